Context: an optimization exercise on an open-source flow, tuned for small area. The choices shown serve that exercise and are no tape-out recipe. RTL that was checked went through simulation tests only; none was proved equivalent to the original. The runs stand in the order in which they began. Some may have run side by side, so a run need not build on the results above it, and the first need not be the original design. Some runs may be left out. An edit can pass the tests and still lose a function that they never use. Only the layout flow was run in runs 3 and 4; the RTL was not checked for function there. Power and IR drop assume default switching activity.

==> design.v <==
module axis_line_buffer#(
    parameter DATA_W    = 8,
    parameter MAX_WIDTH = 131,
    parameter WIN_H     = 3,
    parameter WIN_W     = 3
    )(
    input   clk,
    input   rst_n,
    input                   config_pulse,
    input   [16     -1 : 0] config_width,
    input   [16     -1 : 0] config_height,
    output                  done,
    input   [DATA_W -1 : 0] s_axis_pix_tdata,
    input                   s_axis_pix_tvalid,
    output                  s_axis_pix_tready,
    output  [WIN_H * WIN_W * DATA_W -1 : 0]
                            m_axis_win_tdata,
    output                  m_axis_win_tvalid,
    input                   m_axis_win_tready
    );
    wire    pipeline_enable;
    assign  pipeline_enable = s_axis_pix_tvalid && s_axis_pix_tready;
    reg     [16 -1 : 0] img_width_r;     
    reg     [16 -1 : 0] img_height_r;    
    always @ (posedge clk) begin
        if (!rst_n) begin
            img_width_r     <= 0;
            img_height_r    <= 0;
        end
        else if (done && config_pulse) begin
            img_width_r     <= config_width - 1;
            img_height_r    <= config_height - 1;
        end
    end
    reg     [16 -1 : 0] w_cnt_r;
    reg     [16 -1 : 0] h_cnt_r;
    always @ (posedge clk) begin
        if (!rst_n) begin
            w_cnt_r <= 0;
            h_cnt_r <= 0;
        end
        else if (done && config_pulse) begin
            w_cnt_r <= 0;
            h_cnt_r <= 0;
        end
        else if (pipeline_enable) begin
            if (w_cnt_r == img_width_r) begin
                h_cnt_r <= (h_cnt_r == img_height_r) ? 0 : h_cnt_r + 1;
                w_cnt_r <= 0;
            end
            else begin
                h_cnt_r <= h_cnt_r;
                w_cnt_r <= w_cnt_r + 1;
            end
        end
    end
    reg     done_r;
    assign  done = done_r;
    always @ (posedge clk) begin
        if (!rst_n) begin
            done_r <= 1'b1;
        end
        else if (config_pulse && done) begin
            done_r <= 1'b0;
        end
        else if (pipeline_enable && (w_cnt_r == img_width_r) &&
            (h_cnt_r == img_height_r)) begin
            done_r <= 1'b1;
        end
    end
    genvar iw, ih;
    wire    [WIN_H * DATA_W -1 : 0] row_out_all;
    generate
        for (ih = 0; ih < WIN_H; ih = ih + 1) begin: GEN_ROW
            wire    [DATA_W -1 : 0] row_in;
            wire    [DATA_W -1 : 0] row_out;
            reg     [(WIN_W - 1) * DATA_W   -1 : 0] row_data_r;
            if (ih > 0) begin: ROW_IN_PREV
                assign  row_in = row_out_all[(ih - 1) * DATA_W +: DATA_W];
            end
            else begin: ROW_IN_PIX
                assign  row_in = s_axis_pix_tdata;
            end
            assign  row_out_all[ih * DATA_W +: DATA_W] = row_out;
            if (WIN_W == 2) begin: W2
                always @ (posedge clk) begin
                    if (pipeline_enable) begin
                        row_data_r <= row_in;
                    end
                end
            end
            else begin: WW
                always @ (posedge clk) begin
                    if (pipeline_enable) begin
                        row_data_r <= {row_in, row_data_r[(WIN_W - 1) * DATA_W -1 : DATA_W]};
                    end
                end
            end
            if (ih < WIN_H - 1) begin: TOP_ROW
                cycle_buffer #(
                    .DEPTH          (MAX_WIDTH - WIN_W + 1  ),
                    .DATA_W         (DATA_W                 )
                ) buffer_inst (
                    .clk            (clk                    ),
                    .rst_n          (rst_n                  ),
                    .config_pulse   (config_pulse && done   ),
                    .config_step    (config_width - WIN_W   ),
                    .data_i         (row_data_r[DATA_W-1 :0]),
                    .enable         (pipeline_enable        ),
                    .data_o         (row_out                )
                );
            end
            wire    [WIN_W * DATA_W -1 : 0] m_axis_row_tdata;
            assign  m_axis_row_tdata[DATA_W * WIN_W - 1 -: DATA_W] = row_in;
            assign  m_axis_row_tdata[DATA_W * (WIN_W - 1) -1 : 0] = row_data_r;
            assign  m_axis_win_tdata[(WIN_H - ih) * (WIN_W * DATA_W) -1 
                -: (WIN_W * DATA_W)] = m_axis_row_tdata;
        end
    endgenerate
    reg     win_valid_r;
    always @ (posedge clk) begin
        if (!rst_n) begin
            win_valid_r <= 1'b0;
        end
        else if (pipeline_enable) begin
            if ((w_cnt_r == WIN_W - 2) && (h_cnt_r > WIN_H - 2)) begin
                win_valid_r <= 1'b1;
            end
            else if (w_cnt_r == img_width_r) begin
                win_valid_r <= 1'b0;
            end
        end
    end
    assign  m_axis_win_tvalid = win_valid_r && s_axis_pix_tvalid;
    assign  s_axis_pix_tready = m_axis_win_tready || !win_valid_r;
endmodule
module cycle_buffer #(
    parameter   DEPTH   = 128,
    parameter   DATA_W  = 8
    )(
    input   clk,
    input   rst_n,
    input                   config_pulse,
    input   [16     -1 : 0] config_step,
    input   [DATA_W -1 : 0] data_i,
    input                   enable,
    output  [DATA_W -1 : 0] data_o
    );
    reg     [16 -1 : 0] wr_addr_r;
    reg     [16 -1 : 0] rd_addr_r;
    always @ (posedge clk) begin
        if (!rst_n) begin
            wr_addr_r <= 0;
            rd_addr_r <= 0;
        end
        else if (config_pulse) begin
            wr_addr_r <= config_step;
            rd_addr_r <= 0;
        end
        else if (enable) begin
            wr_addr_r <= (wr_addr_r == DEPTH - 1) ? 0 : wr_addr_r + 1;
            rd_addr_r <= (rd_addr_r == DEPTH - 1) ? 0 : rd_addr_r + 1;
        end
    end
    reg     [DATA_W -1 : 0] buffer[0:DEPTH-1];
    reg     [DATA_W -1 : 0] data_o_r;
    assign  data_o = data_o_r;
    always @ (posedge clk) begin
        if (enable) begin
            data_o_r <= buffer[rd_addr_r];
        end
    end
    always @ (posedge clk) begin
        if (enable) begin
            buffer[wr_addr_r] <= data_i;
        end
    end
endmodule
==> run.sh <==
#!/bin/bash
# synth_recipe.tcl (not shown) runs the flow's synth.tcl, then flattens the netlist and writes it again
# the make line also repeats each setting of config.mk as NAME=value (left out here)
make -C /OpenROAD-flow-scripts/flow DESIGN_CONFIG=/design/flow/config.mk WORK_HOME=/design/flow/orfs CLKGATE_MAP_FILE= SYNTH_SCRIPT=/design/flow/synth_recipe.tcl finish
==> config.mk <==
export PLATFORM = sky130hd
export DESIGN_NAME = axis_line_buffer
export DESIGN_NICKNAME = axis_line_buffer
export VERILOG_FILES = /design/flow/design.v
export SDC_FILE = /design/flow/constraint.sdc
export NUM_CORES = 4
export LEC_CHECK = 0
export CAP_MARGIN = 20
export CORE_MARGIN = 2
export CORE_UTILIZATION = 40
export SLEW_MARGIN = 20
==> constraint.sdc <==
create_clock -name core_clock -period 5.0 [get_ports {clk}]
set_input_delay 1.0000 -clock core_clock [delete_from_list [all_inputs] [get_ports {clk}]]
set_output_delay 1.0000 -clock core_clock [all_outputs]
set_load 0.01 [all_outputs]
==> results of run 1 <==
cell type report:
class                   count  area (um2)  share of cell area (%)
diodes                      2        5.00                 0.00490
clock buffers             274        5900                    5.78
clock inverters           138        1330                    1.31
inverters                  39         156                   0.153
multi-input cells        2251       21500                    21.1
flip-flops and latches   2258       66500                    65.2
well taps                2975        3720                    3.65
repair buffers            312        2940                    2.88
registers in the layout (all words and copies together) (netlist names):
register / count
GEN_ROW.TOP_ROW.buffer_inst.buffer: 2064
GEN_ROW.row_data_r: 48
GEN_ROW.TOP_ROW.buffer_inst.rd_addr_r: 32
GEN_ROW.TOP_ROW.buffer_inst.wr_addr_r: 32
GEN_ROW.TOP_ROW.buffer_inst.data_o_r: 16
h_cnt_r: 16
img_height_r: 16
img_width_r: 16
w_cnt_r: 16
done_r: 1
win_valid_r: 1
kinds of logic after synthesis:
kind of cell,Yosys count,synth area share [%]
DFF,2258,74.2
and+or+nand+nor,931,4.82
muxes,656,13.6
AOI/OAI and AO/OA,527,4.09
buffers and inverters,311,1.79
xor gates and xnor gates,117,1.14
adders and majority gates,20,0.279
cell usage after synthesis, drive strengths merged (40+ instances only):
master / number
a21oi: 114
a22oi: 114
buf: 150
clkbuf: 122
dfxtp: 130
edfxtp: 2128
mux2i: 194
mux4: 448
nand2: 180
nand3: 87
nand4: 42
nor2: 413
o21ai: 68
xnor2: 77
xor2: 40
where the power goes:
part	total (mW)	internal [mW]	switching, mW
Combinational	2.03	0.756	1.27
Sequential	21.0	20.9	0.161
Clock	16.6	9.40	7.22
Total	39.7	31.0	8.65
worst paths after layout:
check | from | end | slack, ns
max reg2reg | GEN_ROW[0].TOP_ROW.buffer_inst.rd_addr_r[0] | GEN_ROW[0].TOP_ROW.buffer_inst.data_o_r[4] | 0.90
min reg2reg | GEN_ROW[1].row_data_r[8] | GEN_ROW[1].row_data_r[0] | 0.45
max | GEN_ROW[0].TOP_ROW.buffer_inst.rd_addr_r[0] | GEN_ROW[0].TOP_ROW.buffer_inst.data_o_r[4] | 0.90
min | GEN_ROW[1].row_data_r[8] | GEN_ROW[1].row_data_r[0] | 0.45
stage by stage:
| stage | cells | hold WS, ns | instance area, um2 | power, mW | utilization (%) |
|---|---|---|---|---|---|
| 6_report | 8249 | 0.446 | 102000 | 39.7 | 45.9 |
| 5_1_grt | 8247 | 0.468 | 102000 | 40.8 | 45.9 |
| 4_1_cts | 8247 | 0.449 | 102000 | 39.9 | 45.9 |
| 3_5_place_dp | 7835 | 0.434 | 94800 | 23.5 | 42.6 |
| 3_3_place_gp | 7835 | 0.431 | 94800 | 23.4 | 42.6 |
| 2_1_floorplan | 4820 | 0.462 | 89600 | 22.6 | - |
routing by layer:
layer	up-vias	global-route usage (%)	wire [um]
li1	20078	-	-
met1	24732	29.4	98800
met2	2210	31.8	109000
met3	384	3.90	20100
met4	6	6.14	7340
met5	-	0	38
worst max-delay path: stages, from the launching register on:
cell and delay, ns:
sky130_fd_sc_hd__dfxtp_4 0.72, sky130_fd_sc_hd__buf_12 0.31, sky130_fd_sc_hd__mux4_2 0.53, sky130_fd_sc_hd__a22oi_1 0.36
sky130_fd_sc_hd__a211oi_1 0.20, sky130_fd_sc_hd__a2111oi_0 1.02, sky130_fd_sc_hd__buf_4 0.24, sky130_fd_sc_hd__a2bb2oi_1 0.07
sky130_fd_sc_hd__o31a_1 0.36
==> results.yml, run 1 <==
synthesis:
  number_of_instances_in_the_synthesized_netlist: 4820
  post_synth.cell_area_avg_um2: 18.6
  ys_seq_elements: 2258
  synthTopCellsByArea: "sky130_fd_sc_hd__edfxtp_1 71%, sky130_fd_sc_hd__mux4_2 11%, sky130_fd_sc_hd__dfxtp_1 2.9%"
  portion_of_synthesized_cell_area_occupied_by_the_leading_cell_type_pct: 71.3
  syn_nets: 4885
  synth_seq_area_share_pct: 74.2
  synth_edf_count: 2128
  netlist_area_um2: 89600
  yosys_warnings: 4
  synthDominantAreaCellType: "sky130_fd_sc_hd__edfxtp_1"
  synth_top_flop_cell: "sky130_fd_sc_hd__edfxtp_1"
  ys_types: 81
  postSynth.asyncResetShare_pct: 0
critical_path:
  worst-r2r-cell-count: 8
  critPathLaunchType: "flip-flop"
  cp-end-kind: "flip-flop"
  worst_ep_required_time_ns: 5.58
  worst_ep_arrival_time_ns: 4.68
  crit_type: "reg -> reg"
  critical_path_peak_fanout: 29
timing:
  final-max-slew-violation-count: 0
  slew_headroom_pct: 23.6
  setup_repair_after_global_routing_missed_its_margin: "false"
  fin_setup_tns_ns: 0
  final.period_utilization_pct: 82.1
  max_clock_freq_ghz: 0.244
  final_worst_path_setup_slack_ns: 0.896
  timing.final.hold_violations: 0
  worst_slew_pin_slew_ns: 1.12
  final_setup_violations: 0
  final_period_demand_of_the_worst_path_ns: 4.10
  fin_worst_skew_ns: 0.0707
die:
  die_height_um: 477
  overall_die_width_um: 477
  std_cell_rows: 173
  die-area_um2: 228000
  core-area_um2: 223000
  floorplan.io_pins: 120
  start_util_pct: 40.3
power:
  ir_drop_mv: 0.376
  static-leakage-power_nw: 31.1
  pwr_density_cell_nw_per_um2: 389
grt:
  number_of_antenna_violations_at_the_first_check_in_global_routing: 13
  grt_remaining_overflow: 0
  global_route_wire_length_before_repair_um: 342000
  via_count_of_the_first_global_routing_pass: 46998
  grt_usage_pct: 20.5
  grt_start_max_net_pins: 126
finish:
  nFillCells: 18910
  syn_to_final_growth_pct: 14.0
  layout.nets: 5149
  layout_common_cells: "2128 x sky130_fd_sc_hd__edfxtp_1, 442 x sky130_fd_sc_hd__mux4_2, 411 x sky130_fd_sc_hd__nor2_1, 226 x sky130_fd_sc_hd__clkbuf_16, 194 x sky130_fd_sc_hd__mux2i_1"
  layout_commonest_cell: "sky130_fd_sc_hd__edfxtp_1"
  drive_gt1_share_pct: 19.3
detailed_routing:
  drtIter0Drc: 5629
  viasPerCell: 5.75
  drtPass1Iterations: 6
  route.antenna.remaining_nets: 0
  post_drt_wl_per_cell_um: 28.6
  route.detailed.drc: 0
  vias_after_detailed_routing: 47410
  routed_wire_length_um: 236000
cts:
  cts_htree_levels: 4
  clkSlewWorstSetupHoldPaths_ns: 0.06
  post-cts-setup-buffer-count: 0
  cts_resized: 0
  clock_tree_from_tritoncts: "yes"
  clock_sinks: 2258
  numCtsBuffers: 222
  worst_skew_pair.late_latency_ns: 0.87
  clock_tree.root_cell: "sky130_fd_sc_hd__clkbuf_16"
  cts_hold_repair.buffers: 0
  ctsLongestPathBuffers: 3
placement:
  gpl_wtd_cong: 0.879
  placement.setup.worst_slack_ns: 0.780
  detailed_place_hpwl_um: 150000
  port_buffers: 119
status:
  run_status: "complete, no violations"
job:
  max_cap_check_violation_count: 0
worst_hold_path:
  min_delay_path_depth: 0
  hold_path.class: "reg -> reg"
==> run 2: changes to the inputs <==
==> design.v (replaced) <==
module axis_line_buffer (
    input           clk,
    input           rst_n,
    input           config_pulse,
    input  [15:0]   config_width,
    input  [15:0]   config_height,
    output          done,
    input  [7:0]    s_axis_pix_tdata,
    input           s_axis_pix_tvalid,
    output          s_axis_pix_tready,
    output [71:0]   m_axis_win_tdata,
    output          m_axis_win_tvalid,
    input           m_axis_win_tready
    );
    wire    start = config_pulse && done;
    reg             done_r;
    reg     [6:0]   wm_r;        
    reg     [7:0]   col_r;       
    reg     [15:0]  hrem_r;      
    reg     [1:0]   row_r;       
    assign  done = done_r;
    wire    win_valid = row_r[1] && (col_r != 8'd253) && (col_r != 8'd254);
    assign  s_axis_pix_tready = m_axis_win_tready || !win_valid;
    assign  m_axis_win_tvalid = win_valid && s_axis_pix_tvalid;
    wire    en       = s_axis_pix_tvalid && s_axis_pix_tready;
    wire    line_end = (col_r == {1'b0, wm_r});
    wire    last     = (hrem_r == 16'd1);
    always @(posedge clk) begin
        if (!rst_n) begin
            done_r  <= 1'b1;
            row_r   <= 2'b00;
        end
        else if (start) begin
            done_r  <= 1'b0;
            row_r   <= 2'b00;
        end
        else if (en && line_end) begin
            if (last)
                done_r <= 1'b1;
            row_r   <= {row_r[1] | row_r[0], 1'b1};
        end
    end
    always @(posedge clk) begin
        if (start) begin
            wm_r    <= config_width[6:0] - 7'd4;
            col_r   <= 8'd253;
            hrem_r  <= config_height;
        end
        else if (en) begin
            if (line_end) begin
                col_r   <= 8'd253;
                hrem_r  <= hrem_r - 16'd1;
            end
            else begin
                col_r   <= col_r + 8'd1;
            end
        end
    end
    reg     [7:0]   s0_r, s1_r;      
    reg     [7:0]   a0_r, a1_r;      
    reg     [7:0]   b0_r, b1_r;      
    wire    [7:0]   d1, d2;          
    always @(posedge clk) begin
        if (en) begin
            s0_r <= s_axis_pix_tdata;
            s1_r <= s0_r;
            a0_r <= d1;
            a1_r <= a0_r;
            b0_r <= d2;
            b1_r <= b0_r;
        end
    end
    var_delay u_d1 (.clk(clk), .en(en), .sel(wm_r), .din(s1_r), .dout(d1));
    var_delay u_d2 (.clk(clk), .en(en), .sel(wm_r), .din(a1_r), .dout(d2));
    assign  m_axis_win_tdata = {s_axis_pix_tdata, s0_r, s1_r,
                                d1, a0_r, a1_r,
                                d2, b0_r, b1_r};
endmodule
module var_delay (
    input           clk,
    input           en,
    input   [6:0]   sel,
    input   [7:0]   din,
    output  [7:0]   dout
    );
    wire    [7:0]   t [0:7];
    assign  t[7] = din;
    genvar k;
    generate
        for (k = 6; k >= 0; k = k - 1) begin: SEG
            reg [8*(1<<k)-1:0] sr;
            if (k == 0) begin: ONE
                always @(posedge clk)
                    if (en) sr <= t[k+1];
            end
            else begin: MANY
                always @(posedge clk)
                    if (en) sr <= {sr[8*((1<<k)-1)-1:0], t[k+1]};
            end
            assign t[k] = sel[k] ? sr[8*(1<<k)-1 -: 8] : t[k+1];
        end
    endgenerate
    reg     [7:0]   f0_r, f1_r;
    always @(posedge clk) begin
        if (en) begin
            f0_r <= t[0];
            f1_r <= f0_r;
        end
    end
    assign  dout = f1_r;
endmodule
==> run 2 against run 1 <==
Effect of this change:
- register-to-register slack improved by 0.69 ns
- cell area decreased by 24%
- count of clock-buffer cells in the layout decreased by 27
- critical path depth decreased by 3
- critical endpoint is now s_axis_pix_tready
==> results.yml, run 2 <==
finish:
  nFillCells: 13532
  syn_to_final_growth_pct: 15.9
  biggestRegsByFlops: "u_d1.SEG.sr (1016), u_d2.SEG.sr (1016), hrem_r (16)"
  layout_commonest_cell: "sky130_fd_sc_hd__edfxtp_1"
  layout.nets: 2958
  finalCoreUtilization_pct: 46.6
  drive_gt1_share_pct: 11.9
  antenna_cells: 0
  stdcell_count: 5282
  layout_common_cells: "2135 x sky130_fd_sc_hd__edfxtp_1, 203 x sky130_fd_sc_hd__clkbuf_16, 110 x sky130_fd_sc_hd__clkdlybuf4s50_1, 74 x sky130_fd_sc_hd__nand2_1, 51 x sky130_fd_sc_hd__clkinv_1"
die:
  floorplan.io_pins: 120
  start_util_pct: 40.2
  std_cell_rows: 150
  overall_die_width_um: 414
  core-area_um2: 167000
  die-area_um2: 171000
  die_height_um: 414
power:
  seq_power_share_pct: 57.9
  p_switching_mw: 7.28
  ir_drop_mv: 0.358
  power_switching_share_pct: 19.7
  combinationalPowerShare_pct: 2.3
  static-leakage-power_nw: 25.8
  pwr_density_cell_nw_per_um2: 474
  power.clock.fraction_pct: 39.8
  final_total_pwr_mw: 36.9
  power.internal_mw: 29.6
timing:
  final_setup_violations: 0
  holdWs_ns: 0.378
  final_worst_path_setup_slack_ns: 1.29
  worst_slew_pin_slew_ns: 0.882
  setup_repair_after_global_routing_missed_its_margin: "false"
  fin_worst_skew_ns: 0.0522
  final.period_utilization_pct: 74.3
  max_clock_freq_ghz: 0.269
  slew_headroom_pct: 41.2
  final_period_demand_of_the_worst_path_ns: 3.71
  final-max-slew-violation-count: 0
  timing.final.hold_violations: 0
cts:
  cts_hold_repair.buffers: 0
  clock_sinks: 2146
  cts_htree_levels: 4
  clock_tree.root_cell: "sky130_fd_sc_hd__clkbuf_16"
  ctsLongestPathBuffers: 3
  cts_resized: 0
  clock_tree_from_tritoncts: "yes"
  worst_skew_pair.late_latency_ns: 0.81
  clkSlewWorstSetupHoldPaths_ns: 0.06
  post-cts-setup-buffer-count: 0
  numCtsBuffers: 202
synthesis:
  yosys_warnings: 2
  synthDominantAreaCellType: "sky130_fd_sc_hd__edfxtp_1"
  synth_seq_area_share_pct: 95.8
  synth_compound_area_share_pct: 1.73
  netlist_area_um2: 67200
  share_of_the_synthesized_netlist_area_taken_by_xor_and_xnor_gates_pct: 0.339
  synth_top_family_by_area: "compound AO/OA/AOI/OAI gates"
  ys_seq_elements: 2146
  synthMostInstantiatedCell: "sky130_fd_sc_hd__edfxtp_1"
  ys_types: 48
  synth_top_flop_cell: "sky130_fd_sc_hd__edfxtp_1"
  postSynth.asyncResetShare_pct: 0
  synthMuxAreaShare_pct: 0.268
  synthTopCellsByArea: "sky130_fd_sc_hd__edfxtp_1 95%, sky130_fd_sc_hd__nand2_1 0.42%, sky130_fd_sc_hd__dfxtp_1 0.33%"
  number_of_instances_in_the_synthesized_netlist: 2590
  syn_nets: 2641
  post_synth_most_frequent_cells: "2135 x sky130_fd_sc_hd__edfxtp_1, 75 x sky130_fd_sc_hd__nand2_1, 37 x sky130_fd_sc_hd__a21oi_1"
  synth_simple_gate_area_share_pct: 1.38
  synth_edf_count: 2135
  synth-adder-area-share_pct: 0.112
  portion_of_synthesized_cell_area_occupied_by_the_leading_cell_type_pct: 95.5
  post_synth.cell_area_avg_um2: 25.9
critical_path:
  path_cells: "inv_1, ha_1, o21a_1, a311o_1, clkdlybuf4s50_1"
  crit_type: "reg -> out"
  cp-end-kind: "output port"
  worst_path_largest_cell_delay_ns: 0.52
  r2r_end: "u_d1.SEG[6].sr[158]"
  worst_ep_required_time_ns: 4.00
  worst_ep_arrival_time_ns: 2.71
  cp_num_cells: 5
  worst-r2r-cell-count: 8
  critical_path_peak_fanout: 8
  endpoint: "s_axis_pix_tready"
  critPathSlowestCell: "sky130_fd_sc_hd__clkdlybuf4s50_1"
  cpLargestDelayFamily: "compound AO/OA/AOI/OAI gates"
  critPathLaunchType: "flip-flop"
  crit-reg2reg-launch: "col_r[0]"
  cp_num_buf_inv: 2
  cp-startpoint: "col_r[0]"
  r2r_slack_ns: 1.59
worst_hold_path:
  min_delay_path_depth: 0
  hold_path.class: "reg -> reg"
status:
  run_status: "complete, no violations"
detailed_routing:
  route.antenna.remaining_nets: 0
  drtPass1Iterations: 5
  routed_wire_length_um: 88500
  viasPerCell: 4.56
  vias_after_detailed_routing: 24110
  route.detailed.drc: 0
  post_drt_wl_per_cell_um: 16.7
  drtIter0Drc: 2270
placement:
  port_buffers: 110
  detailed_place_hpwl_um: 42200
  gpl_wtd_cong: 0.682
  placedCellCount: 4907
  placement.setup.worst_slack_ns: 0.973
grt:
  via_count_of_the_first_global_routing_pass: 23531
  number_of_antenna_violations_at_the_first_check_in_global_routing: 5
  grt_usage_pct: 10.2
  grt_start_max_net_pins: 178
  global_route_wire_length_before_repair_um: 136000
  grt_remaining_overflow: 0
job:
  max_cap_check_violation_count: 0
## run 2: power by group through the flow
stage               sequential, mW  clock (mW)  combinational (mW)
global placement              21.7           0               0.840
global route                  21.5        15.9               0.938
CTS                           21.4        15.3               0.862
detailed placement            21.7           0               0.862
finish                        21.4        14.7               0.836
floorplan                     21.7           0               0.514
## run 2: per-layer routing
| metal | up-vias | track usage, % | part of all wire [%] |
|---|---|---|---|
| met5 | - | 0 | 0 |
| met4 | 0 | 3.88 | 2.6 |
| met3 | 184 | 2.68 | 4.6 |
| met2 | 457 | 13.8 | 42 |
| met1 | 12385 | 15.8 | 51 |
| li1 | 11084 | - | - |
## run 2: final cells by class
class | count | area, um2 | share of cell area, %
Timing Repair Buffer | 153 | 1610 | 2.07
Clock inverter | 128 | 1210 | 1.56
Inverter | 12 | 71.3 | 0.0917
Tap cell | 2204 | 2760 | 3.54
Multi-Input combinational cell | 392 | 2580 | 3.31
Sequential cell | 2146 | 64300 | 82.7
Clock buffer | 247 | 5250 | 6.74
## run 2: logic make-up (layout without fill, tap and decap cells)
family,after synthesis,after routing
AO/OA/AOI/OAI,159,159
XOR/XNOR,26,26
adder cells (fa/ha/maj),6,6
buffers and inverters,52,540
flip-flops,2146,2146
multiplexers,16,16
AND/OR/NAND/NOR,185,185
## run 2: how the worst min path moves through the flow
stage,startpoint,endpoint,slack [ns]
floorplan,u_d1.SEG[1].sr[2],u_d1.SEG[1].sr[10],0.40
global placement,u_d1.SEG[1].sr[2],u_d1.SEG[1].sr[10],0.40
detailed placement,u_d1.SEG[4].sr[112],u_d1.SEG[4].sr[120],0.40
CTS,u_d2.SEG[5].sr[20],u_d2.SEG[5].sr[28],0.37
global route,u_d2.SEG[5].sr[20],u_d2.SEG[5].sr[28],0.38
finish,u_d2.SEG[5].sr[20],u_d2.SEG[5].sr[28],0.38
## run 2: stage by stage
step	setup TNS (ns)	area (um2)
floorplan	-2846.69	67200
global placement	0	71400
detailed placement	0	71400
CTS	0	77800
global route	0	77800
finish	0	77800
==> run 3: changes to the inputs <==
--- a/design.v
+++ b/design.v
@@ -13,5 +13,4 @@
     input           m_axis_win_tready
     );
-    wire    start = config_pulse && done;
     reg             done_r;
     reg     [6:0]   wm_r;        
@@ -29,19 +28,25 @@
         if (!rst_n) begin
             done_r  <= 1'b1;
-            row_r   <= 2'b00;
         end
-        else if (start) begin
-            done_r  <= 1'b0;
-            row_r   <= 2'b00;
+        else if (done_r) begin
+            if (config_pulse)
+                done_r <= 1'b0;
         end
-        else if (en && line_end) begin
-            if (last)
-                done_r <= 1'b1;
-            row_r   <= {row_r[1] | row_r[0], 1'b1};
+        else if (en && line_end && last) begin
+            done_r  <= 1'b1;
         end
     end
     always @(posedge clk) begin
-        if (start) begin
+        if (!rst_n || done_r)
+            row_r   <= 2'b00;
+        else if (en && line_end)
+            row_r   <= {row_r[1] | row_r[0], 1'b1};
+    end
+    always @(posedge clk) begin
+        if (done_r)
             wm_r    <= config_width[6:0] - 7'd4;
+    end
+    always @(posedge clk) begin
+        if (done_r) begin
             col_r   <= 8'd253;
             hrem_r  <= config_height;
@@ -84,28 +89,33 @@
     output  [7:0]   dout
     );
-    wire    [7:0]   t [0:7];
-    assign  t[7] = din;
-    genvar k;
-    generate
-        for (k = 6; k >= 0; k = k - 1) begin: SEG
-            reg [8*(1<<k)-1:0] sr;
-            if (k == 0) begin: ONE
-                always @(posedge clk)
-                    if (en) sr <= t[k+1];
-            end
-            else begin: MANY
-                always @(posedge clk)
-                    if (en) sr <= {sr[8*((1<<k)-1)-1:0], t[k+1]};
-            end
-            assign t[k] = sel[k] ? sr[8*(1<<k)-1 -: 8] : t[k+1];
-        end
-    endgenerate
-    reg     [7:0]   f0_r, f1_r;
+    reg     [8*64-1:0]  s6_r;    
+    reg     [8*32-1:0]  s5_r;    
+    reg     [8*16-1:0]  s4_r;    
+    reg     [8*8-1:0]   s3_r;    
+    reg     [8*4-1:0]   s2_r;    
+    reg     [8*2-1:0]   s1_r;    
+    reg     [7:0]       s0_r;    
+    reg     [7:0]       f0_r;    
+    reg     [7:0]       f1_r;    
+    wire    [7:0]   t6 = ~(sel[6] ? s6_r[8*64-1 -: 8] : din);    
+    wire    [7:0]   t5 = ~(sel[5] ? s5_r[8*32-1 -: 8] : t6);     
+    wire    [7:0]   t4 = ~(sel[4] ? s4_r[8*16-1 -: 8] : f0_r);   
+    wire    [7:0]   t3 = ~(sel[3] ? s3_r[8*8-1  -: 8] : t4);     
+    wire    [7:0]   t2 = ~(sel[2] ? s2_r[8*4-1  -: 8] : t3);     
+    wire    [7:0]   t1 = ~(sel[1] ? s1_r[8*2-1  -: 8] : t2);     
+    wire    [7:0]   t0 = ~(sel[0] ? s0_r              : t1);     
     always @(posedge clk) begin
         if (en) begin
-            f0_r <= t[0];
-            f1_r <= f0_r;
+            s6_r <= {s6_r[8*63-1:0], din};
+            s5_r <= {s5_r[8*31-1:0], t6};
+            f0_r <= t5;
+            s4_r <= {s4_r[8*15-1:0], f0_r};
+            s3_r <= {s3_r[8*7-1:0],  t4};
+            s2_r <= {s2_r[8*3-1:0],  t3};
+            s1_r <= {s1_r[8*1-1:0],  t2};
+            s0_r <= t1;
+            f1_r <= t0;
         end
     end
-    assign  dout = f1_r;
+    assign  dout = ~f1_r;
 endmodule
==> flow/run.sh (new file) <==
#!/bin/bash
# Standard ORFS layout (standard.sh) with two changes:
#  - clock tree synthesis with a chosen clock buffer and sink cluster size,
#    and no dummy loads,
#  - port buffers use the smallest buffer cell.
export CTS_ARGS="-sink_clustering_enable -repair_clock_nets -dont_use_dummy_load -buf_list sky130_fd_sc_hd__clkbuf_4 -sink_clustering_size 12 -sink_clustering_max_diameter 40"
export BUFFER_PORTS_ARGS="-buffer_cell sky130_fd_sc_hd__buf_1"
bash standard.sh finish > standard.log 2>&1
==> standard.sh (new file) <==
#!/bin/bash
# synth_recipe.tcl (not shown) runs the flow's synth.tcl, then flattens the netlist and writes it again
# the make line also repeats each setting of config.mk as NAME=value (left out here)
make -C /OpenROAD-flow-scripts/flow DESIGN_CONFIG=/design/flow/config.mk WORK_HOME=/design/flow/orfs CLKGATE_MAP_FILE= SYNTH_SCRIPT=/design/flow/synth_recipe.tcl "${@:-finish}"
--- a/config.mk
+++ b/config.mk
@@ -8,4 +8,4 @@
 export CAP_MARGIN = 20
 export CORE_MARGIN = 2
-export CORE_UTILIZATION = 40
+export CORE_UTILIZATION = 65
 export SLEW_MARGIN = 20
removed: run.sh
==> run 3 against run 2 <==
Effect of this change:
- critical endpoint unchanged
- worst setup slack better by 0.074 ns
- register-to-register slack worse by 0.18 ns
- clock skew up 0.036 ns
- core utilization up 23 points
==> results.yml, run 3 <==
die:
  die-area_um2: 105000
  std_cell_rows: 117
  start_util_pct: 65.5
  overall_die_width_um: 324
  floorplan.io_pins: 120
  die_height_um: 324
  core-area_um2: 102000
critical_path:
  critical_path_peak_fanout: 9
  crit-reg2reg-launch: "col_r[0]"
  r2r_end: "u_d2.s6_r[210]"
  worst-r2r-cell-count: 9
  worst_path_largest_cell_delay_ns: 0.52
  cp-end-kind: "output port"
  critPathSlowestCell: "sky130_fd_sc_hd__dfxtp_1"
  path_cells: "inv_1, ha_1, or2_2, a41o_4, buf_1"
  worst_ep_required_time_ns: 4.00
  r2r_slack_ns: 1.41
  worst_ep_arrival_time_ns: 2.64
  crit_type: "reg -> out"
  critPathLaunchType: "flip-flop"
job:
  max_cap_check_violation_count: 0
synthesis:
  netlist_area_um2: 66700
  ys_types: 46
  synth_seq_area_share_pct: 96.5
  yosys_warnings: 2
  synthDominantAreaCellType: "sky130_fd_sc_hd__edfxtp_1"
  number_of_instances_in_the_synthesized_netlist: 2456
  post_synth.cell_area_avg_um2: 27.2
  synthTopCellsByArea: "sky130_fd_sc_hd__edfxtp_1 96%, sky130_fd_sc_hd__mux2i_1 1.7%, sky130_fd_sc_hd__dfxtp_1 0.33%"
  syn_nets: 2507
  postSynth.asyncResetShare_pct: 0
  ys_seq_elements: 2146
  post_synth_most_frequent_cells: "2135 x sky130_fd_sc_hd__edfxtp_1, 112 x sky130_fd_sc_hd__mux2i_1, 29 x sky130_fd_sc_hd__nand2_1"
  synth_top_flop_cell: "sky130_fd_sc_hd__edfxtp_1"
  synth_edf_count: 2135
  portion_of_synthesized_cell_area_occupied_by_the_leading_cell_type_pct: 96.1
  synthMostInstantiatedCell: "sky130_fd_sc_hd__edfxtp_1"
timing:
  final_period_demand_of_the_worst_path_ns: 3.64
  timing.final.hold_violations: 0
  final.period_utilization_pct: 72.8
  slew_headroom_pct: 30.1
  fin_setup_tns_ns: 0
  worst_slew_pin_slew_ns: 1.04
  fin_worst_skew_ns: 0.0886
  max_clock_freq_ghz: 0.275
  final_setup_violations: 0
  final-max-slew-violation-count: 0
  setup_repair_after_global_routing_missed_its_margin: "false"
detailed_routing:
  drtIter0Drc: 2129
  route.detailed.drc: 0
  viasPerCell: 5.51
  routed_wire_length_um: 82100
  drtPass1Iterations: 5
  post_drt_wl_per_cell_um: 19.7
  vias_after_detailed_routing: 23014
  route.antenna.remaining_nets: 0
finish:
  biggestRegsByFlops: "u_d1.s6_r (512), u_d2.s6_r (512)"
  layout_common_cells: "2135 x sky130_fd_sc_hd__edfxtp_1, 210 x sky130_fd_sc_hd__clkbuf_4, 112 x sky130_fd_sc_hd__mux2i_1, 110 x sky130_fd_sc_hd__buf_1, 29 x sky130_fd_sc_hd__nand2_1"
  layout_commonest_cell: "sky130_fd_sc_hd__edfxtp_1"
  layout.nets: 2853
  syn_to_final_growth_pct: 6.27
  nFillCells: 6091
  register_area_um2: 64300
  drive_gt1_share_pct: 9.46
  multi_input_gate_area_in_the_final_layout_um2: 2070
placement:
  gpl_wtd_cong: 0.723
  detailed_place_hpwl_um: 39000
  port_buffers: 110
grt:
  grt_usage_pct: 15.7
  number_of_antenna_violations_at_the_first_check_in_global_routing: 3
  global_route_wire_length_before_repair_um: 125000
  grt_start_max_net_pins: 155
  grt_remaining_overflow: 0
  via_count_of_the_first_global_routing_pass: 22244
power:
  pwr_density_cell_nw_per_um2: 405
  power_switching_share_pct: 19.6
  static-leakage-power_nw: 23.5
  p_switching_mw: 5.62
  ir_drop_mv: 0.248
  combinationalPowerShare_pct: 2.5
  seq_power_share_pct: 74.4
  power.clock.fraction_pct: 23.2
  final_total_pwr_mw: 28.7
  power.internal_mw: 23.1
cts:
  numCtsBuffers: 210
  worst_skew_pair.late_latency_ns: 1.13
  post-cts-setup-buffer-count: 0
  clock_tree_from_tritoncts: "yes"
  clkSlewWorstSetupHoldPaths_ns: 0.10
  clock_tree.root_cell: "sky130_fd_sc_hd__clkbuf_4"
  clock_sinks: 2146
  ctsLongestPathBuffers: 3
  cts_htree_levels: 4
worst_hold_path:
  whs_endpoint: "done_r"
  min_delay_path_depth: 2
  hp-start: "rst_n"
  hold_path.class: "in -> reg"
status:
  run_status: "complete, no violations"
## run 3: changes by cell type after synthesis, moves of 17 or more
cell	before	now
sky130_fd_sc_hd__o31ai_1	17	0
sky130_fd_sc_hd__nand2_1	75	29
sky130_fd_sc_hd__nor2_1	32	15
sky130_fd_sc_hd__a21oi_1	37	4
sky130_fd_sc_hd__o21a_1	17	0
sky130_fd_sc_hd__nor2b_1	32	0
sky130_fd_sc_hd__mux2i_1	0	112
sky130_fd_sc_hd__clkbuf_1	24	5
sky130_fd_sc_hd__a211oi_1	26	1
## run 3: cell families (layout without fill, tap and decap cells)
group | count (synthesis) | after routing | synth area share, %
DFF | 2146 | 2146 | 96.5
AOI/OAI and AO/OA | 37 | 37 | 0.364
and+or+nand+nor | 76 | 76 | 0.612
xor gates and xnor gates | 23 | 23 | 0.302
other | 0 | 7 | 0
buffers and inverters | 56 | 400 | 0.456
muxes | 112 | 112 | 1.68
adders and majority gates | 6 | 6 | 0.113
## run 3: power by group through the flow
stage / Sequential [mW] / Clock, mW / Combinational [mW]
after CTS: 21.4 / 7.11 / 0.735
after floorplan: 22.6 / 0 / 0.464
after detailed placement: 21.7 / 0 / 0.733
final: 21.4 / 6.65 / 0.715
after global placement: 21.7 / 0 / 0.698
after global routing: 21.5 / 7.72 / 0.796
## run 3: per-layer routing
metal / up-vias / routed length [um] / track usage [%]
met4: 0 / 2180 / 5.94
li1: 10500 / - / -
met2: 430 / 34500 / 20.9
met3: 193 / 3310 / 3.40
met1: 11891 / 42100 / 25.9
met5: - / 0 / 0
## run 3: how the worst max path moves through the flow
stage / end / slack, ns / startpoint / cells past startpoint
after detailed placement: u_d2.s6_r[194] / 1.26 / m_axis_win_tready / 8
after global placement: u_d2.s6_r[210] / 1.32 / m_axis_win_tready / 8
after floorplan: a0_r[0] / -28.76 / m_axis_win_tready / 4
after CTS: s_axis_pix_tready / 1.20 / col_r[0] / 5
after global routing: s_axis_pix_tready / 1.18 / col_r[0] / 5
final: s_axis_pix_tready / 1.36 / col_r[0] / 5
## run 3: repair_timing
action / CTS / global route
endpoints found under the setup margin: 0 / 0
hold buffers: 11 / 0
gates resized for setup: 0 / 0
hold endpoints to repair: 11 / 0
## run 3: area by class of cell
cell class	instances	share of cell area, %
diodes	7	0.0247
inverters	27	0.148
flip-flops and latches	2146	90.8
repair buffers	163	1.48
well taps	1368	2.42
multi-input cells	254	2.92
clock buffers	210	2.22
## run 3: critical path: cells and delay by family (launching register included)
| family | cells | cell delay [ns] |
|---|---|---|
| fa+ha+maj | 1 | 0.21 |
| compound gates | 1 | 0.30 |
| buf+inv | 2 | 0.22 |
| flops | 1 | 0.52 |
| simple gates | 1 | 0.32 |
## run 3: stage by stage
step	utilization (%)	setup WS, ns	hold slack [ns]	instances	cell area [um2]
6_report	69.7	1.36	0.179	4175	70900
5_1_grt	69.7	1.18	0.0458	4175	70900
4_1_cts	69.6	1.20	0.00758	4168	70800
3_5_place_dp	68.0	1.26	0.405	3947	69200
3_3_place_gp	68.0	1.32	0.401	3947	69200
2_1_floorplan	-	-28.76	0.400	2456	66700
==> run 4: changes to the inputs <==
==> flow/run.sh (replaced) <==
#!/bin/bash
# Standard ORFS layout (standard.sh) with two changes:
#  - clock tree synthesis: clkbuf_16 for the root and upper levels, a small
#    leaf buffer with a chosen sink cluster size, and no dummy loads,
#  - port buffers use the smallest buffer cell.
export CTS_ARGS="-sink_clustering_enable -repair_clock_nets -dont_use_dummy_load -root_buf sky130_fd_sc_hd__clkbuf_16 -tree_buf sky130_fd_sc_hd__clkbuf_16 -buf_list sky130_fd_sc_hd__clkbuf_4 -sink_clustering_buffer sky130_fd_sc_hd__clkbuf_4 -sink_clustering_size 12 -sink_clustering_max_diameter 30"
export BUFFER_PORTS_ARGS="-buffer_cell sky130_fd_sc_hd__buf_1"
bash standard.sh finish > standard.log 2>&1
--- a/config.mk
+++ b/config.mk
@@ -8,4 +8,5 @@
 export CAP_MARGIN = 20
 export CORE_MARGIN = 2
-export CORE_UTILIZATION = 65
+export CORE_UTILIZATION = 80
+export PLACE_DENSITY = 0.85
 export SLEW_MARGIN = 20
==> run 4 against run 3 <==
Effect of this change:
- the run now fails in 4_1_cts
- area after synthesis is the same
- synthesized cell count is the same
==> results.yml, run 4 <==
synthesis:
  post_synth_most_frequent_cells: "2135 x sky130_fd_sc_hd__edfxtp_1, 112 x sky130_fd_sc_hd__mux2i_1, 29 x sky130_fd_sc_hd__nand2_1"
  synthMostInstantiatedCell: "sky130_fd_sc_hd__edfxtp_1"
  number_of_instances_in_the_synthesized_netlist: 2456
  synth_top_flop_cell: "sky130_fd_sc_hd__edfxtp_1"
  netlist_area_um2: 66700
  ys_seq_elements: 2146
  yosys_warnings: 2
  postSynth.asyncResetShare_pct: 0
  synth_edf_count: 2135
  synthDominantAreaCellType: "sky130_fd_sc_hd__edfxtp_1"
  synth_seq_area_share_pct: 96.5
  portion_of_synthesized_cell_area_occupied_by_the_leading_cell_type_pct: 96.1
  post_synth.cell_area_avg_um2: 27.2
  synthTopCellsByArea: "sky130_fd_sc_hd__edfxtp_1 96%, sky130_fd_sc_hd__mux2i_1 1.7%, sky130_fd_sc_hd__dfxtp_1 0.33%"
  ys_types: 46
  syn_nets: 2507
die:
  die_height_um: 293
  start_util_pct: 81.1
  std_cell_rows: 105
  overall_die_width_um: 293
  floorplan.io_pins: 120
status:
  run_status: "aborted with a tool error"
  failing_step: "4_1_cts"
  run_stopping_error: "[ERROR DPL-0033] detailed placement checks failed during check placement."
placement:
  gpl_wtd_cong: 0.808
  detailed_place_hpwl_um: 51400
  port_buffers: 110
  dpl_cell_area_um2: 68800
  placedCellCount: 3659
cts:
  clock_sinks: 2146
  post-cts-setup-buffer-count: 0
  ctsLongestPathBuffers: 4
  cts_htree_levels: 5
  cts_resized: 0
  cts_hold_repair.buffers: 0
  clock_tree.root_cell: "sky130_fd_sc_hd__clkbuf_16"
  numCtsBuffers: 277
## run 4: worst min path at each step
| stage | from | end | slack (ns) |
|---|---|---|---|
| 3_5_place_dp | u_d1.s2_r[6] | u_d1.s2_r[14] | 0.40 |
| 3_3_place_gp | u_d1.s3_r[52] | u_d1.s3_r[60] | 0.40 |
| 2_1_floorplan | u_d1.s1_r[2] | u_d1.s1_r[10] | 0.40 |
## run 4: cell families after synthesis
family          after synthesis  synth area share, %
buf+inv                      56                0.456
xor+xnor                     23                0.302
compound gates               37                0.364
fa+ha+maj                     6                0.113
flops                      2146                 96.5
mux                         112                 1.68
simple gates                 76                0.612
## run 4: power by group through the flow
stage	clock (mW)	combinational, mW	sequential [mW]
2_1_floorplan	0	0.464	22.6
3_3_place_gp	0	0.683	21.7
3_5_place_dp	0	0.767	21.8
## run 4: stage by stage
step | hold WS, ns | setup WS [ns] | total power, mW
after global placement | 0.401 | 1.40 | 22.4
after floorplan | 0.400 | -28.76 | 23.1
after detailed placement | 0.405 | 1.19 | 22.6
==> run 5: changes to the inputs <==
--- a/design.v
+++ b/design.v
@@ -98,5 +98,5 @@
     reg     [7:0]       f0_r;    
     reg     [7:0]       f1_r;    
-    wire    [7:0]   t6 = ~(sel[6] ? s6_r[8*64-1 -: 8] : din);    
+    wire    [7:0]   t6 =  (sel[6] ? s6_r[8*64-1 -: 8] : din);    
     wire    [7:0]   t5 = ~(sel[5] ? s5_r[8*32-1 -: 8] : t6);     
     wire    [7:0]   t4 = ~(sel[4] ? s4_r[8*16-1 -: 8] : f0_r);   
@@ -118,4 +118,4 @@
         end
     end
-    assign  dout = ~f1_r;
+    assign  dout = f1_r;
 endmodule
--- a/config.mk
+++ b/config.mk
@@ -8,5 +8,4 @@
 export CAP_MARGIN = 20
 export CORE_MARGIN = 2
-export CORE_UTILIZATION = 80
-export PLACE_DENSITY = 0.85
+export CORE_UTILIZATION = 70
 export SLEW_MARGIN = 20
==> run 5 against run 4 <==
Effect of this change:
- the run now finishes clean
- area after synthesis hardly changed
- synthesized cell count is 0.65% lower
==> results.yml, run 5 <==
synthesis:
  post_synth_most_frequent_cells: "2135 x sky130_fd_sc_hd__edfxtp_1, 97 x sky130_fd_sc_hd__mux2i_1, 25 x sky130_fd_sc_hd__nand2_1"
  number_of_instances_in_the_synthesized_netlist: 2440
  portion_of_synthesized_cell_area_occupied_by_the_leading_cell_type_pct: 96.2
  netlist_area_um2: 66600
  synth_top_flop_cell: "sky130_fd_sc_hd__edfxtp_1"
  ys_types: 44
  ys_seq_elements: 2146
  synthMostInstantiatedCell: "sky130_fd_sc_hd__edfxtp_1"
  yosys_warnings: 2
  post_synth.cell_area_avg_um2: 27.3
  postSynth.asyncResetShare_pct: 0
  syn_nets: 2491
  synthTopCellsByArea: "sky130_fd_sc_hd__edfxtp_1 96%, sky130_fd_sc_hd__mux2i_1 1.5%, sky130_fd_sc_hd__dfxtp_1 0.33%"
  synthDominantAreaCellType: "sky130_fd_sc_hd__edfxtp_1"
  synth_edf_count: 2135
  synth_seq_area_share_pct: 96.6
critical_path:
  critPathLaunchType: "flip-flop"
  crit_type: "reg -> reg"
  worst_ep_arrival_time_ns: 3.86
  r2r_slack_ns: 1.80
  worst-r2r-cell-count: 9
  r2r_end: "col_r[3]"
  cp-end-kind: "flip-flop"
  crit-reg2reg-launch: "col_r[0]"
  critical_path_peak_fanout: 187
  worst_ep_required_time_ns: 5.65
placement:
  gpl_wtd_cong: 0.752
  dpl_cell_area_um2: 69000
  detailed_place_hpwl_um: 40200
  placement.setup.worst_slack_ns: 1.40
  port_buffers: 110
timing:
  final_setup_violations: 0
  final-max-slew-violation-count: 0
  final_worst_path_setup_slack_ns: 1.80
  slew_headroom_pct: 32.5
  max_clock_freq_ghz: 0.312
  worst_slew_pin_slew_ns: 1.01
  setup_repair_after_global_routing_missed_its_margin: "false"
  fin_worst_skew_ns: 0.0671
  timing.final.hold_violations: 0
  final.period_utilization_pct: 64.0
  final_period_demand_of_the_worst_path_ns: 3.20
  fin_setup_tns_ns: 0
  holdWs_ns: 0.353
detailed_routing:
  detailroute.wirelength.met3_um: 4300
  vias_after_detailed_routing: 23673
  post_drt_wl_per_cell_um: 20.5
  met2RoutedLength_um: 35100
  drtIter0Drc: 2390
  drtPass1Iterations: 7
  route.antenna.remaining_nets: 0
  viasPerCell: 5.72
  top_metal_used: "met4"
  route.detailed.drc: 0
  routed_wire_length_um: 84800
  met1_routed_length_um: 43500
grt:
  number_of_antenna_violations_at_the_first_check_in_global_routing: 4
  grt_usage_pct: 17.7
  global_route_wire_length_before_repair_um: 132000
  grt_start_max_net_pins: 188
  grt_remaining_overflow: 0
  via_count_of_the_first_global_routing_pass: 23447
cts:
  numCtsBuffers: 319
  cts_hold_repair.buffers: 0
  worst_skew_pair.late_latency_ns: 0.82
  post-cts-setup-buffer-count: 0
  ctsLongestPathBuffers: 4
  clock_tree_from_tritoncts: "yes"
  clock_sinks: 2146
  clock_tree.root_cell: "sky130_fd_sc_hd__clkbuf_16"
  clkSlewWorstSetupHoldPaths_ns: 0.11
  cts_htree_levels: 5
  cts_resized: 0
job:
  max_cap_check_violation_count: 0
finish:
  multi_input_gate_area_in_the_final_layout_um2: 2080
  final_standard_cell_area_without_fillers_um2: 72200
  drive_gt1_share_pct: 13.4
  biggestRegsByFlops: "u_d1.s6_r (512), u_d2.s6_r (512)"
  layout_commonest_cell: "sky130_fd_sc_hd__edfxtp_1"
  antenna_cells: 0
  syn_to_final_growth_pct: 8.39
  register_area_um2: 64300
  layout.nets: 2930
  nFillCells: 4941
  layout_common_cells: "2135 x sky130_fd_sc_hd__edfxtp_1, 270 x sky130_fd_sc_hd__clkbuf_4, 110 x sky130_fd_sc_hd__buf_1, 97 x sky130_fd_sc_hd__mux2i_1, 49 x sky130_fd_sc_hd__clkbuf_16"
power:
  pwr_density_cell_nw_per_um2: 436
  static-leakage-power_nw: 24.3
  ir_drop_mv: 0.329
die:
  core-area_um2: 94600
  overall_die_width_um: 312
  start_util_pct: 70.4
  die_height_um: 312
  floorplan.io_pins: 120
  std_cell_rows: 113
  die-area_um2: 97700
status:
  run_status: "complete, no violations"
worst_hold_path:
  min_delay_path_depth: 0
  whs_endpoint: "u_d1.s6_r[384]"
  hp-start: "u_d1.s6_r[376]"
  hold_path.class: "reg -> reg"
[run 5: logic make-up after synthesis]
| logic type | after synthesis | synth area share, % |
|---|---|---|
| flops | 2146 | 96.6 |
| mux | 113 | 1.73 |
| simple gates | 72 | 0.578 |
| buf+inv | 41 | 0.334 |
| compound gates | 39 | 0.378 |
| xor+xnor | 23 | 0.302 |
| fa+ha+maj | 6 | 0.113 |
[run 5: metrics by stage]
step | util (%) | std cells | total power [mW]
6_report | 76.3 | 4142 | 31.5
5_1_grt | 76.3 | 4142 | 32.9
4_1_cts | 76.3 | 4142 | 32.0
3_5_place_dp | 72.9 | 3823 | 22.5
3_3_place_gp | 72.9 | 3823 | 22.4
2_1_floorplan | - | 2440 | 23.1
[run 5: critical path, stage by stage (launching register included)]
cell and delay (ns):
sky130_fd_sc_hd__dfxtp_1 0.47, sky130_fd_sc_hd__inv_1 0.09, sky130_fd_sc_hd__ha_1 0.22, sky130_fd_sc_hd__o211ai_1 0.31, sky130_fd_sc_hd__o21ai_2 0.12, sky130_fd_sc_hd__nand2_2 0.25
sky130_fd_sc_hd__clkinvlp_4 0.48, sky130_fd_sc_hd__buf_12 0.40, sky130_fd_sc_hd__o32ai_1 0.44, sky130_fd_sc_hd__a21oi_1 0.08
[run 5: cell type report]
type,count,share of cell area (%)
timing repair buffer,149,1.28
clock buffer,319,4.51
multi-input combinational,253,2.88
inverter,10,0.0572
sequential,2146,89.1
tap,1265,2.19
[run 5: worst max-delay path by stage]
stage          slack [ns]               from  cells past startpoint             end
3_3_place_gp         1.54  m_axis_win_tready                      7  u_d1.s6_r[381]
5_1_grt              1.61           col_r[2]                      6  u_d1.s6_r[317]
4_1_cts              1.62           col_r[1]                      7  u_d1.s6_r[317]
6_report             1.80           col_r[0]                      9        col_r[3]
2_1_floorplan      -28.55  m_axis_win_tready                      4         a0_r[0]
3_5_place_dp         1.40  m_axis_win_tready                      7  u_d1.s6_r[373]
[run 5: where the power goes]
| group | leakage [nW] | internal [mW] | switching (mW) | total [mW] |
|---|---|---|---|---|
| Sequential | 21.0 | 21.0 | 0.370 | 21.4 |
| Combinational | 1.41 | 0.170 | 0.541 | 0.712 |
| Clock | 1.85 | 4.23 | 5.17 | 9.40 |
| Total | 24.3 | 25.4 | 6.08 | 31.5 |
[run 5: per-layer routing]
metal  GRT usage [%]  vias to the layer above
met2            22.5                      665
met3            4.15                      196
met1            30.3                    12131
met5               0                        -
li1                -                    10681
met4            7.11                        0
==> run 6: changes to the inputs <==
==> flow/run.sh (replaced) <==
#!/bin/bash
# Standard ORFS layout (standard.sh) with two changes:
#  - clock tree synthesis with small clock buffers, a chosen sink cluster
#    size, and no dummy loads,
#  - port buffers use the smallest buffer cell.
export CTS_ARGS="-sink_clustering_enable -repair_clock_nets -dont_use_dummy_load -buf_list sky130_fd_sc_hd__clkbuf_4 -sink_clustering_size 10 -sink_clustering_max_diameter 40"
export BUFFER_PORTS_ARGS="-buffer_cell sky130_fd_sc_hd__buf_1"
bash standard.sh finish > standard.log 2>&1
--- a/config.mk
+++ b/config.mk
@@ -8,4 +8,4 @@
 export CAP_MARGIN = 20
 export CORE_MARGIN = 2
-export CORE_UTILIZATION = 70
+export CORE_UTILIZATION = 65
 export SLEW_MARGIN = 20
==> run 6 against run 5 <==
Effect of this change:
- synthesized cell count did not move
- register-to-register slack got worse by 0.29 ns
- sequential share of layout area increased by 1.6 points
- flip-flop and latch count did not move
- non-clock buffer count grew 7
- clock power down 25%
- cell area fell by 1.8%
- via count fell by 1.7%
- worst hold slack got worse by 0.14 ns
- clock skew shrank 0.0082 ns
- critical path depth decreased by 1
- wire length up 0.15%
==> results.yml, run 6 <==
grt:
  number_of_antenna_violations_at_the_first_check_in_global_routing: 4
  global_route_wire_length_before_repair_um: 131000
  via_count_of_the_first_global_routing_pass: 22577
  grt_start_max_net_pins: 198
  grt_remaining_overflow: 0
  grt_usage_pct: 16.4
timing:
  setup_repair_after_global_routing_missed_its_margin: "false"
  final_period_demand_of_the_worst_path_ns: 3.49
  fin_worst_skew_ns: 0.0589
  holdWs_ns: 0.218
  fin_setup_tns_ns: 0
  final.period_utilization_pct: 69.7
  timing.final.hold_violations: 0
  final_setup_violations: 0
  slew_headroom_pct: 26.2
  final-max-slew-violation-count: 0
  max_clock_freq_ghz: 0.287
  worst_slew_pin_slew_ns: 1.11
synthesis:
  yosys_warnings: 2
  synthTopCellsByArea: "sky130_fd_sc_hd__edfxtp_1 96%, sky130_fd_sc_hd__mux2i_1 1.5%, sky130_fd_sc_hd__dfxtp_1 0.33%"
  ys_types: 44
  postSynth.asyncResetShare_pct: 0
  post_synth.cell_area_avg_um2: 27.3
  syn_nets: 2491
  number_of_instances_in_the_synthesized_netlist: 2440
  portion_of_synthesized_cell_area_occupied_by_the_leading_cell_type_pct: 96.2
  synth_seq_area_share_pct: 96.6
  post_synth_most_frequent_cells: "2135 x sky130_fd_sc_hd__edfxtp_1, 97 x sky130_fd_sc_hd__mux2i_1, 25 x sky130_fd_sc_hd__nand2_1"
  synth_top_flop_cell: "sky130_fd_sc_hd__edfxtp_1"
  synthMostInstantiatedCell: "sky130_fd_sc_hd__edfxtp_1"
  synthDominantAreaCellType: "sky130_fd_sc_hd__edfxtp_1"
  ys_seq_elements: 2146
  netlist_area_um2: 66600
  synth_edf_count: 2135
power:
  ir_drop_mv: 0.249
  static-leakage-power_nw: 23.5
  pwr_density_cell_nw_per_um2: 410
detailed_routing:
  viasPerCell: 5.57
  vias_after_detailed_routing: 23273
  drtIter0Drc: 2421
  routed_wire_length_um: 84900
  route.antenna.remaining_nets: 0
  post_drt_wl_per_cell_um: 20.3
  route.detailed.drc: 0
  drtPass1Iterations: 4
cts:
  cts_htree_levels: 4
  cts_resized: 0
  clock_tree.root_cell: "sky130_fd_sc_hd__clkbuf_4"
  clock_tree_from_tritoncts: "yes"
  worst_skew_pair.late_latency_ns: 1.12
  clock_sinks: 2146
  clkSlewWorstSetupHoldPaths_ns: 0.10
  numCtsBuffers: 237
  ctsLongestPathBuffers: 3
placement:
  detailed_place_hpwl_um: 39900
  gpl_wtd_cong: 0.733
  port_buffers: 110
finish:
  layout_common_cells: "2135 x sky130_fd_sc_hd__edfxtp_1, 237 x sky130_fd_sc_hd__clkbuf_4, 110 x sky130_fd_sc_hd__buf_1, 97 x sky130_fd_sc_hd__mux2i_1, 24 x sky130_fd_sc_hd__nand2_1"
  layout_commonest_cell: "sky130_fd_sc_hd__edfxtp_1"
  layout.nets: 2855
  drive_gt1_share_pct: 10.6
  syn_to_final_growth_pct: 6.46
  biggestRegsByFlops: "u_d1.s6_r (512), u_d2.s6_r (512)"
critical_path:
  crit-reg2reg-launch: "col_r[0]"
  worst_path_largest_cell_delay_ns: 0.64
  critPathLaunchType: "flip-flop"
  cpLargestDelayFamily: "buffers and inverters"
  path_common_cell: "sky130_fd_sc_hd__buf_12"
  worst_ep_arrival_time_ns: 4.17
  critical_path_peak_fanout: 183
  cp_num_buf_inv: 4
  cp-startpoint: "col_r[0]"
  worst_ep_required_time_ns: 5.69
  cp-end-kind: "flip-flop"
  path_cells: "inv_1, ha_1, o211ai_1, o21ai_2, nand2_2, clkinvlp_4, buf_12, buf_12"
  crit_type: "reg -> reg"
  critPathSlowestCell: "sky130_fd_sc_hd__clkinvlp_4"
  r2r_slack_ns: 1.51
die:
  die_height_um: 324
  die-area_um2: 105000
  floorplan.io_pins: 120
  start_util_pct: 65.5
  std_cell_rows: 117
  overall_die_width_um: 324
  core-area_um2: 102000
worst_hold_path:
  hp-start: "config_height[3]"
  hold_path.class: "in -> reg"
status:
  run_status: "complete, no violations"
job:
  max_cap_check_violation_count: 0
==> run 6: worst paths after layout <==
check | cells past startpoint | end
worst max-delay path | 8 | u_d2.s6_r[84]
worst min-delay path | 3 | hrem_r[3]
worst max register to register | 8 | u_d2.s6_r[84]
worst min register to register | 0 | u_d1.s6_r[152]
==> run 6: metal layers <==
| layer | up-vias | part of all wire (%) | global-route usage [%] |
|---|---|---|---|
| met5 | - | 0 | 0 |
| met4 | 0 | 2.3 | 5.90 |
| met3 | 171 | 5.0 | 3.88 |
| met2 | 511 | 41 | 20.8 |
| met1 | 12067 | 52 | 28.2 |
| li1 | 10524 | - | - |
==> run 6: logic make-up (layout without fill, tap and decap cells) <==
family,after synthesis,after routing,synth area share (%)
compound gates,39,39,0.378
xor+xnor,23,23,0.302
fa+ha+maj,6,6,0.113
buf+inv,41,403,0.334
flops,2146,2146,96.6
mux,113,113,1.73
other cells,0,10,0
simple gates,72,72,0.578
==> run 6: power breakdown <==
group	internal, mW	total (mW)	switching (mW)
sequential	21.0	21.4	0.359
combinational	0.169	0.712	0.544
clock	2.17	7.03	4.86
==> run 6: tightest hold or removal path: stages <==
cell                      delay (ns)
sky130_fd_sc_hd__buf_1          0.08
sky130_fd_sc_hd__nand2_1        0.06
sky130_fd_sc_hd__o21ai_0        0.06
==> run 6: area by class of cell <==
class | instances | area, um2
clock buffer | 237 | 1780
sequential | 2146 | 64300
timing repair buffer | 156 | 956
fill | 6101 | 30800
antenna | 10 | 25.0
multi-input combinational | 253 | 2080
inverter | 10 | 41.3
tap | 1368 | 1710
==> run 6: timing repair <==
action	4_1_cts	5_1_grt
buffers inserted	0	0
endpoints found under the hold margin	14	0
hold buffers	14	0
endpoints found under the setup margin	0	0
==> run 6: metrics by stage <==
step / cell area, um2 / util (%) / total power, mW / std cells / setup slack (ns)
detailed placement: 69000 / 67.8 / 22.5 / 3919 / 1.24
finish: 70900 / 69.7 / 29.1 / 4180 / 1.51
CTS: 70900 / 69.7 / 29.6 / 4170 / 1.35
floorplan: 66600 / - / 23.1 / 2440 / -28.55
global placement: 69000 / 67.8 / 22.4 / 3919 / 1.36
global route: 70900 / 69.7 / 30.4 / 4180 / 1.22
==> run 7: changes to the inputs <==
==> flow/run.sh (replaced) <==
#!/bin/bash
# Standard ORFS layout (standard.sh) with two changes:
#  - clock tree synthesis with small clock buffers, a chosen sink cluster
#    size, and no dummy loads,
#  - port buffers use the smallest buffer cell.
export CTS_ARGS="-sink_clustering_enable -repair_clock_nets -dont_use_dummy_load -buf_list sky130_fd_sc_hd__clkbuf_8 -sink_clustering_size 20 -sink_clustering_max_diameter 30"
export BUFFER_PORTS_ARGS="-buffer_cell sky130_fd_sc_hd__buf_1"
bash standard.sh finish > standard.log 2>&1
==> run 7 against run 6 <==
Effect of this change:
- still clean
- fmax down 1.9%
- global-route usage up 0.18 points
- critical path depth is the same
- cell count grew 1.9%
- core utilization is 2.7 points higher
- register-to-register slack worse by 0.07 ns
- clock skew rose by 0.020 ns
- sequential power about the same
- total power rose by 16%
- area after synthesis unchanged
- critical path type unchanged
==> results.yml, run 7 <==
status:
  run_status: "complete, no violations"
detailed_routing:
  routed_wire_length_um: 86400
  viasPerCell: 5.52
  route.detailed.drc: 0
  post_drt_wl_per_cell_um: 20.3
  met1_routed_length_um: 44700
  drtIter0Drc: 2412
  met2RoutedLength_um: 35400
  drtPass1Iterations: 5
  top_metal_used: "met4"
  vias_after_detailed_routing: 23527
  detailroute.wirelength.met3_um: 4670
  route.antenna.remaining_nets: 0
synthesis:
  synth_edf_count: 2135
  post_synth.cell_area_avg_um2: 27.3
  synthTopCellsByArea: "sky130_fd_sc_hd__edfxtp_1 96%, sky130_fd_sc_hd__mux2i_1 1.5%, sky130_fd_sc_hd__dfxtp_1 0.33%"
  postSynth.asyncResetShare_pct: 0
  synth_top_flop_cell: "sky130_fd_sc_hd__edfxtp_1"
  portion_of_synthesized_cell_area_occupied_by_the_leading_cell_type_pct: 96.2
  synthMostInstantiatedCell: "sky130_fd_sc_hd__edfxtp_1"
  synthDominantAreaCellType: "sky130_fd_sc_hd__edfxtp_1"
  netlist_area_um2: 66600
  yosys_warnings: 2
  number_of_instances_in_the_synthesized_netlist: 2440
  ys_seq_elements: 2146
  syn_nets: 2491
  post_synth_most_frequent_cells: "2135 x sky130_fd_sc_hd__edfxtp_1, 97 x sky130_fd_sc_hd__mux2i_1, 25 x sky130_fd_sc_hd__nand2_1"
  ys_types: 44
  synth_seq_area_share_pct: 96.6
timing:
  fin_setup_tns_ns: 0
  max_clock_freq_ghz: 0.281
  setup_repair_after_global_routing_missed_its_margin: "false"
  timing.final.hold_violations: 0
  final.period_utilization_pct: 71.1
  final_setup_violations: 0
  final_period_demand_of_the_worst_path_ns: 3.55
  fin_worst_skew_ns: 0.0794
  final-max-slew-violation-count: 0
  slew_headroom_pct: 24.2
  worst_slew_pin_slew_ns: 1.14
power:
  seq_power_share_pct: 63.7
  static-leakage-power_nw: 24.8
  combinationalPowerShare_pct: 2.1
  pwr_density_cell_nw_per_um2: 457
  power_switching_share_pct: 19.2
  p_switching_mw: 6.46
  ir_drop_mv: 0.304
  power.internal_mw: 27.2
  power.clock.fraction_pct: 34.2
die:
  die-area_um2: 105000
  floorplan.io_pins: 120
  std_cell_rows: 117
  overall_die_width_um: 324
  die_height_um: 324
  core-area_um2: 102000
  start_util_pct: 65.5
finish:
  nFillCells: 5705
  biggestRegsByFlops: "u_d1.s6_r (512), u_d2.s6_r (512)"
  stdcell_count: 4259
  layout_common_cells: "2135 x sky130_fd_sc_hd__edfxtp_1, 339 x sky130_fd_sc_hd__clkbuf_8, 110 x sky130_fd_sc_hd__buf_1, 97 x sky130_fd_sc_hd__mux2i_1, 24 x sky130_fd_sc_hd__nand2_1"
  final_standard_cell_area_without_fillers_um2: 73600
  syn_to_final_growth_pct: 10.6
  layout.nets: 2943
  layout_commonest_cell: "sky130_fd_sc_hd__edfxtp_1"
  drive_gt1_share_pct: 13.8
cts:
  post-cts-setup-buffer-count: 0
  clock_tree.root_cell: "sky130_fd_sc_hd__clkbuf_8"
  clkSlewWorstSetupHoldPaths_ns: 0.06
  clock_sinks: 2146
  ctsLongestPathBuffers: 4
  clock_tree_from_tritoncts: "yes"
  worst_skew_pair.late_latency_ns: 0.93
  cts_htree_levels: 5
  cts_resized: 0
  cts_hold_repair.buffers: 0
  numCtsBuffers: 339
critical_path:
  critPathSlowestCell: "sky130_fd_sc_hd__clkinvlp_4"
  critPathLaunchType: "flip-flop"
  crit_type: "reg -> reg"
  cp_num_buf_inv: 4
  path_cells: "inv_1, ha_1, o211ai_1, o21ai_2, nand2_2, clkinvlp_4, buf_12, buf_12"
  worst_ep_required_time_ns: 5.43
  worst_ep_arrival_time_ns: 3.99
  cpLargestDelayFamily: "buffers and inverters"
  critical_path_peak_fanout: 183
  cp-end-kind: "flip-flop"
  worst_path_largest_cell_delay_ns: 0.64
  path_common_cell: "sky130_fd_sc_hd__buf_12"
grt:
  grt_usage_pct: 16.6
  number_of_antenna_violations_at_the_first_check_in_global_routing: 3
  grt_remaining_overflow: 0
  global_route_wire_length_before_repair_um: 132000
  grt_start_max_net_pins: 198
  via_count_of_the_first_global_routing_pass: 23495
placement:
  gpl_wtd_cong: 0.733
  detailed_place_hpwl_um: 39900
  placedCellCount: 3919
  dpl_cell_area_um2: 69000
  port_buffers: 110
worst_hold_path:
  hold_path.class: "in -> reg"
job:
  max_cap_check_violation_count: 0
==> run 7: changes by cell type in the layout (fill, tap and decap cells not counted), sizes merged <==
cell         previous run  this run
clkbuf                237       339
diode                  10         1
dlygate4sd3            14         0
==> run 7: per-layer routing <==
metal	vias up	global-route usage [%]
met1	12207	27.8
met5	-	0
met3	147	4.64
li1	10586	-
met2	587	20.9
met4	0	6.42
==> run 7: cells by family after synthesis <==
logic type	Yosys count	synth area share [%]
XOR/XNOR	23	0.302
adder cells (fa/ha/maj)	6	0.113
buffers and inverters	41	0.334
AO/OA/AOI/OAI	39	0.378
AND/OR/NAND/NOR	72	0.578
flip-flops	2146	96.6
multiplexers	113	1.73
==> run 7: power groups by stage <==
stage          sequential [mW]  combinational (mW)  clock [mW]
6_report                  21.4               0.705        11.5
5_1_grt                   21.5               0.783        12.8
4_1_cts                   21.4               0.723        12.0
3_5_place_dp              21.8               0.725           0
3_3_place_gp              21.7               0.695           0
2_1_floorplan             22.6               0.448           0
==> run 7: per-stage QoR <==
| step | power, mW | utilization [%] | setup slack (ns) | hold WS [ns] |
|---|---|---|---|---|
| finish | 33.6 | 72.4 | 1.45 | 0.271 |
| global route | 35.0 | 72.4 | 1.17 | 0.216 |
| CTS | 34.2 | 72.4 | 1.45 | 0.154 |
| detailed placement | 22.5 | 67.8 | 1.24 | 0.405 |
| global placement | 22.4 | 67.8 | 1.36 | 0.401 |
| floorplan | 23.1 | - | -28.55 | 0.400 |
==> run 7: worst reg2reg max path: stages (launching register included) <==
cell and delay, ns:
sky130_fd_sc_hd__dfxtp_1 0.48, sky130_fd_sc_hd__inv_1 0.08, sky130_fd_sc_hd__ha_1 0.21, sky130_fd_sc_hd__o211ai_1 0.25, sky130_fd_sc_hd__o21ai_2 0.11, sky130_fd_sc_hd__nand2_2 0.24
sky130_fd_sc_hd__clkinvlp_4 0.64, sky130_fd_sc_hd__buf_12 0.48, sky130_fd_sc_hd__buf_12 0.35
==> run 7: cell type report <==
type | instances | area [um2] | area share, %
Sequential cell | 2146 | 64300 | 87.4
Clock buffer | 339 | 4670 | 6.34
Multi-Input combinational cell | 253 | 2080 | 2.82
Tap cell | 1368 | 1710 | 2.32
Timing Repair Buffer | 142 | 816 | 1.11
Inverter | 10 | 41.3 | 0.0561
Antenna cell | 1 | 2.50 | 0.00340
==> run 7: worst paths after layout <==
| path | from | endpoint | slack, ns | cells after the start |
|---|---|---|---|---|
| hold / removal | s_axis_pix_tdata[0] | s0_r[0] | 0.27 | 1 |
| setup reg to reg | col_r[0] | u_d2.s6_r[210] | 1.45 | 8 |
| hold reg to reg | u_d2.s6_r[388] | u_d2.s6_r[396] | 0.35 | 0 |
| setup / recovery | col_r[0] | u_d2.s6_r[210] | 1.45 | 8 |
==> run 8: changes to the inputs <==
==> flow/run.sh (replaced) <==
#!/bin/bash
# Standard ORFS layout (standard.sh) with two changes:
#  - clock tree synthesis with small clock buffers, a chosen sink cluster
#    size, and no dummy loads,
#  - port buffers use the smallest buffer cell.
export CTS_ARGS="-sink_clustering_enable -repair_clock_nets -dont_use_dummy_load -buf_list sky130_fd_sc_hd__clkbuf_4 -sink_clustering_size 10 -sink_clustering_max_diameter 40"
export BUFFER_PORTS_ARGS="-buffer_cell sky130_fd_sc_hd__buf_1"
bash standard.sh finish > standard.log 2>&1
--- a/config.mk
+++ b/config.mk
@@ -8,4 +8,4 @@
 export CAP_MARGIN = 20
 export CORE_MARGIN = 2
-export CORE_UTILIZATION = 65
+export CORE_UTILIZATION = 70
 export SLEW_MARGIN = 20
==> run 8 against run 7 <==
Effect of this change:
- die area decreased by 7.1%
- wire length shrank 3.2%
- synthesized cell count is the same
- via count fell by 1.4%
- total power decreased by 14%
- worst hold slack lost 0.10 ns
- worst setup slack improved by 0.033 ns
- register-to-register slack improved by 0.39 ns
- count of clock-buffer cells in the layout shrank 101
- sequential power about the same
- critical path depth decreased by 3
- critical path type is now reg -> out
==> results.yml, run 8 <==
synthesis:
  synthDominantAreaCellType: "sky130_fd_sc_hd__edfxtp_1"
  ys_seq_elements: 2146
  yosys_warnings: 2
  postSynth.asyncResetShare_pct: 0
  synthMostInstantiatedCell: "sky130_fd_sc_hd__edfxtp_1"
  ys_types: 44
  netlist_area_um2: 66600
  synth_seq_area_share_pct: 96.6
  synth_edf_count: 2135
  portion_of_synthesized_cell_area_occupied_by_the_leading_cell_type_pct: 96.2
  synthTopCellsByArea: "sky130_fd_sc_hd__edfxtp_1 96%, sky130_fd_sc_hd__mux2i_1 1.5%, sky130_fd_sc_hd__dfxtp_1 0.33%"
  number_of_instances_in_the_synthesized_netlist: 2440
  post_synth.cell_area_avg_um2: 27.3
  synth_top_flop_cell: "sky130_fd_sc_hd__edfxtp_1"
  syn_nets: 2491
  post_synth_most_frequent_cells: "2135 x sky130_fd_sc_hd__edfxtp_1, 97 x sky130_fd_sc_hd__mux2i_1, 25 x sky130_fd_sc_hd__nand2_1"
timing:
  worst_slew_pin_slew_ns: 0.960
  timing.final.hold_violations: 0
  fin_setup_tns_ns: 0
  setup_repair_after_global_routing_missed_its_margin: "false"
  max_clock_freq_ghz: 0.284
  final_setup_violations: 0
  final_period_demand_of_the_worst_path_ns: 3.52
  final_worst_path_setup_slack_ns: 1.48
  final.period_utilization_pct: 70.4
  slew_headroom_pct: 36.0
  final-max-slew-violation-count: 0
  holdWs_ns: 0.168
  fin_worst_skew_ns: 0.0718
placement:
  placement.setup.worst_slack_ns: 1.40
  gpl_wtd_cong: 0.752
  detailed_place_hpwl_um: 40200
  port_buffers: 110
finish:
  drive_gt1_share_pct: 10.9
  syn_to_final_growth_pct: 6.36
  layout_common_cells: "2135 x sky130_fd_sc_hd__edfxtp_1, 238 x sky130_fd_sc_hd__clkbuf_4, 110 x sky130_fd_sc_hd__buf_1, 97 x sky130_fd_sc_hd__mux2i_1, 24 x sky130_fd_sc_hd__nand2_1"
  biggestRegsByFlops: "u_d1.s6_r (512), u_d2.s6_r (512)"
  layout_commonest_cell: "sky130_fd_sc_hd__edfxtp_1"
  layout.nets: 2859
die:
  floorplan.io_pins: 120
  core-area_um2: 94600
  die-area_um2: 97700
  start_util_pct: 70.4
  std_cell_rows: 113
  overall_die_width_um: 312
  die_height_um: 312
status:
  run_status: "complete, no violations"
power:
  power.internal_mw: 23.4
  ir_drop_mv: 0.273
  power_switching_share_pct: 19.6
  pwr_density_cell_nw_per_um2: 410
  seq_power_share_pct: 73.6
  final_total_pwr_mw: 29.1
  static-leakage-power_nw: 23.5
  p_switching_mw: 5.69
  power.clock.fraction_pct: 24.0
  combinationalPowerShare_pct: 2.5
job:
  max_cap_check_violation_count: 0
detailed_routing:
  vias_after_detailed_routing: 23203
  viasPerCell: 5.69
  route.detailed.drc: 0
  routed_wire_length_um: 83600
  drtIter0Drc: 2320
  drtPass1Iterations: 5
  route.antenna.remaining_nets: 0
  post_drt_wl_per_cell_um: 20.5
cts:
  clock_sinks: 2146
  cts_htree_levels: 4
  clock_tree.root_cell: "sky130_fd_sc_hd__clkbuf_4"
  ctsLongestPathBuffers: 3
  worst_skew_pair.late_latency_ns: 1.10
  clock_tree_from_tritoncts: "yes"
  numCtsBuffers: 238
  clkSlewWorstSetupHoldPaths_ns: 0.09
grt:
  grt_remaining_overflow: 0
  number_of_antenna_violations_at_the_first_check_in_global_routing: 6
  grt_start_max_net_pins: 188
  global_route_wire_length_before_repair_um: 130000
  grt_usage_pct: 17.5
  via_count_of_the_first_global_routing_pass: 22644
critical_path:
  worst_ep_arrival_time_ns: 2.52
  critPathLaunchType: "flip-flop"
  crit_type: "reg -> out"
  critical_path_peak_fanout: 7
  worst_ep_required_time_ns: 4.00
  cp-end-kind: "output port"
worst_hold_path:
  hold_path.class: "in -> reg"
## run 8: cell types whose count changed in the layout (fill, tap and decap cells not counted), sizes merged
cell | previous run | this run
diode | 1 | 5
clkbuf | 339 | 238
buf | 142 | 149
dlygate4sd3 | 0 | 10
## run 8: layout make-up
class / count / area (um2)
antenna: 5 / 12.5
fill: 5064 / 23700
sequential: 2146 / 64300
multi-input combinational: 253 / 2080
timing repair buffer: 159 / 1020
clock buffer: 238 / 1790
inverter: 10 / 41.3
tap: 1265 / 1580
## run 8: worst paths after layout
check | slack [ns] | start | depth (start not counted) | to
max | 1.48 | col_r[0] | 5 | m_axis_win_tvalid
min | 0.17 | s_axis_pix_tdata[5] | 1 | s0_r[5]
max reg2reg | 1.84 | col_r[0] | 9 | col_r[3]
min reg2reg | 0.39 | u_d1.s6_r[376] | 0 | u_d1.s6_r[384]
## run 8: power groups by stage
| stage | clock (mW) | combinational (mW) | sequential [mW] |
|---|---|---|---|
| after floorplan | 0 | 0.448 | 22.6 |
| after global placement | 0 | 0.693 | 21.7 |
| after detailed placement | 0 | 0.732 | 21.8 |
| after CTS | 7.38 | 0.732 | 21.4 |
| after global routing | 8.06 | 0.794 | 21.5 |
| final | 6.96 | 0.717 | 21.4 |
## run 8: cells by family after synthesis
logic type | share of synthesized area [%]
compound gates | 0.378
buf+inv | 0.334
mux | 1.73
fa+ha+maj | 0.113
flops | 96.6
xor+xnor | 0.302
simple gates | 0.578
## run 8: layer usage
metal | vias to the layer above | part of all wire (%) | track usage [%] | routed length [um]
met5 | - | 0 | 0 | 0
met4 | 0 | 2.0 | 5.74 | 1670
met3 | 152 | 5.5 | 3.94 | 4630
met2 | 621 | 41 | 22.4 | 34500
met1 | 11909 | 51 | 30.4 | 42700
li1 | 10521 | - | - | -
## run 8: critical path: stages, from the launching register on
cell	delay, ns
sky130_fd_sc_hd__dfxtp_1	0.49
sky130_fd_sc_hd__inv_1	0.09
sky130_fd_sc_hd__ha_1	0.22
sky130_fd_sc_hd__o211ai_1	0.32
sky130_fd_sc_hd__o211a_1	0.18
sky130_fd_sc_hd__buf_1	0.15
## run 8: per-stage QoR
stage | area, um2 | util (%) | std cells
3_3_place_gp | 69000 | 72.9 | 3823
3_5_place_dp | 69000 | 72.9 | 3823
4_1_cts | 70800 | 74.9 | 4071
2_1_floorplan | 66600 | - | 2440
5_1_grt | 70900 | 74.9 | 4074
6_report | 70900 | 74.9 | 4076
## run 8: timing repair
| item | CTS | global route |
|---|---|---|
| setup endpoints to repair | 0 | 0 |
| hold buffers | 10 | 0 |
| endpoints found under the hold margin | 10 | 0 |
| gates resized for setup | 0 | 0 |
| buffers inserted | 0 | 0 |
==> run 9: changes to the inputs <==
==> flow/run.sh (replaced) <==
#!/bin/bash
# Standard ORFS layout (standard.sh) with two changes:
#  - clock tree synthesis with small clock buffers, a chosen sink cluster
#    size, and no dummy loads,
#  - port buffers use the smallest buffer cell.
export CTS_ARGS="-sink_clustering_enable -repair_clock_nets -dont_use_dummy_load -buf_list sky130_fd_sc_hd__clkbuf_4 -sink_clustering_size 11 -sink_clustering_max_diameter 40"
export BUFFER_PORTS_ARGS="-buffer_cell sky130_fd_sc_hd__buf_1"
bash standard.sh finish > standard.log 2>&1
--- a/config.mk
+++ b/config.mk
@@ -8,4 +8,4 @@
 export CAP_MARGIN = 20
 export CORE_MARGIN = 2
-export CORE_UTILIZATION = 70
+export CORE_UTILIZATION = 65
 export SLEW_MARGIN = 20
==> run 9 against run 8 <==
Effect of this change:
- first-iteration DRC count is 1.6% lower
- wire length rose by 1.4%
- clock power shrank 2%
- sequential share of layout area is 0.11 points higher
- count of clock-buffer cells in the layout is 16 lower
- fmax down 0.34%
- combinational power decreased by 0.8%
- sequential power barely moved
- register-to-register slack worse by 0.37 ns
- core utilization is 5.4 points lower
- cell count is 2.1% higher
- flip-flop and latch count unchanged
- largest cell class unchanged
- largest power group unchanged
==> results.yml, run 9 <==
synthesis:
  ys_seq_elements: 2146
  post_synth_most_frequent_cells: "2135 x sky130_fd_sc_hd__edfxtp_1, 97 x sky130_fd_sc_hd__mux2i_1, 25 x sky130_fd_sc_hd__nand2_1"
  post_synth.cell_area_avg_um2: 27.3
  yosys_warnings: 2
  number_of_instances_in_the_synthesized_netlist: 2440
  synthDominantAreaCellType: "sky130_fd_sc_hd__edfxtp_1"
  portion_of_synthesized_cell_area_occupied_by_the_leading_cell_type_pct: 96.2
  postSynth.asyncResetShare_pct: 0
  synthTopCellsByArea: "sky130_fd_sc_hd__edfxtp_1 96%, sky130_fd_sc_hd__mux2i_1 1.5%, sky130_fd_sc_hd__dfxtp_1 0.33%"
  netlist_area_um2: 66600
  synth_edf_count: 2135
  synthMostInstantiatedCell: "sky130_fd_sc_hd__edfxtp_1"
  ys_types: 44
  syn_nets: 2491
  synth_seq_area_share_pct: 96.6
  synth_top_flop_cell: "sky130_fd_sc_hd__edfxtp_1"
cts:
  post-cts-setup-buffer-count: 0
  clock_sinks: 2146
  cts_htree_levels: 4
  cts_hold_repair.buffers: 10
  clock_tree_from_tritoncts: "yes"
  clock_tree.root_cell: "sky130_fd_sc_hd__clkbuf_4"
  ctsLongestPathBuffers: 3
  numCtsBuffers: 222
  clkSlewWorstSetupHoldPaths_ns: 0.11
  cts_resized: 0
  worst_skew_pair.late_latency_ns: 1.13
finish:
  drive_gt1_share_pct: 10.1
  layout.nets: 2836
  register_area_um2: 64300
  final_standard_cell_area_without_fillers_um2: 70800
  biggestRegsByFlops: "u_d1.s6_r (512), u_d2.s6_r (512)"
  syn_to_final_growth_pct: 6.23
  multi_input_gate_area_in_the_final_layout_um2: 2080
  layout_common_cells: "2135 x sky130_fd_sc_hd__edfxtp_1, 222 x sky130_fd_sc_hd__clkbuf_4, 110 x sky130_fd_sc_hd__buf_1, 97 x sky130_fd_sc_hd__mux2i_1, 24 x sky130_fd_sc_hd__nand2_1"
  layout_commonest_cell: "sky130_fd_sc_hd__edfxtp_1"
  nFillCells: 6135
timing:
  worst_slew_pin_slew_ns: 1.08
  holdWs_ns: 0.199
  final_setup_violations: 0
  slew_headroom_pct: 28.1
  timing.final.hold_violations: 0
  fin_worst_skew_ns: 0.0708
  final-max-slew-violation-count: 0
  final_period_demand_of_the_worst_path_ns: 3.53
  setup_repair_after_global_routing_missed_its_margin: "false"
  max_clock_freq_ghz: 0.283
  final_worst_path_setup_slack_ns: 1.47
  final.period_utilization_pct: 70.6
  fin_setup_tns_ns: 0
critical_path:
  path_cells: "nand4_1, o21ai_2, nand2_2, clkinvlp_4, buf_12, buf_12"
  cp_num_buf_inv: 3
  path_common_cell: "sky130_fd_sc_hd__buf_12"
  critPathLaunchType: "flip-flop"
  cpLargestDelayFamily: "buffers and inverters"
  critPathSlowestCell: "sky130_fd_sc_hd__buf_12"
  critical_path_peak_fanout: 183
  worst_path_largest_cell_delay_ns: 0.58
  cp-end-kind: "flip-flop"
  crit_type: "reg -> reg"
  worst_ep_required_time_ns: 5.71
  worst_ep_arrival_time_ns: 4.24
detailed_routing:
  vias_after_detailed_routing: 23155
  route.antenna.remaining_nets: 0
  drtIter0Drc: 2282
  drtPass1Iterations: 6
  routed_wire_length_um: 84700
  post_drt_wl_per_cell_um: 20.4
  route.detailed.drc: 0
  viasPerCell: 5.56
grt:
  grt_start_max_net_pins: 198
  via_count_of_the_first_global_routing_pass: 22367
  global_route_wire_length_before_repair_um: 129000
  number_of_antenna_violations_at_the_first_check_in_global_routing: 4
  grt_usage_pct: 16.2
  grt_remaining_overflow: 0
die:
  std_cell_rows: 117
  start_util_pct: 65.5
  die-area_um2: 105000
  floorplan.io_pins: 120
  die_height_um: 324
  overall_die_width_um: 324
  core-area_um2: 102000
placement:
  gpl_wtd_cong: 0.733
  port_buffers: 110
  placement.setup.worst_slack_ns: 1.24
  detailed_place_hpwl_um: 39900
  dpl_cell_area_um2: 69000
power:
  combinationalPowerShare_pct: 2.5
  power.clock.fraction_pct: 23.6
  power.internal_mw: 23.2
  static-leakage-power_nw: 23.4
  seq_power_share_pct: 73.9
  ir_drop_mv: 0.253
  final_total_pwr_mw: 28.9
  pwr_density_cell_nw_per_um2: 409
  power_switching_share_pct: 19.7
  p_switching_mw: 5.70
worst_hold_path:
  hold_path.class: "in -> reg"
job:
  max_cap_check_violation_count: 0
status:
  run_status: "complete, no violations"
==> run 9: logic make-up after synthesis <==
| logic type | Yosys count | share of synthesized area, % |
|---|---|---|
| AO/OA/AOI/OAI | 39 | 0.378 |
| XOR/XNOR | 23 | 0.302 |
| adder cells (fa/ha/maj) | 6 | 0.113 |
| buffers and inverters | 41 | 0.334 |
| flip-flops | 2146 | 96.6 |
| multiplexers | 113 | 1.73 |
| AND/OR/NAND/NOR | 72 | 0.578 |
==> run 9: through the flow <==
stage,utilization (%),instances
final,69.6,4161
after floorplan,-,2440
after detailed placement,67.8,3919
after global placement,67.8,3919
after CTS,69.5,4151
after global routing,69.6,4161
==> run 9: path summary, 6_finish.rpt <==
path | from | to | slack, ns | depth (start not counted)
max | col_r[2] | u_d2.s6_r[76] | 1.47 | 6
min | config_width[2] | wm_r[2] | 0.20 | 2
max reg2reg | col_r[2] | u_d2.s6_r[76] | 1.47 | 6
min reg2reg | u_d1.s5_r[187] | u_d1.s5_r[195] | 0.38 | 0
==> run 9: power groups by stage <==
| stage | clock network [mW] | logic (mW) | registers (mW) |
|---|---|---|---|
| after floorplan | 0 | 0.448 | 22.6 |
| after global placement | 0 | 0.695 | 21.7 |
| after detailed placement | 0 | 0.725 | 21.8 |
| after CTS | 7.28 | 0.728 | 21.4 |
| after global routing | 7.89 | 0.789 | 21.5 |
| final | 6.83 | 0.711 | 21.4 |
==> run 9: area by class of cell <==
class | count | share of cell area (%)
Antenna cell | 10 | 0.0354
Clock buffer | 222 | 2.35
Inverter | 10 | 0.0583
Multi-Input combinational cell | 253 | 2.94
Sequential cell | 2146 | 90.9
Tap cell | 1368 | 2.42
Timing Repair Buffer | 152 | 1.29
==> run 9: routing by layer <==
metal  vias to the layer above  GRT usage, %  share of wire (%)
met3                       187          3.82                5.1
met2                       517          20.7                 40
li1                      10467             -                  -
met1                     11984          27.6                 52
met4                         0          5.82                2.3
met5                         -             0                  0
==> run 10: changes to the inputs <==
==> flow/run.sh (replaced) <==
#!/bin/bash
# Standard ORFS layout (standard.sh) with two changes:
#  - clock tree synthesis with small clock buffers, a chosen sink cluster
#    size, and no dummy loads,
#  - port buffers use the smallest buffer cell.
export CTS_ARGS="-sink_clustering_enable -repair_clock_nets -dont_use_dummy_load -buf_list sky130_fd_sc_hd__clkbuf_4 -sink_clustering_size 10 -sink_clustering_max_diameter 40"
export BUFFER_PORTS_ARGS="-buffer_cell sky130_fd_sc_hd__buf_1"
bash standard.sh finish > standard.log 2>&1
--- a/config.mk
+++ b/config.mk
@@ -6,6 +6,6 @@
 export NUM_CORES = 4
 export LEC_CHECK = 0
-export CAP_MARGIN = 20
+export CAP_MARGIN = 0
 export CORE_MARGIN = 2
 export CORE_UTILIZATION = 65
-export SLEW_MARGIN = 20
+export SLEW_MARGIN = 0
==> run 10 against run 9 <==
Effect of this change:
- still clean
- global-route usage grew 0.21 points
- area after synthesis stayed put
- sequential power is essentially flat
==> results.yml, run 10 <==
synthesis:
  post_synth_most_frequent_cells: "2135 x sky130_fd_sc_hd__edfxtp_1, 97 x sky130_fd_sc_hd__mux2i_1, 25 x sky130_fd_sc_hd__nand2_1"
  yosys_warnings: 2
  syn_nets: 2491
  postSynth.asyncResetShare_pct: 0
  synth_top_flop_cell: "sky130_fd_sc_hd__edfxtp_1"
  synthDominantAreaCellType: "sky130_fd_sc_hd__edfxtp_1"
  synthMostInstantiatedCell: "sky130_fd_sc_hd__edfxtp_1"
  portion_of_synthesized_cell_area_occupied_by_the_leading_cell_type_pct: 96.2
  ys_seq_elements: 2146
  synth_edf_count: 2135
  ys_types: 44
  post_synth.cell_area_avg_um2: 27.3
  synthTopCellsByArea: "sky130_fd_sc_hd__edfxtp_1 96%, sky130_fd_sc_hd__mux2i_1 1.5%, sky130_fd_sc_hd__dfxtp_1 0.33%"
  synth_seq_area_share_pct: 96.6
  number_of_instances_in_the_synthesized_netlist: 2440
  netlist_area_um2: 66600
finish:
  layout_commonest_cell: "sky130_fd_sc_hd__edfxtp_1"
  biggestRegsByFlops: "u_d1.s6_r (512), u_d2.s6_r (512)"
  stdcell_count: 4180
  nFillCells: 6101
  layout_common_cells: "2135 x sky130_fd_sc_hd__edfxtp_1, 237 x sky130_fd_sc_hd__clkbuf_4, 110 x sky130_fd_sc_hd__buf_1, 97 x sky130_fd_sc_hd__mux2i_1, 24 x sky130_fd_sc_hd__nand2_1"
  syn_to_final_growth_pct: 6.46
  final_standard_cell_area_without_fillers_um2: 70900
  layout.nets: 2855
  drive_gt1_share_pct: 10.6
job:
  max_cap_check_violation_count: 0
placement:
  dpl_cell_area_um2: 69000
  gpl_wtd_cong: 0.733
  detailed_place_hpwl_um: 39900
  port_buffers: 110
  placedCellCount: 3919
cts:
  cts_htree_levels: 4
  numCtsBuffers: 237
  post-cts-setup-buffer-count: 0
  worst_skew_pair.late_latency_ns: 1.12
  clock_sinks: 2146
  ctsLongestPathBuffers: 3
  clock_tree.root_cell: "sky130_fd_sc_hd__clkbuf_4"
  clkSlewWorstSetupHoldPaths_ns: 0.10
  clock_tree_from_tritoncts: "yes"
critical_path:
  cp-end-kind: "flip-flop"
  path_cells: "inv_1, ha_1, o211ai_1, o21ai_2, nand2_2, clkinvlp_4, buf_12, buf_12"
  critPathSlowestCell: "sky130_fd_sc_hd__clkinvlp_4"
  r2r_slack_ns: 1.51
  cp_num_buf_inv: 4
  critPathLaunchType: "flip-flop"
  crit_type: "reg -> reg"
  worst_path_largest_cell_delay_ns: 0.64
  cpLargestDelayFamily: "buffers and inverters"
  critical_path_peak_fanout: 183
  worst_ep_required_time_ns: 5.69
  worst_ep_arrival_time_ns: 4.17
  path_common_cell: "sky130_fd_sc_hd__buf_12"
timing:
  final_setup_violations: 0
  timing.final.hold_violations: 0
  fin_worst_skew_ns: 0.0589
  final_period_demand_of_the_worst_path_ns: 3.49
  setup_repair_after_global_routing_missed_its_margin: "false"
  fin_setup_tns_ns: 0
  max_clock_freq_ghz: 0.287
  worst_slew_pin_slew_ns: 1.11
  final.period_utilization_pct: 69.7
  slew_headroom_pct: 26.2
  final-max-slew-violation-count: 0
detailed_routing:
  route.antenna.remaining_nets: 0
  viasPerCell: 5.57
  drtIter0Drc: 2421
  routed_wire_length_um: 84900
  route.detailed.drc: 0
  drtPass1Iterations: 4
  vias_after_detailed_routing: 23273
  post_drt_wl_per_cell_um: 20.3
grt:
  grt_usage_pct: 16.4
  grt_start_max_net_pins: 198
  grt_remaining_overflow: 0
  global_route_wire_length_before_repair_um: 131000
  via_count_of_the_first_global_routing_pass: 22577
  number_of_antenna_violations_at_the_first_check_in_global_routing: 4
worst_hold_path:
  hold_path.class: "in -> reg"
die:
  die-area_um2: 105000
  floorplan.io_pins: 120
  start_util_pct: 65.5
  core-area_um2: 102000
  overall_die_width_um: 324
  die_height_um: 324
  std_cell_rows: 117
power:
  ir_drop_mv: 0.249
  static-leakage-power_nw: 23.5
  pwr_density_cell_nw_per_um2: 410
  final_total_pwr_mw: 29.1
status:
  run_status: "complete, no violations"
## run 10: cell counts after synthesis
Identical to the previous run, type by type.
## run 10: metal layers
metal,part of all wire (%),vias to the layer above,wire [um],global-route usage (%)
met5,0,-,0,0
met4,2.3,0,1950,5.90
met3,5.0,171,4290,3.88
met2,41,511,34700,20.8
met1,52,12067,44000,28.2
li1,-,10524,-,-
## run 10: cell families (layout without fill, tap and decap cells)
group	after synthesis	count (layout)	synth area share, %
XOR/XNOR	23	23	0.302
AO/OA/AOI/OAI	39	39	0.378
adder cells (fa/ha/maj)	6	6	0.113
AND/OR/NAND/NOR	72	72	0.578
multiplexers	113	113	1.73
flip-flops	2146	2146	96.6
other	0	10	0
buffers and inverters	41	403	0.334
## run 10: cell type report
type | count | area (um2) | area share, %
Timing Repair Buffer | 156 | 956 | 1.35
Sequential cell | 2146 | 64300 | 90.7
Antenna cell | 10 | 25.0 | 0.0353
Multi-Input combinational cell | 253 | 2080 | 2.93
Tap cell | 1368 | 1710 | 2.41
Clock buffer | 237 | 1780 | 2.51
Inverter | 10 | 41.3 | 0.0582
## run 10: path summary, 6_finish.rpt
check,from,endpoint,cells past startpoint
max,col_r[0],u_d2.s6_r[84],8
min,config_height[3],hrem_r[3],3
max reg2reg,col_r[0],u_d2.s6_r[84],8
min reg2reg,u_d1.s6_r[144],u_d1.s6_r[152],0
## run 10: metrics by stage
stage	setup WS (ns)	util, %	hold slack (ns)
floorplan	-28.55	-	0.400
CTS	1.35	69.7	0.0196
global placement	1.36	67.8	0.401
finish	1.51	69.7	0.218
global route	1.22	69.7	0.0369
detailed placement	1.24	67.8	0.405
## run 10: power breakdown
| group | switching (mW) | leakage, nW | internal, mW |
|---|---|---|---|
| clock | 4.86 | 1.09 | 2.17 |
| combinational | 0.544 | 1.42 | 0.169 |
| sequential | 0.359 | 21.0 | 21.0 |
## run 10: worst min-delay path, cell delays in order
cell and delay [ns]:
sky130_fd_sc_hd__buf_1 0.08, sky130_fd_sc_hd__nand2_1 0.06, sky130_fd_sc_hd__o21ai_0 0.06
## run 10: repair_timing
action,4_1_cts,5_1_grt
endpoints found under the hold margin,14,0
gates resized for setup,0,0
hold buffers,14,0
==> run 11: changes to the inputs <==
--- a/config.mk
+++ b/config.mk
@@ -6,6 +6,6 @@
 export NUM_CORES = 4
 export LEC_CHECK = 0
-export CAP_MARGIN = 0
+export CAP_MARGIN = 5
 export CORE_MARGIN = 2
 export CORE_UTILIZATION = 65
-export SLEW_MARGIN = 0
+export SLEW_MARGIN = 5
==> run 11 against run 10 <==
Effect of this change:
- non-clock buffer count unchanged
- combinational power about the same
- worst hold slack unchanged
- sequential share of layout area unchanged
- die area unchanged
- sequential power about the same
- flip-flop and latch count unchanged
- clock skew unchanged
- critical path depth unchanged
- critical path type unchanged
- largest cell class unchanged
==> results.yml, run 11 <==
synthesis:
  synth_edf_count: 2135
  share_of_the_synthesized_netlist_area_taken_by_xor_and_xnor_gates_pct: 0.302
  postSynth.asyncResetShare_pct: 0
  synthMuxAreaShare_pct: 1.73
  netlist_area_um2: 66600
  ys_seq_elements: 2146
  number_of_instances_in_the_synthesized_netlist: 2440
  portion_of_synthesized_cell_area_occupied_by_the_leading_cell_type_pct: 96.2
  yosys_warnings: 2
  post_synth.cell_area_avg_um2: 27.3
  synthMostInstantiatedCell: "sky130_fd_sc_hd__edfxtp_1"
  synthDominantAreaCellType: "sky130_fd_sc_hd__edfxtp_1"
  post_synth_most_frequent_cells: "2135 x sky130_fd_sc_hd__edfxtp_1, 97 x sky130_fd_sc_hd__mux2i_1, 25 x sky130_fd_sc_hd__nand2_1"
  ys_types: 44
  synth-adder-area-share_pct: 0.113
  synth_seq_area_share_pct: 96.6
  synth_top_family_by_area: "multiplexers"
  synth_simple_gate_area_share_pct: 0.578
  syn_nets: 2491
  synthTopCellsByArea: "sky130_fd_sc_hd__edfxtp_1 96%, sky130_fd_sc_hd__mux2i_1 1.5%, sky130_fd_sc_hd__dfxtp_1 0.33%"
  synth_compound_area_share_pct: 0.378
  synth_top_flop_cell: "sky130_fd_sc_hd__edfxtp_1"
placement:
  placement.setup.worst_slack_ns: 1.24
  dpl_cell_area_um2: 69000
  port_buffers: 110
  detailed_place_hpwl_um: 39900
  gpl_wtd_cong: 0.733
  placedCellCount: 3919
timing:
  setup_repair_after_global_routing_missed_its_margin: "false"
  timing.final.hold_violations: 0
  final.period_utilization_pct: 69.7
  holdWs_ns: 0.218
  final_setup_violations: 0
  fin_setup_tns_ns: 0
  worst_slew_pin_slew_ns: 1.11
  fin_worst_skew_ns: 0.0589
  max_clock_freq_ghz: 0.287
  final_worst_path_setup_slack_ns: 1.51
  final-max-slew-violation-count: 0
  slew_headroom_pct: 26.2
  final_period_demand_of_the_worst_path_ns: 3.49
finish:
  final_standard_cell_area_without_fillers_um2: 70900
  biggestRegsByFlops: "u_d1.s6_r (512), u_d2.s6_r (512)"
  stdcell_count: 4180
  layout_commonest_cell: "sky130_fd_sc_hd__edfxtp_1"
  layout.nets: 2855
  syn_to_final_growth_pct: 6.46
  finalCoreUtilization_pct: 69.7
  layout_common_cells: "2135 x sky130_fd_sc_hd__edfxtp_1, 237 x sky130_fd_sc_hd__clkbuf_4, 110 x sky130_fd_sc_hd__buf_1, 97 x sky130_fd_sc_hd__mux2i_1, 24 x sky130_fd_sc_hd__nand2_1"
  drive_gt1_share_pct: 10.6
detailed_routing:
  route.antenna.remaining_nets: 0
  drtIter0Drc: 2421
  post_drt_wl_per_cell_um: 20.3
  drtPass1Iterations: 4
  routed_wire_length_um: 84900
  vias_after_detailed_routing: 23273
  route.detailed.drc: 0
  viasPerCell: 5.57
die:
  core-area_um2: 102000
  std_cell_rows: 117
  die_height_um: 324
  overall_die_width_um: 324
  die-area_um2: 105000
  start_util_pct: 65.5
  floorplan.io_pins: 120
critical_path:
  crit_type: "reg -> reg"
  critPathLaunchType: "flip-flop"
  worst_ep_arrival_time_ns: 4.17
  cp-end-kind: "flip-flop"
  worst_ep_required_time_ns: 5.69
  critical_path_peak_fanout: 183
grt:
  via_count_of_the_first_global_routing_pass: 22577
  global_route_wire_length_before_repair_um: 131000
  number_of_antenna_violations_at_the_first_check_in_global_routing: 4
  grt_remaining_overflow: 0
  grt_start_max_net_pins: 198
  grt_usage_pct: 16.4
cts:
  clkSlewWorstSetupHoldPaths_ns: 0.10
  clock_tree.root_cell: "sky130_fd_sc_hd__clkbuf_4"
  numCtsBuffers: 237
  worst_skew_pair.late_latency_ns: 1.12
  cts_htree_levels: 4
  ctsLongestPathBuffers: 3
  post-cts-setup-buffer-count: 0
  clock_sinks: 2146
  clock_tree_from_tritoncts: "yes"
worst_hold_path:
  hold_path.class: "in -> reg"
power:
  static-leakage-power_nw: 23.5
  pwr_density_cell_nw_per_um2: 410
  final_total_pwr_mw: 29.1
  ir_drop_mv: 0.249
status:
  run_status: "complete, no violations"
job:
  max_cap_check_violation_count: 0
==> run 11: cell type report <==
class,count,area (um2)
antenna,10,25.0
clock buffer,237,1780
fill,6101,30800
inverter,10,41.3
multi-input combinational,253,2080
sequential,2146,64300
tap,1368,1710
timing repair buffer,156,956
==> run 11: repair_timing <==
item | in CTS | in global routing
hold buffers | 14 | 0
hold endpoints to repair | 14 | 0
gates resized for setup | 0 | 0
==> run 11: final timing paths <==
path                          from             end  slack, ns  cells past startpoint
hold / removal    config_height[3]       hrem_r[3]       0.22                      3
hold reg to reg     u_d1.s6_r[144]  u_d1.s6_r[152]       0.39                      0
setup / recovery          col_r[0]   u_d2.s6_r[84]       1.51                      8
setup reg to reg          col_r[0]   u_d2.s6_r[84]       1.51                      8
==> run 11: cells by family (layout without fill, tap and decap cells) <==
| kind of cell | after synthesis | count (layout) |
|---|---|---|
| simple gates | 72 | 72 |
| xor+xnor | 23 | 23 |
| flops | 2146 | 2146 |
| fa+ha+maj | 6 | 6 |
| buf+inv | 41 | 403 |
| compound gates | 39 | 39 |
| mux | 113 | 113 |
| other cells | 0 | 10 |
==> run 11: where the power goes <==
part / internal (mW) / switching, mW
Combinational: 0.169 / 0.544
Sequential: 21.0 / 0.359
Clock: 2.17 / 4.86
Total: 23.3 / 5.76
==> run 11: per-layer routing <==
metal / GRT usage [%] / vias up / wire [um]
li1: - / 10524 / -
met1: 28.2 / 12067 / 44000
met2: 20.8 / 511 / 34700
met3: 3.88 / 171 / 4290
met4: 5.90 / 0 / 1950
met5: 0 / - / 0
==> run 11: critical path, cell delays in order (launching register included) <==
cell and delay [ns]:
sky130_fd_sc_hd__dfxtp_1 0.50, sky130_fd_sc_hd__inv_1 0.08, sky130_fd_sc_hd__ha_1 0.21, sky130_fd_sc_hd__o211ai_1 0.25, sky130_fd_sc_hd__o21ai_2 0.11, sky130_fd_sc_hd__nand2_2 0.24
sky130_fd_sc_hd__clkinvlp_4 0.64, sky130_fd_sc_hd__buf_12 0.48, sky130_fd_sc_hd__buf_12 0.30
==> run 12: changes to the inputs <==
==> flow/run.sh (replaced) <==
#!/bin/bash
# Standard ORFS layout (standard.sh) with two changes:
#  - clock tree synthesis with small clock buffers, a chosen sink cluster
#    size, and no dummy loads,
#  - port buffers use the smallest buffer cell.
export CTS_ARGS="-sink_clustering_enable -repair_clock_nets -dont_use_dummy_load -buf_list sky130_fd_sc_hd__clkbuf_4 -sink_clustering_size 12 -sink_clustering_max_diameter 30"
export BUFFER_PORTS_ARGS="-buffer_cell sky130_fd_sc_hd__buf_1"
bash standard.sh finish > standard.log 2>&1
--- a/config.mk
+++ b/config.mk
@@ -6,6 +6,6 @@
 export NUM_CORES = 4
 export LEC_CHECK = 0
-export CAP_MARGIN = 5
+export CAP_MARGIN = 20
 export CORE_MARGIN = 2
-export CORE_UTILIZATION = 65
-export SLEW_MARGIN = 5
+export CORE_UTILIZATION = 70
+export SLEW_MARGIN = 20
==> run 12 against run 11 <==
Effect of this change:
- still clean
- via count increased by 1.8%
- wire length decreased by 0.42%
- flip-flop and latch count unchanged
==> results.yml, run 12 <==
critical_path:
  r2r_end: "u_d2.s5_r[217]"
  worst_ep_required_time_ns: 4.00
  worst_path_largest_cell_delay_ns: 0.47
  critPathLaunchType: "flip-flop"
  cp_num_buf_inv: 2
  worst_ep_arrival_time_ns: 2.54
  cpLargestDelayFamily: "compound AO/OA/AOI/OAI gates"
  r2r_slack_ns: 1.86
  critPathSlowestCell: "sky130_fd_sc_hd__dfxtp_1"
  crit_type: "reg -> out"
  crit-reg2reg-launch: "col_r[2]"
  critical_path_peak_fanout: 7
  worst-r2r-cell-count: 6
  cp-end-kind: "output port"
  path_cells: "inv_1, ha_1, o211ai_1, o211a_1, buf_1"
synthesis:
  synth-adder-area-share_pct: 0.113
  share_of_the_synthesized_netlist_area_taken_by_xor_and_xnor_gates_pct: 0.302
  portion_of_synthesized_cell_area_occupied_by_the_leading_cell_type_pct: 96.2
  syn_nets: 2491
  yosys_warnings: 2
  synth_simple_gate_area_share_pct: 0.578
  ys_seq_elements: 2146
  synth_top_family_by_area: "multiplexers"
  ys_types: 44
  postSynth.asyncResetShare_pct: 0
  synthTopCellsByArea: "sky130_fd_sc_hd__edfxtp_1 96%, sky130_fd_sc_hd__mux2i_1 1.5%, sky130_fd_sc_hd__dfxtp_1 0.33%"
  synthMuxAreaShare_pct: 1.73
  synth_edf_count: 2135
  post_synth.cell_area_avg_um2: 27.3
  post_synth_most_frequent_cells: "2135 x sky130_fd_sc_hd__edfxtp_1, 97 x sky130_fd_sc_hd__mux2i_1, 25 x sky130_fd_sc_hd__nand2_1"
  synth_compound_area_share_pct: 0.378
  netlist_area_um2: 66600
  number_of_instances_in_the_synthesized_netlist: 2440
  synthDominantAreaCellType: "sky130_fd_sc_hd__edfxtp_1"
  synth_top_flop_cell: "sky130_fd_sc_hd__edfxtp_1"
  synthMostInstantiatedCell: "sky130_fd_sc_hd__edfxtp_1"
  synth_seq_area_share_pct: 96.6
finish:
  syn_to_final_growth_pct: 7.30
  layout_commonest_cell: "sky130_fd_sc_hd__edfxtp_1"
  biggestRegsByFlops: "u_d1.s6_r (512), u_d2.s6_r (512)"
  layout_common_cells: "2135 x sky130_fd_sc_hd__edfxtp_1, 319 x sky130_fd_sc_hd__clkbuf_4, 110 x sky130_fd_sc_hd__buf_1, 97 x sky130_fd_sc_hd__mux2i_1, 24 x sky130_fd_sc_hd__nand2_1"
  drive_gt1_share_pct: 13.4
  layout.nets: 2941
grt:
  global_route_wire_length_before_repair_um: 132000
  grt_usage_pct: 17.7
  grt_remaining_overflow: 0
  number_of_antenna_violations_at_the_first_check_in_global_routing: 6
  via_count_of_the_first_global_routing_pass: 23480
  grt_start_max_net_pins: 188
timing:
  final_period_demand_of_the_worst_path_ns: 3.54
  max_clock_freq_ghz: 0.283
  fin_worst_skew_ns: 0.0839
  slew_headroom_pct: 34.0
  setup_repair_after_global_routing_missed_its_margin: "false"
  worst_slew_pin_slew_ns: 0.990
  fin_setup_tns_ns: 0
  final_setup_violations: 0
  timing.final.hold_violations: 0
  final.period_utilization_pct: 70.7
  final-max-slew-violation-count: 0
worst_hold_path:
  min_delay_path_depth: 3
  whs_endpoint: "hrem_r[8]"
  hold_path.class: "in -> reg"
  hp-start: "config_height[8]"
status:
  run_status: "complete, no violations"
cts:
  worst_skew_pair.late_latency_ns: 1.16
  cts_resized: 0
  post-cts-setup-buffer-count: 0
  clock_tree_from_tritoncts: "yes"
  numCtsBuffers: 319
  clock_tree.root_cell: "sky130_fd_sc_hd__clkbuf_4"
  clkSlewWorstSetupHoldPaths_ns: 0.09
  cts_htree_levels: 5
  ctsLongestPathBuffers: 4
  clock_sinks: 2146
power:
  combinationalPowerShare_pct: 2.4
  seq_power_share_pct: 71.2
  final_total_pwr_mw: 30.0
  power.internal_mw: 24.1
  power_switching_share_pct: 19.6
  p_switching_mw: 5.90
  pwr_density_cell_nw_per_um2: 420
  power.clock.fraction_pct: 26.4
  static-leakage-power_nw: 23.9
  ir_drop_mv: 0.301
detailed_routing:
  routed_wire_length_um: 84600
  drtPass1Iterations: 5
  viasPerCell: 5.69
  route.antenna.remaining_nets: 0
  drtIter0Drc: 2361
  post_drt_wl_per_cell_um: 20.3
  route.detailed.drc: 0
  vias_after_detailed_routing: 23685
placement:
  detailed_place_hpwl_um: 40200
  port_buffers: 110
  gpl_wtd_cong: 0.752
job:
  max_cap_check_violation_count: 0
die:
  die-area_um2: 97700
  start_util_pct: 70.4
  overall_die_width_um: 312
  std_cell_rows: 113
  floorplan.io_pins: 120
  core-area_um2: 94600
  die_height_um: 312
[run 12: changes by cell type in the layout (fill, tap and decap cells not counted), sizes merged]
cell         change
diode            -2
dlygate4sd3      -3
clkbuf          +82
buf              +7
[run 12: area by class of cell]
type | count | area [um2]
flip-flops and latches | 2146 | 64300
fillers | 5062 | 23100
clock buffers | 319 | 2390
multi-input cells | 253 | 2080
well taps | 1265 | 1580
repair buffers | 160 | 1030
inverters | 10 | 41.3
diodes | 8 | 20.0
[run 12: power groups by stage]
stage | clock [mW] | sequential, mW | combinational (mW)
global placement | 0 | 21.7 | 0.693
finish | 7.93 | 21.4 | 0.718
CTS | 8.37 | 21.4 | 0.732
detailed placement | 0 | 21.8 | 0.732
global route | 9.09 | 21.5 | 0.796
floorplan | 0 | 22.6 | 0.448
[run 12: worst max path at each step]
| stage | cells after the start | startpoint | slack, ns | to |
|---|---|---|---|---|
| after floorplan | 4 | m_axis_win_tready | -28.55 | a0_r[0] |
| after global placement | 7 | m_axis_win_tready | 1.54 | u_d1.s6_r[381] |
| after detailed placement | 7 | m_axis_win_tready | 1.40 | u_d1.s6_r[373] |
| after CTS | 5 | col_r[0] | 1.34 | m_axis_win_tvalid |
| after global routing | 5 | col_r[0] | 1.28 | m_axis_win_tvalid |
| final | 5 | col_r[0] | 1.46 | m_axis_win_tvalid |
[run 12: worst min-delay path, stage by stage]
cell and delay (ns):
sky130_fd_sc_hd__buf_1 0.08, sky130_fd_sc_hd__nand2_1 0.05, sky130_fd_sc_hd__o21ai_0 0.05
[run 12: logic make-up after synthesis]
group / after synthesis
AOI/OAI and AO/OA: 39
adders and majority gates: 6
and+or+nand+nor: 72
xor gates and xnor gates: 23
muxes: 113
buffers and inverters: 41
DFF: 2146
[run 12: through the flow]
stage               instances  utilization, %  hold slack, ns  instance area, um2  setup WS (ns)
floorplan                2440               -           0.400               66600         -28.55
global placement         3823            72.9           0.401               69000           1.54
detailed placement       3823            72.9           0.405               69000           1.40
CTS                      4153            75.5          0.0192               71500           1.34
global route             4161            75.6          0.0379               71500           1.28
finish                   4161            75.6           0.160               71500           1.46
[run 12: repair_timing]
action | in CTS | in global routing
hold buffers | 11 | 0
endpoints found under the setup margin | 0 | 0
hold endpoints to repair | 12 | 0
[run 12: layer usage]
| metal | vias to the layer above | part of all wire [%] | track usage (%) |
|---|---|---|---|
| met5 | - | 0 | 0 |
| met4 | 0 | 2.2 | 7.20 |
| met3 | 186 | 5.1 | 3.90 |
| met2 | 671 | 42 | 22.3 |
| met1 | 12128 | 51 | 30.6 |
| li1 | 10700 | - | - |
==> run 13: changes to the inputs <==
==> flow/run.sh (replaced) <==
#!/bin/bash
# Standard ORFS layout (standard.sh) with two changes:
#  - clock tree synthesis with small clock buffers, a chosen sink cluster
#    size, and no dummy loads,
#  - port buffers use the smallest buffer cell.
export CTS_ARGS="-sink_clustering_enable -repair_clock_nets -dont_use_dummy_load -buf_list sky130_fd_sc_hd__clkbuf_4 -sink_clustering_size 11 -sink_clustering_max_diameter 50"
export BUFFER_PORTS_ARGS="-buffer_cell sky130_fd_sc_hd__buf_1"
bash standard.sh finish > standard.log 2>&1
--- a/config.mk
+++ b/config.mk
@@ -8,4 +8,4 @@
 export CAP_MARGIN = 20
 export CORE_MARGIN = 2
-export CORE_UTILIZATION = 70
+export CORE_UTILIZATION = 65
 export SLEW_MARGIN = 20
==> run 13 against run 12 <==
Effect of this change:
- wire length shrank 0.14%
- sequential power is essentially flat
- count of clock-buffer cells in the layout shrank 106
- flip-flop and latch count is the same
- die area grew 7.6%
- global-route usage shrank 1.4 points
- largest cell class unchanged
- clock power shrank 15%
==> results.yml, run 13 <==
status:
  run_status: "complete, no violations"
synthesis:
  post_synth.cell_area_avg_um2: 27.3
  synthMostInstantiatedCell: "sky130_fd_sc_hd__edfxtp_1"
  synth_seq_area_share_pct: 96.6
  ys_types: 44
  netlist_area_um2: 66600
  postSynth.asyncResetShare_pct: 0
  synth_edf_count: 2135
  synth_top_flop_cell: "sky130_fd_sc_hd__edfxtp_1"
  synthTopCellsByArea: "sky130_fd_sc_hd__edfxtp_1 96%, sky130_fd_sc_hd__mux2i_1 1.5%, sky130_fd_sc_hd__dfxtp_1 0.33%"
  yosys_warnings: 2
  synthDominantAreaCellType: "sky130_fd_sc_hd__edfxtp_1"
  number_of_instances_in_the_synthesized_netlist: 2440
  portion_of_synthesized_cell_area_occupied_by_the_leading_cell_type_pct: 96.2
  syn_nets: 2491
  ys_seq_elements: 2146
  post_synth_most_frequent_cells: "2135 x sky130_fd_sc_hd__edfxtp_1, 97 x sky130_fd_sc_hd__mux2i_1, 25 x sky130_fd_sc_hd__nand2_1"
finish:
  layout_common_cells: "2135 x sky130_fd_sc_hd__edfxtp_1, 213 x sky130_fd_sc_hd__clkbuf_4, 110 x sky130_fd_sc_hd__buf_1, 97 x sky130_fd_sc_hd__mux2i_1, 24 x sky130_fd_sc_hd__nand2_1"
  nFillCells: 6122
  layout_commonest_cell: "sky130_fd_sc_hd__edfxtp_1"
  syn_to_final_growth_pct: 6.12
  stdcell_count: 4150
  layout.nets: 2827
  biggestRegsByFlops: "u_d1.s6_r (512), u_d2.s6_r (512)"
  drive_gt1_share_pct: 9.84
  final_standard_cell_area_without_fillers_um2: 70700
timing:
  fin_worst_skew_ns: 0.0579
  timing.final.hold_violations: 0
  final_period_demand_of_the_worst_path_ns: 3.53
  final-max-slew-violation-count: 0
  setup_repair_after_global_routing_missed_its_margin: "false"
  fin_setup_tns_ns: 0
  worst_slew_pin_slew_ns: 1.09
  final_setup_violations: 0
  max_clock_freq_ghz: 0.284
  slew_headroom_pct: 27.1
  final.period_utilization_pct: 70.5
job:
  max_cap_check_violation_count: 0
grt:
  via_count_of_the_first_global_routing_pass: 22318
  grt_start_max_net_pins: 198
  grt_usage_pct: 16.2
  global_route_wire_length_before_repair_um: 129000
  grt_remaining_overflow: 0
  number_of_antenna_violations_at_the_first_check_in_global_routing: 4
cts:
  cts_resized: 0
  cts_htree_levels: 4
  clock_sinks: 2146
  post-cts-setup-buffer-count: 0
  clock_tree_from_tritoncts: "yes"
  clkSlewWorstSetupHoldPaths_ns: 0.11
  worst_skew_pair.late_latency_ns: 1.11
  clock_tree.root_cell: "sky130_fd_sc_hd__clkbuf_4"
  numCtsBuffers: 213
  cts_hold_repair.buffers: 10
  ctsLongestPathBuffers: 3
worst_hold_path:
  hold_path.class: "in -> reg"
  hp-start: "config_width[2]"
  min_delay_path_depth: 2
  whs_endpoint: "wm_r[2]"
critical_path:
  cp-end-kind: "flip-flop"
  worst_ep_arrival_time_ns: 4.24
  worst_ep_required_time_ns: 5.71
  cp-startpoint: "col_r[2]"
  crit_type: "reg -> reg"
  critPathLaunchType: "flip-flop"
  crit-reg2reg-launch: "col_r[2]"
  worst-r2r-cell-count: 6
  r2r_end: "u_d2.s6_r[84]"
  r2r_slack_ns: 1.47
  critical_path_peak_fanout: 183
placement:
  dpl_cell_area_um2: 69000
  gpl_wtd_cong: 0.733
  port_buffers: 110
  placedCellCount: 3919
  detailed_place_hpwl_um: 39900
detailed_routing:
  route.antenna.remaining_nets: 0
  routed_wire_length_um: 84500
  drtPass1Iterations: 5
  route.detailed.drc: 0
  viasPerCell: 5.59
  post_drt_wl_per_cell_um: 20.4
  drtIter0Drc: 2288
  vias_after_detailed_routing: 23189
power:
  pwr_density_cell_nw_per_um2: 407
  static-leakage-power_nw: 23.4
  ir_drop_mv: 0.259
die:
  core-area_um2: 102000
  die-area_um2: 105000
  overall_die_width_um: 324
  floorplan.io_pins: 120
  die_height_um: 324
  std_cell_rows: 117
  start_util_pct: 65.5
==> run 13: cell count changes in the layout (fill, tap and decap cells not counted), sizes merged <==
cell,previous run,this run
clkbuf,319,213
dlygate4sd3,11,10
buf,149,142
==> run 13: metal layers <==
layer,wire (um),GRT usage [%]
met1,44000,27.8
met4,1960,5.70
met2,34400,20.7
met5,0,0
met3,4160,3.69
==> run 13: per-stage QoR <==
stage | worst slack [ns] | total power, mW | utilization, % | hold slack (ns)
4_1_cts | 1.37 | 29.3 | 69.5 | 0.0121
3_3_place_gp | 1.36 | 22.4 | 67.8 | 0.401
2_1_floorplan | -28.55 | 23.1 | - | 0.400
3_5_place_dp | 1.24 | 22.5 | 67.8 | 0.405
6_report | 1.47 | 28.8 | 69.5 | 0.196
5_1_grt | 1.23 | 30.1 | 69.5 | 0.0467
==> run 13: worst max path at each step <==
stage | endpoint | slack (ns) | cells after the start
after global placement | u_d2.s6_r[148] | 1.36 | 7
after floorplan | a0_r[0] | -28.55 | 4
after CTS | m_axis_win_tvalid | 1.37 | 5
after detailed placement | u_d2.s6_r[148] | 1.24 | 7
final | u_d2.s6_r[84] | 1.47 | 6
after global routing | u_d2.s6_r[414] | 1.23 | 6
==> run 13: cell families (layout without fill, tap and decap cells) <==
kind of cell,Yosys count,after routing,share of synthesized area (%)
xor+xnor,23,23,0.302
fa+ha+maj,6,6,0.113
buf+inv,41,375,0.334
flops,2146,2146,96.6
simple gates,72,72,0.578
mux,113,113,1.73
compound gates,39,39,0.378
other cells,0,8,0
==> run 13: cell type report <==
| cell class | count | area (um2) | area share (%) |
|---|---|---|---|
| Multi-Input combinational cell | 253 | 2080 | 2.94 |
| Clock buffer | 213 | 1600 | 2.26 |
| Tap cell | 1368 | 1710 | 2.42 |
| Antenna cell | 8 | 20.0 | 0.0283 |
| Inverter | 10 | 41.3 | 0.0584 |
| Timing Repair Buffer | 152 | 916 | 1.30 |
| Sequential cell | 2146 | 64300 | 91.0 |
==> run 13: report_power, final <==
| group | switching (mW) | leakage [nW] | internal (mW) |
|---|---|---|---|
| clock | 4.76 | 0.980 | 1.96 |
| sequential | 0.359 | 21.0 | 21.0 |
| combinational | 0.544 | 1.40 | 0.167 |
| total | 5.66 | 23.4 | 23.1 |
==> run 13: worst max-delay path, stage by stage (launching register included) <==
cell	delay, ns
sky130_fd_sc_hd__dfxtp_1	0.54
sky130_fd_sc_hd__nand4_1	0.28
sky130_fd_sc_hd__o21ai_2	0.27
sky130_fd_sc_hd__nand2_2	0.21
sky130_fd_sc_hd__clkinvlp_4	0.55
sky130_fd_sc_hd__buf_12	0.42
sky130_fd_sc_hd__buf_12	0.58

afterwards: timing with drivers on the ports:
In the flow no input, the clock included, has a driving cell. The finished layouts below were timed again as built, in two steps.
Step 1, drivers: a clkbuf_16 drives clk and a buf_2 each remaining input, both assumed.
Step 2 adds t to the input delays and takes it off the output delays; t is the mean of the earliest and latest rising clock arrival at the registers after step 1. Input paths then give back, and output paths get back, about the clock's delay inside the block.
a / b / c = ideal ports / drivers / drivers and shift; a / b = the first two.
run	t, ns	setup slack, ns	worst setup path at the end	worst register clock-pin slew, ns
run 1	0.933	0.896 / 0.896 / 0.705	input to register	0.07 / 0.07
run 2	0.853	1.285 / 1.219 / 1.005	input to register	0.07 / 0.07
run 3	1.147	1.359 / 1.295 / 1.349	input to register	0.12 / 0.12
run 5	0.863	1.800 / 1.738 / 1.627	input to register	0.11 / 0.11
run 6	1.155	1.514 / 1.484 / 1.268	input to register	0.11 / 0.11
run 7	0.949	1.447 / 1.447 / 1.229	input to register	0.08 / 0.08
run 8	1.141	1.480 / 1.411 / 1.682	input to register	0.11 / 0.11
run 9	1.156	1.468 / 1.468 / 1.260	input to register	0.12 / 0.12
run 10	1.155	1.514 / 1.484 / 1.268	input to register	0.11 / 0.11
run 11	1.155	1.514 / 1.484 / 1.268	input to register	0.11 / 0.11
run 12	1.190	1.463 / 1.392 / 1.646	input to register	0.12 / 0.12
run 13	1.147	1.473 / 1.473 / 1.256	input to register	0.12 / 0.12
After both steps setup and hold are still met in every run listed. The setup slack of run 2, which loses most, moves by -0.066 ns with the drivers and by -0.280 ns with both steps.
